Background: an optimization exercise with open tools, aiming at small area. Do not read the settings as production practice. Where RTL was checked, it was by simulation tests only, not by an equivalence proof against the original. Order is by start time. A run may have started before the one above it ended, and the first run may already hold edits. Not every run is shown, and edits may drop behaviour that the tests do not exercise. No functional check of the RTL was part of run 2. The clock port is modelled as an ideal driver; clocking choices that lean on that would not hold on a real chip. No activity file was given, so power comes from the tool's default toggle rates.

**flow/run.sh**
```bash
#!/bin/bash
# synth_recipe.tcl (not shown) runs the flow's synth.tcl, then flattens the netlist and writes it again
# the make line also repeats each setting of config.mk as NAME=value (left out here)
make -C /OpenROAD-flow-scripts/flow DESIGN_CONFIG=/design/flow/config.mk WORK_HOME=/design/flow/orfs CLKGATE_MAP_FILE= SYNTH_SCRIPT=/design/flow/synth_recipe.tcl finish
```
**flow/constraint.sdc**
```tcl
create_clock -name core_clock -period 10.0 [get_ports {Clk}]
set_input_delay 2.0000 -clock core_clock [delete_from_list [all_inputs] [get_ports {Clk}]]
set_output_delay 2.0000 -clock core_clock [all_outputs]
set_load 0.01 [all_outputs]
```
**flow/design.v**
```verilog
module uart_byte_rx(
	Clk,
	Rst_n,
	baud_set,
	uart_rx,
	data_byte,
	Rx_Done
);
	input Clk;     
	input Rst_n;   
	input [2:0]baud_set;  
	input uart_rx;   
	output [7:0]data_byte;  
	output Rx_Done;    
	reg [7:0]data_byte;
	reg Rx_Done;
	reg uart_rx_sync1;   
	reg uart_rx_sync2;   
	reg uart_rx_reg1;    
	reg uart_rx_reg2;    
	reg [15:0]bps_DR;    
	reg [15:0]div_cnt;   
	reg bps_clk;   
	reg [7:0] bps_cnt;   
	reg uart_state;
	wire uart_rx_nedge;  
	reg [2:0]START_BIT;
	reg [2:0]STOP_BIT;
	reg [2:0]data_byte_pre [7:0];
	always@(posedge Clk or negedge Rst_n)
	if(!Rst_n)begin
		uart_rx_sync1 <= 1'b0;
		uart_rx_sync2 <= 1'b0;	
	end
	else begin
		uart_rx_sync1 <= uart_rx;
		uart_rx_sync2 <= uart_rx_sync1;	
	end
	always@(posedge Clk or negedge Rst_n)
	if(!Rst_n)begin
		uart_rx_reg1 <= 1'b0;
		uart_rx_reg2 <= 1'b0;	
	end
	else begin
		uart_rx_reg1 <= uart_rx_sync2;
		uart_rx_reg2 <= uart_rx_reg1;	
	end
	assign uart_rx_nedge = !uart_rx_reg1 & uart_rx_reg2;
	always@(posedge Clk or negedge Rst_n)
	if(!Rst_n)
		bps_DR <= 16'd324;
	else begin
		case(baud_set)
			0:bps_DR <= 16'd324;
			1:bps_DR <= 16'd162;
			2:bps_DR <= 16'd80;
			3:bps_DR <= 16'd53;
			4:bps_DR <= 16'd26;
			default:bps_DR <= 16'd324;			
		endcase
	end
	always@(posedge Clk or negedge Rst_n)
	if(!Rst_n)
		div_cnt <= 16'd0;
	else if(uart_state)begin
		if(div_cnt == bps_DR)
			div_cnt <= 16'd0;
		else
			div_cnt <= div_cnt + 1'b1;
	end
	else
		div_cnt <= 16'd0;
	always@(posedge Clk or negedge Rst_n)
	if(!Rst_n)
		bps_clk <= 1'b0;
	else if(div_cnt == 16'd1)
		bps_clk <= 1'b1;
	else
		bps_clk <= 1'b0;
	always@(posedge Clk or negedge Rst_n)
	if(!Rst_n)	
		bps_cnt <= 8'd0;
	else if(bps_cnt == 8'd159 | (bps_cnt == 8'd12 && (START_BIT > 2)))
		bps_cnt <= 8'd0;
	else if(bps_clk)
		bps_cnt <= bps_cnt + 1'b1;
	else
		bps_cnt <= bps_cnt;
	always@(posedge Clk or negedge Rst_n)
	if(!Rst_n)
		Rx_Done <= 1'b0;
	else if(bps_cnt == 8'd159)
		Rx_Done <= 1'b1;
	else
		Rx_Done <= 1'b0;		
	always@(posedge Clk or negedge Rst_n)
	if(!Rst_n)begin
		START_BIT <= 3'd0;
		data_byte_pre[0] <= 3'd0;
		data_byte_pre[1] <= 3'd0;
		data_byte_pre[2] <= 3'd0;
		data_byte_pre[3] <= 3'd0;
		data_byte_pre[4] <= 3'd0;
		data_byte_pre[5] <= 3'd0;
		data_byte_pre[6] <= 3'd0;
		data_byte_pre[7] <= 3'd0;
		STOP_BIT <= 3'd0;
	end
	else if(bps_clk)begin
		case(bps_cnt)
			0:begin
        START_BIT <= 3'd0;
        data_byte_pre[0] <= 3'd0;
        data_byte_pre[1] <= 3'd0;
        data_byte_pre[2] <= 3'd0;
        data_byte_pre[3] <= 3'd0;
        data_byte_pre[4] <= 3'd0;
        data_byte_pre[5] <= 3'd0;
        data_byte_pre[6] <= 3'd0;
        data_byte_pre[7] <= 3'd0;
        STOP_BIT <= 3'd0;			
      end
			6 ,7 ,8 ,9 ,10,11:START_BIT <= START_BIT + uart_rx_sync2;
			22,23,24,25,26,27:data_byte_pre[0] <= data_byte_pre[0] + uart_rx_sync2;
			38,39,40,41,42,43:data_byte_pre[1] <= data_byte_pre[1] + uart_rx_sync2;
			54,55,56,57,58,59:data_byte_pre[2] <= data_byte_pre[2] + uart_rx_sync2;
			70,71,72,73,74,75:data_byte_pre[3] <= data_byte_pre[3] + uart_rx_sync2;
			86,87,88,89,90,91:data_byte_pre[4] <= data_byte_pre[4] + uart_rx_sync2;
			102,103,104,105,106,107:data_byte_pre[5] <= data_byte_pre[5] + uart_rx_sync2;
			118,119,120,121,122,123:data_byte_pre[6] <= data_byte_pre[6] + uart_rx_sync2;
			134,135,136,137,138,139:data_byte_pre[7] <= data_byte_pre[7] + uart_rx_sync2;
			150,151,152,153,154,155:STOP_BIT <= STOP_BIT + uart_rx_sync2;
			default:
      begin
        START_BIT <= START_BIT;
        data_byte_pre[0] <= data_byte_pre[0];
        data_byte_pre[1] <= data_byte_pre[1];
        data_byte_pre[2] <= data_byte_pre[2];
        data_byte_pre[3] <= data_byte_pre[3];
        data_byte_pre[4] <= data_byte_pre[4];
        data_byte_pre[5] <= data_byte_pre[5];
        data_byte_pre[6] <= data_byte_pre[6];
        data_byte_pre[7] <= data_byte_pre[7];
        STOP_BIT <= STOP_BIT;
      end
		endcase
	end
	always@(posedge Clk or negedge Rst_n)
	if(!Rst_n)
		data_byte <= 8'd0;
	else if(bps_cnt == 8'd159)begin
		data_byte[0] <= data_byte_pre[0][2];
		data_byte[1] <= data_byte_pre[1][2];
		data_byte[2] <= data_byte_pre[2][2];
		data_byte[3] <= data_byte_pre[3][2];
		data_byte[4] <= data_byte_pre[4][2];
		data_byte[5] <= data_byte_pre[5][2];
		data_byte[6] <= data_byte_pre[6][2];
		data_byte[7] <= data_byte_pre[7][2];
	end	
	always@(posedge Clk or negedge Rst_n)
	if(!Rst_n)
		uart_state <= 1'b0;
	else if(uart_rx_nedge)
		uart_state <= 1'b1;
	else if(Rx_Done || (bps_cnt == 8'd12 && (START_BIT > 2)) || (bps_cnt == 8'd155 && (STOP_BIT < 3)))
		uart_state <= 1'b0;
	else
		uart_state <= uart_state;		
endmodule
module uart_byte_tx(
	Clk,
	Rst_n,
	data_byte,
	send_en,   
	Baud_Set,  
	uart_tx,  
	Tx_Done,   
	uart_state 
);
	input Clk ;     
	input Rst_n;    
	input [7:0]data_byte;   
	input send_en;    
	input [2:0]Baud_Set;   
	output reg uart_tx;    
	output reg Tx_Done;     
	output reg uart_state; 
	localparam START_BIT = 1'b0;
	localparam STOP_BIT = 1'b1; 
	reg bps_clk;	     
	reg [15:0]div_cnt;      
	reg [15:0]bps_DR;       
	reg [3:0]bps_cnt;      
	reg [7:0]data_byte_reg; 
	always@(posedge Clk or negedge Rst_n)
	if(!Rst_n)
		uart_state <= 1'b0;
	else if(send_en)
		uart_state <= 1'b1;
	else if(bps_cnt == 4'd11)
		uart_state <= 1'b0;
	else
		uart_state <= uart_state;
	always@(posedge Clk or negedge Rst_n)
	if(!Rst_n)
		data_byte_reg <= 8'd0;
	else if(send_en)
		data_byte_reg <= data_byte;
	else
		data_byte_reg <= data_byte_reg;
	always@(posedge Clk or negedge Rst_n)
	if(!Rst_n)
		bps_DR <= 16'd5207;
	else begin
		case(Baud_Set)
			0:bps_DR <= 16'd5207;
			1:bps_DR <= 16'd2603;
			2:bps_DR <= 16'd1301;
			3:bps_DR <= 16'd867;
			4:bps_DR <= 16'd433;
			default:bps_DR <= 16'd5207;			
		endcase
	end	
	always@(posedge Clk or negedge Rst_n)
	if(!Rst_n)
		div_cnt <= 16'd0;
	else if(uart_state)begin
		if(div_cnt == bps_DR)
			div_cnt <= 16'd0;
		else
			div_cnt <= div_cnt + 1'b1;
	end
	else
		div_cnt <= 16'd0;
	always@(posedge Clk or negedge Rst_n)
	if(!Rst_n)
		bps_clk <= 1'b0;
	else if(div_cnt == 16'd1)
		bps_clk <= 1'b1;
	else
		bps_clk <= 1'b0;
	always@(posedge Clk or negedge Rst_n)
	if(!Rst_n)	
		bps_cnt <= 4'd0;
	else if(bps_cnt == 4'd11)
		bps_cnt <= 4'd0;
	else if(bps_clk)
		bps_cnt <= bps_cnt + 1'b1;
	else
		bps_cnt <= bps_cnt;
	always@(posedge Clk or negedge Rst_n)
	if(!Rst_n)
		Tx_Done <= 1'b0;
	else if(bps_cnt == 4'd11)
		Tx_Done <= 1'b1;
	else
		Tx_Done <= 1'b0;
	always@(posedge Clk or negedge Rst_n)
	if(!Rst_n)
		uart_tx <= 1'b1;
	else begin
		case(bps_cnt)
			0:uart_tx <= 1'b1;
			1:uart_tx <= START_BIT;
			2:uart_tx <= data_byte_reg[0];
			3:uart_tx <= data_byte_reg[1];
			4:uart_tx <= data_byte_reg[2];
			5:uart_tx <= data_byte_reg[3];
			6:uart_tx <= data_byte_reg[4];
			7:uart_tx <= data_byte_reg[5];
			8:uart_tx <= data_byte_reg[6];
			9:uart_tx <= data_byte_reg[7];
			10:uart_tx <= STOP_BIT;
			default:uart_tx <= 1'b1;
		endcase
	end	
endmodule
module uart_data_rx(
	Clk,
	Rst_n,
  	uart_rx,
	data,
	Rx_Done,
	timeout_flag,
	Baud_Set
);
	parameter DATA_WIDTH = 16;
	parameter MSB_FIRST = 1;
	input Clk;
	input Rst_n;
	input uart_rx;
	output reg [DATA_WIDTH - 1 : 0]data;
	input [2:0]Baud_Set;
	output reg Rx_Done;
	output reg timeout_flag;
	reg [DATA_WIDTH - 1 : 0]data_r;
	wire [7:0] data_byte;
	wire byte_rx_done;
	wire [19:0] TIMEOUT;
	uart_byte_rx uart_byte_rx(
		.Clk(Clk),
		.Rst_n(Rst_n),
		.baud_set(Baud_Set),
		.uart_rx(uart_rx),
		.data_byte(data_byte),
		.Rx_Done(byte_rx_done)
	);
    assign TIMEOUT = (Baud_Set == 3'd0) ? 20'd182291:
                     (Baud_Set == 3'd1) ? 20'd91145:
                     (Baud_Set == 3'd2) ? 20'd45572:
                     (Baud_Set == 3'd3) ? 20'd30381:
                                          20'd15190;
	reg [8:0]cnt;
	reg [1:0]state;
	localparam S0 = 0;	
	localparam S1 = 1;	
	localparam S2 = 2;	
	reg [31:0]timeout_cnt;
	always@(posedge Clk or negedge Rst_n)
	if(!Rst_n)
		timeout_flag <= 1'd0;
    else if(timeout_cnt >= TIMEOUT)
		timeout_flag <= 1'd1;
	else if(state == S0)
	    timeout_flag <= 1'd0;
	reg to_state;
	always@(posedge Clk or negedge Rst_n)
	if(!Rst_n)
	   	to_state <= 0;
	else if(!uart_rx)
	   to_state <= 1;
    else if(byte_rx_done)
        to_state <= 0; 
	always@(posedge Clk or negedge Rst_n)
	if(!Rst_n)
		timeout_cnt <= 32'd0;
	else if(to_state)begin
        if(byte_rx_done)
            timeout_cnt <= 32'd0;
        else if(timeout_cnt >= TIMEOUT)
            timeout_cnt <= TIMEOUT;
        else
            timeout_cnt <= timeout_cnt + 1'd1;
    end
	always@(posedge Clk or negedge Rst_n)
	if(!Rst_n)begin
		data_r <= 0;
		state <= S0;
		cnt <= 0;
		data <= 0;
		Rx_Done <= 0;
	end
	else begin
		case(state)
			S0: 
				begin
					Rx_Done <= 0;
					data_r <= 0;
					if(DATA_WIDTH == 8)begin
						data <= data_byte;
						Rx_Done <= byte_rx_done;
					end
					else if(byte_rx_done)begin
						state <= S1;
						cnt <= cnt + 9'd8;
						if(MSB_FIRST == 1)
							data_r <= {data_r[DATA_WIDTH - 1 - 8 : 0], data_byte};
						else
							data_r <= {data_byte, data_r[DATA_WIDTH - 1 : 8]};
					end
				end
			S1:
				if(timeout_flag)begin
					state <= S0;
					Rx_Done <= 1;	
				end
				else if(byte_rx_done)begin
					state <= S2;
					cnt <= cnt + 9'd8;
					if(MSB_FIRST == 1)
						data_r <= {data_r[DATA_WIDTH - 1 - 8 : 0], data_byte};
					else
						data_r <= {data_byte, data_r[DATA_WIDTH - 1 : 8]};
				end
			S2:
				if(cnt >= DATA_WIDTH)begin
					state <= S0;
					cnt <= 0;
					data <= data_r;
					Rx_Done <= 1;
				end
				else begin
					state <= S1;
					Rx_Done <= 0;
				end
			default:state <= S0;
		endcase	
	end
endmodule
module uart_data_tx(
	Clk,
	Rst_n,
	data,
	send_en,   
	Baud_Set,  
	uart_tx,  
	Tx_Done,   
	uart_state
);
	parameter DATA_WIDTH = 8;
	parameter MSB_FIRST = 1;
	input Clk;
	input Rst_n;
	input [DATA_WIDTH - 1 : 0]data;
	input send_en;
	input [2:0]Baud_Set;
	output uart_tx;
	output reg Tx_Done;
	output uart_state;
	reg [DATA_WIDTH - 1 : 0]data_r;
	reg [7:0] data_byte;
	reg byte_send_en;
	wire byte_tx_done;
	uart_byte_tx uart_byte_tx(
		.Clk(Clk),
		.Rst_n(Rst_n),
		.data_byte(data_byte),
		.send_en(byte_send_en),   
		.Baud_Set(Baud_Set),  
		.uart_tx(uart_tx),  
		.Tx_Done(byte_tx_done),   
		.uart_state(uart_state) 
	);
	reg [8:0]cnt;
	reg [1:0]state;
	localparam S0 = 0;	
	localparam S1 = 1;	
	localparam S2 = 2;	
	localparam S3 = 3;	
	always@(posedge Clk or negedge Rst_n)
	if(!Rst_n)begin
		data_byte <= 0;
		byte_send_en <= 0;
		state <= S0;
		cnt <= 0;
		Tx_Done <= 0;
		data_r <= 0;
	end
	else begin
		case(state)
			S0: 
				begin
					data_byte <= 0;
					cnt <= 0;
					Tx_Done <= 0;
					if(send_en)begin
						state <= S1;
						data_r <= data;
					end
					else begin
						state <= S0;
						data_r <= data_r;
					end
				end
			S1:
				begin
					byte_send_en <= 1;
					if(MSB_FIRST == 1)begin
						data_byte <= data_r[DATA_WIDTH-1:DATA_WIDTH - 8];
						data_r <= data_r << 8;
					end
					else begin
						data_byte <= data_r[7:0];
						data_r <= data_r >> 8;					
					end
					state <= S2;
				end
			S2:
				begin
					byte_send_en <= 0;
					if(byte_tx_done)begin
						state <= S3;
						cnt <= cnt + 9'd8;
					end
					else
						state <= S2;
				end
			S3:
				if(cnt >= DATA_WIDTH)begin
					state <= S0;
					cnt <= 0;
					Tx_Done <= 1;
				end
				else begin
					state <= S1;
					Tx_Done <= 0;
				end
			default:state <= S0;
		endcase	
	end
endmodule
`timescale 1ns / 1ps
module Hex8(
    Clk,
    Reset_n,
    Disp_Data,
    SEL,
    SEG
    );
    input Reset_n;
    input Clk;
    input[31:0] Disp_Data;
    output reg [7:0] SEG;
    output reg [7:0] SEL;
    reg[29:0] cnt;
    reg[2:0] which;
    parameter CLOCK_FREQ = 50_000_000;
    parameter TURN_FREQ = 1000;
    parameter MCNT = CLOCK_FREQ / TURN_FREQ - 1;
    always@(posedge Clk or negedge Reset_n)
    begin
        if (!Reset_n)
            cnt <= 0;
        else if (cnt == MCNT)
            cnt <= 0;
        else
            cnt <= cnt + 1;
    end
    always@(posedge Clk or negedge Reset_n)
    begin
        if (!Reset_n)
            which <= 0;
        else if (cnt == MCNT)
            which <= which + 1;
    end
    always@(posedge Clk or negedge Reset_n)
    begin
        if (!Reset_n)
            SEL <= 8'b00000000;
        else
            begin
                case(which)
                    3'd0:SEL <= 8'b00000001;
                    3'd1:SEL <= 8'b00000010;
                    3'd2:SEL <= 8'b00000100;
                    3'd3:SEL <= 8'b00001000;
                    3'd4:SEL <= 8'b00010000;
                    3'd5:SEL <= 8'b00100000;
                    3'd6:SEL <= 8'b01000000;
                    3'd7:SEL <= 8'b10000000;
                endcase
            end
    end
    reg [3:0] data_temp;
    always@(posedge Clk)
    begin
        case(data_temp)
            0:SEG <= 8'b1100_0000;
            1:SEG <= 8'b1111_1001;
            2:SEG <= 8'b1010_0100;
            3:SEG <= 8'b1011_0000;
            4:SEG <= 8'b1001_1001;
            5:SEG <= 8'b1001_0010;
            6:SEG <= 8'b1000_0010;
            7:SEG <= 8'b1111_1000;
            8:SEG <= 8'b1000_0000;
            9:SEG <= 8'b1001_0000;
            10:SEG <= 8'b1000_1000;
            11:SEG <= 8'b1000_0011;
            12:SEG <= 8'b1100_0110;
            13:SEG <= 8'b1010_0001;
            14:SEG <= 8'b1000_0110;
            15:SEG <= 8'b1000_1110;
        endcase
    end
    always@(*)
        case (which)
            0: data_temp <= Disp_Data[3:0];
            1: data_temp <= Disp_Data[7:4];
            2: data_temp <= Disp_Data[11:8];
            3: data_temp <= Disp_Data[15:12];
            4: data_temp <= Disp_Data[19:16];
            5: data_temp <= Disp_Data[23:20];
            6: data_temp <= Disp_Data[27:24];
            7: data_temp <= Disp_Data[31:28];
        endcase
endmodule
`timescale 1ns / 1ps
module HC595_Driver(
    Clk,
    Reset_n,
    SEG,
    SEL,
    DIO,
    SRCLK,
    RCLK
    );
input Reset_n;
input Clk;
input [7:0] SEG;
input [7:0] SEL;
output reg DIO;
output reg SRCLK;
output reg RCLK;
reg[29:0] cnt;
parameter CLOCK_FREQ = 50_000_000;
parameter SRCLK_FREQ = 12_500_000; 
parameter MCNT = CLOCK_FREQ / (2 * SRCLK_FREQ)  - 1; 
always @(posedge Clk or negedge Reset_n) begin
    if (!Reset_n) begin
        cnt <= 0;
    end else begin
        if (cnt == MCNT) 
        cnt <= 0;
        else
        cnt <= cnt + 1;
    end
end  
reg[4:0] R_cnt; 
always@(posedge Clk or negedge Reset_n)
    if (!Reset_n) 
        R_cnt <= 0;
    else 
        if (cnt == MCNT) 
            R_cnt <= R_cnt + 1;
always@(posedge Clk or negedge Reset_n) 
    if (!Reset_n) begin
        DIO <= 0;
        SRCLK <= 0;
        RCLK<=0;
    end
    else begin
        case (R_cnt)
            0:begin DIO <= SEG[7]; SRCLK <= 0;RCLK<=1;end 
            1:begin SRCLK <= 1;RCLK<=0; end                
            2:begin DIO <= SEG[6]; SRCLK <= 0;end
            3:SRCLK <= 1;
            4:begin DIO <= SEG[5]; SRCLK <= 0;end
            5:SRCLK <= 1;
            6:begin DIO <= SEG[4]; SRCLK <= 0;end
            7:SRCLK <= 1;
            8:begin DIO <= SEG[3]; SRCLK <= 0;end
            9:SRCLK <= 1;
            10:begin DIO <= SEG[2]; SRCLK <= 0;end
            11:SRCLK <= 1;
            12:begin DIO <= SEG[1]; SRCLK <= 0;end
            13:SRCLK <= 1;
            14:begin DIO <= SEG[0]; SRCLK <= 0;end
            15:SRCLK <= 1;
            16:begin DIO <= SEL[7]; SRCLK <= 0;end
            17:SRCLK <= 1;
            18:begin DIO <= SEL[6]; SRCLK <= 0;end
            19:SRCLK <= 1;
            20:begin DIO <= SEL[5]; SRCLK <= 0;end
            21:SRCLK <= 1;
            22:begin DIO <= SEL[4]; SRCLK <= 0;end
            23:SRCLK <= 1;
            24:begin DIO <= SEL[3]; SRCLK <= 0;end
            25:SRCLK <= 1;
            26:begin DIO <= SEL[2]; SRCLK <= 0;end
            27:SRCLK <= 1;
            28:begin DIO <= SEL[1]; SRCLK <= 0;end
            29:SRCLK <= 1;
            30:begin DIO <= SEL[0]; SRCLK <= 0;end
            31:SRCLK <= 1;
        endcase
    end
endmodule
module hex8_hc595_test(
    Clk,
    Reset_n,
    Disp_Data,
    DIO,
    SRCLK,
    RCLK
    );
input Reset_n;
input Clk;
output  DIO;
output  SRCLK;
output  RCLK;
wire [7:0] SEG,SEL;
input [31:0] Disp_Data;
HC595_Driver HC595_Driver(
    .Reset_n(Reset_n),
    .Clk(Clk),
    .SEG(SEG),
    .SEL(SEL),
    .DIO(DIO),
    .SRCLK(SRCLK),
    .RCLK(RCLK)
);
Hex8 Hex8(
    .Clk(Clk),
    .Reset_n(Reset_n),
    .Disp_Data(Disp_Data),
    .SEL(SEL),
    .SEG(SEG)
);
endmodule
module uart_loopback(
    Clk,
    Rst_n,
    uart_rx,
    uart_tx,
    DIO,
    SRCLK,
    RCLK
 );
    parameter DATA_WIDTH = 32;  
	parameter MSB_FIRST = 0; 
    input Clk;
    input Rst_n;
    input uart_rx;
    output uart_tx;
    wire [DATA_WIDTH-1:0]rx_data_r;
    wire [DATA_WIDTH-1:0]rx_data;
    wire Rx_Done;
    wire [7:0]data_byte;
    output  DIO;
    output  SRCLK;
    output  RCLK;
    genvar i;
    generate
        for (i = ((DATA_WIDTH / 8) - 1); i>=0; i= i -1) begin
            assign rx_data_r[((i+1)*8 - 1):i*8] = rx_data[((DATA_WIDTH / 8  - i)*8 -1):((DATA_WIDTH / 8  - i - 1)*8)];
        end
    endgenerate
    uart_data_rx 
    #(
		.DATA_WIDTH(DATA_WIDTH),
		.MSB_FIRST(MSB_FIRST)		
	)
	uart_data_rx(
        .Clk(Clk),
        .Rst_n(Rst_n),
        .uart_rx(uart_rx),
        .data(rx_data),
        .Rx_Done(Rx_Done),
        .timeout_flag(),
        .Baud_Set(3'd4)
     );
    uart_data_tx 
    #(
		.DATA_WIDTH(DATA_WIDTH),
		.MSB_FIRST(MSB_FIRST)
	)uart_data_tx(
        .Clk(Clk),
        .Rst_n(Rst_n),
        .data(rx_data),
        .send_en(Rx_Done),   
        .Baud_Set(3'd4),  
        .uart_tx(uart_tx),  
        .Tx_Done(),   
        .uart_state()
    );
    hex8_hc595_test hex8_hc595_test(
        .Clk(Clk),
        .Reset_n(Rst_n),
        .Disp_Data(rx_data_r),
        .DIO(DIO),
        .SRCLK(SRCLK),
        .RCLK(RCLK)
    );
endmodule
```
**flow/config.mk**
```make
export PLATFORM = sky130hd
export DESIGN_NAME = uart_loopback
export DESIGN_NICKNAME = uart_loopback
export VERILOG_FILES = /design/flow/design.v
export SDC_FILE = /design/flow/constraint.sdc
export NUM_CORES = 4
export LEC_CHECK = 0
export CAP_MARGIN = 20
export CORE_MARGIN = 2
export CORE_UTILIZATION = 40
export SLEW_MARGIN = 20
```
==> summary.txt, run 1 <==
Status
  – Run status: finished clean

Final layout
  – Multi-input gate area: 7080 um2
  – Fill cell count: 3780
  – Storage cell area: 8600 um2
  – Area growth, synth to finish: 11.9%
  – Diode count: 0
  – Fraction of layout cells with a size suffix above 1: 7.46%
  – Nets: 1672
  – Final Util: 45.4%

Routing
  – DR pass1 iterations: 5
  – Total detailed-routing wirelength: 31000 um
  – Drt drc: 0
  – DRT iter0 DRCs: 720
  – Routed length per instance: 14.4 um
  – Met1 WL: 15600 um
  – Wire length on met3: 955 um
  – Met2 wire length: 13800 um
  – Final ANT Viol Nets: 0
  – Top Metal Used: met4
  – DR vias: 11149
  – Via density: 5.16

Logic synthesis
  – Avg Cell Area, Syn: 10.1 um2
  – Number of synthesized register bits: 345
  – Commonest cells in the synthesized netlist: 336 x dfrtp_1, 288 x nand2_1, 121 x o21ai_0
  – Async SR Flop Fraction: 98.0%
  – Synth Area in XOR/XNOR: 5.09%
  – Syn nets: 1674
  – Synth area leaders: dfrtp_1 52%, nand2_1 6.7%, ha_1 5.0%
  – Post-synthesis cell count: 1607
  – Top cell type's share of synthesized area: 52.0%
  – Most frequent cell after synthesis: dfrtp_1
  – Synth area leader: dfrtp_1
  – Post-synthesis mux area share: 4.20%
  – Compound-gate portion of the synthesized area: 9.85%
  – Simple-Gate Fraction of Synth Area: 19.5%
  – Main combinational cell family by area after synthesis: simple AND/OR/NAND/NOR gates
  – Yosys cell types: 74
  – Top_reg_cell synth: dfrtp_1
  – Number of synthesis warnings: 7
  – Number of synthesized flops with an enable pin: 0
  – Sequential area share after synthesis: 53.2%
  – Mapped Area: 16200 um2
  – Post-Synth Adder-Cell Area: 4.96%

Place
  – Input/output buffers: 6
  – Dpl hpwl: 19900 um
  – Routability Congestion: 0.821

Floorplanning
  – # IOs: 7
  – Total core area: 39800 um2
  – Die area: 42000 um2
  – Starting density of the core: 40.6%
  – # rows: 73
  – Die Height: 205 um
  – Die span in x: 205 um

Setup path
  – Worst-path maximum fanout: 1
  – Cell chain of the critical path: clkdlybuf4s50_1
  – CP Capture Type: output pin
  – Crit path launch type: register
  – Crit path kind: reg -> out
  – Reg2Reg Depth: 7
  – Crit path max-delay cell type: clkdlybuf4s50_1
  – Worst r2r src: hex8_hc595_test.Hex8.which[2]$_DFFE_PN0N_
  – Register-to-Register Setup Slack: 6880 ps
  – Top delay family on crit path: buffers and inverters
  – Required @ worst endpoint: 8000 ps
  – Reg-to-reg endpoint: hex8_hc595_test.Hex8.SEG[4]$_DFF_P_
  – Worst Path Buf+Inv: 1
  – Crit path largest cell delay: 540 ps
  – Crit path DAT: 1590 ps

Clock network
  – Post-CTS Setup Inserts: 0
  – Clock Sinks: 345
  – CTS tree: built
  – Cts bufs inserted: 40
  – Clock transition at path regs: 60 ps
  – Clk buf depth: 3
  – Hold Buf Count CTS: 0
  – H-tree depth: 2
  – Post-CTS sizing: 0
  – Clock Latency Late Sink: 550 ps
  – CTS Root Cell: clkbuf_16

Power
  – Pwr Density: 170 nW/um2
  – Leakage: 8.15 nW
  – VDD IR-drop max: 0.121 mV
  – Pwr Total: 3.08 mW

STA
  – Final hold violation count: 0
  – Crit share post-route: 35.9%
  – RSZ-0062 raised after global routing: false
  – Fin crit period: 3590 ps
  – Normalized max-slew margin: 33.6%
  – F_max: 0.278 GHz
  – Final setup skew: 18.8 ps
  – Pins Over Slew Limit: 0
  – Worst slew pin tran: 991 ps
  – Setup_tns: 0 ps
  – Final setup viols: 0

Hold path
  – Worst Hold Class: reg -> reg
  – HP Start: uart_data_rx.uart_byte_rx.uart_rx_sync1$_DFF_PN0_
  – Hold path endpoint: uart_data_rx.uart_byte_rx.uart_rx_sync2$_DFF_PN0_
  – Hold Path Cell Cnt: 0

Global route
  – Global-route wire length before repair: 54500 um
  – Largest net degree at the start of global routing: 93
  – GRT overflow: 0
  – Global router's overall resource usage: 15.6%
  – Number of global-route vias before repair: 11012
  – Initial antenna violation count: 0

Run
  – MaxCap Viol Count: 0
[cell type report]
cell class              count  share of cell area, %
clock buffers              50                   6.08
clock inverters            22                   1.26
inverters                  69                   1.43
multi-input cells        1130                   39.1
flip-flops and latches    345                   47.6
well taps                 525                   3.63
repair buffers             19                  0.899
[logic make-up after synthesis]
| family | after synthesis |
|---|---|
| fa+ha+maj | 64 |
| buf+inv | 132 |
| xor+xnor | 94 |
| other cells | 2 |
| simple gates | 652 |
| compound gates | 254 |
| mux | 64 |
| flops | 345 |
[worst max path at each step]
stage	end	slack, ps	cells past startpoint	from
after floorplan	hex8_hc595_test.Hex8.SEG[3]$_DFF_P_	7200	10	hex8_hc595_test.Hex8.which[2]$_DFFE_PN0N_
after global placement	uart_data_rx.timeout_cnt[28]$_DFFE_PN0P_	5800	3	Rst_n
after detailed placement	uart_data_rx.timeout_cnt[16]$_DFFE_PN0P_	5760	3	Rst_n
after CTS	uart_data_rx.data[20]$_DFFE_PN0P_	6350	3	Rst_n
after global routing	uart_data_rx.data[20]$_DFFE_PN0P_	6110	3	Rst_n
final	uart_tx	6410	1	uart_data_tx.uart_byte_tx.uart_tx$_DFF_PN1_
[metrics by stage]
| stage | setup slack (ps) | area (um2) | hold WS (ps) | instances |
|---|---|---|---|---|
| after floorplan | 7200 | 16200 | 331 | 1607 |
| after global placement | 5800 | 16800 | 334 | 2088 |
| after detailed placement | 5760 | 16800 | 340 | 2088 |
| after CTS | 6350 | 18100 | 355 | 2160 |
| after global routing | 6110 | 18100 | 369 | 2160 |
| final | 6410 | 18100 | 357 | 2160 |
[report_power, final]
| part | internal (mW) | switching, mW |
|---|---|---|
| registers | 1.42 | 0.0485 |
| logic | 0.0512 | 0.0843 |
| clock network | 0.885 | 0.587 |
| total | 2.36 | 0.720 |
[placed cells by master (no fill, tap or decap), types with 12 or more instances in the layout]
master,netlist,layout
dfrtp_1,336,336
nand2_1,288,288
o21ai_0,121,120
nor2_1,87,87
inv_1,69,69
ha_1,64,63
xnor2_1,62,62
nand3_1,51,51
mux2i_1,43,43
nand4_1,42,42
clkbuf_16,0,41
nor2b_1,36,35
xor2_1,32,32
nor4_1,31,30
a21oi_1,30,28
and3_1,25,25
nor3_1,20,20
mux2_2,20,20
and4_1,17,17
and2_1,15,15
a22o_1,14,14
buf_4,1,13
clkinv_2,0,12
[layer usage]
metal	up-vias	global-route usage, %
met4	0	4.91
met3	49	2.74
met2	112	24.1
met1	5409	22.2
li1	5579	-
met5	-	0
==> run 2: changes to the inputs <==
==> flow/design.v (replaced) <==
module uart_loopback(
    Clk,
    Rst_n,
    uart_rx,
    uart_tx,
    DIO,
    SRCLK,
    RCLK
);
    input  Clk;
    input  Rst_n;
    input  uart_rx;
    output uart_tx;
    output DIO;
    output SRCLK;
    output RCLK;
    reg s1, s2, r1, r2;
    always @(posedge Clk or negedge Rst_n)
        if (!Rst_n) begin
            s1 <= 1'b0; s2 <= 1'b0; r1 <= 1'b0; r2 <= 1'b0;
        end else begin
            s1 <= uart_rx; s2 <= s1; r1 <= s2; r2 <= r1;
        end
    wire nedge = ~r1 & r2;
    reg       rx_on;       
    reg [4:0] rdiv;        
    reg       rtick;       
    reg [7:0] rcnt;        
    reg [2:0] acc;         
    reg [7:0] rsr;         
    reg       bdone;       
    wire r_is12  = (rcnt == 8'd12);
    wire r_is155 = (rcnt == 8'd155);
    wire r_is159 = (rcnt == 8'd159);
    wire acc_hi  = acc[2] | (acc[1] & acc[0]);    
    always @(posedge Clk or negedge Rst_n)
        if (!Rst_n) begin
            rdiv  <= 5'd0;
            rtick <= 1'b0;
            rcnt  <= 8'd0;
            bdone <= 1'b0;
            rx_on <= 1'b0;
        end else begin
            if (rx_on)
                rdiv <= (rdiv == 5'd26) ? 5'd0 : rdiv + 5'd1;
            else
                rdiv <= 5'd0;
            rtick <= (rdiv == 5'd1);
            if (r_is159 | (r_is12 & acc_hi))
                rcnt <= 8'd0;
            else if (rtick)
                rcnt <= rcnt + 8'd1;
            bdone <= r_is159;
            if (nedge)
                rx_on <= 1'b1;
            else if (bdone | (r_is12 & acc_hi) | (r_is155 & ~acc_hi))
                rx_on <= 1'b0;
        end
    always @(posedge Clk)
        if (rtick) begin
            if (rcnt[3:0] == 4'd0) begin
                acc <= 3'd0;
                rsr <= {acc[2], rsr[7:1]};
            end else if (rcnt[3:0] >= 4'd6 && rcnt[3:0] <= 4'd11)
                acc <= acc + {2'b0, s2};
        end
    localparam W0 = 2'd0, W1 = 2'd1, W2 = 2'd2, W3 = 2'd3;   
    reg [1:0]  wst;
    reg [5:0]  wcnt;       
    reg        wdone;
    reg [31:0] dr;
    reg [31:0] data;       
    reg        to_state;
    reg [13:0] tcnt;
    reg        tflag;
    wire t_full = (tcnt == 14'd15190);
    always @(posedge Clk or negedge Rst_n)
        if (!Rst_n) begin
            to_state <= 1'b0;
            tcnt     <= 14'd0;
            tflag    <= 1'b0;
        end else begin
            if (!uart_rx)
                to_state <= 1'b1;
            else if (bdone)
                to_state <= 1'b0;
            if (to_state) begin
                if (bdone)
                    tcnt <= 14'd0;
                else if (!t_full)
                    tcnt <= tcnt + 14'd1;
            end
            if (t_full)
                tflag <= 1'b1;
            else if (wst == W0 || wst == W3)
                tflag <= 1'b0;
        end
    always @(posedge Clk or negedge Rst_n)
        if (!Rst_n) begin
            wst   <= W0;
            wcnt  <= 6'd0;
            wdone <= 1'b0;
            data  <= 32'd0;
        end else begin
            case (wst)
                W0: begin
                    wdone <= 1'b0;
                    if (bdone) begin
                        wst  <= W1;
                        wcnt <= wcnt + 6'd1;
                    end
                end
                W1:
                    if (tflag) begin
                        wst   <= W0;
                        wdone <= 1'b1;
                    end else if (bdone) begin
                        wst  <= W2;
                        wcnt <= wcnt + 6'd1;
                    end
                W2:
                    if (wcnt[5:2] != 4'd0) begin
                        wst   <= W3;
                        wcnt  <= 6'd0;
                        wdone <= 1'b1;
                    end else
                        wst <= W1;
                W3: begin
                    wst   <= W0;
                    wdone <= 1'b0;
                    data  <= dr;
                end
            endcase
        end
    always @(posedge Clk)
        case (wst)
            W0:      dr <= bdone ? {rsr, dr[31:8]} : 32'd0;
            W1:      if (!tflag && bdone) dr <= {rsr, dr[31:8]};
            W3:      dr <= 32'd0;
            default: ;
        endcase
    reg [3:0]  tslot;
    reg [1:0]  tbyte;
    reg [8:0]  ttim;
    reg [15:0] tcp;        
    wire t_last = (tbyte == 2'd3);
    wire t_end  = (tslot == 4'd14) ? (ttim == 9'd5) :
                  (tslot == 4'd8)  ? (t_last ? (ttim == 9'd435) : (ttim == 9'd441)) :
                                     (ttim == 9'd433);
    always @(posedge Clk or negedge Rst_n)
        if (!Rst_n) begin
            tslot <= 4'd13;
            tbyte <= 2'd0;
            ttim  <= 9'd0;
        end else if (tslot == 4'd13) begin
            ttim  <= 9'd0;
            tbyte <= 2'd0;
            if (wdone)
                tslot <= 4'd14;
        end else if (t_end) begin
            ttim <= 9'd0;
            if (tslot == 4'd8) begin
                tslot <= t_last ? 4'd13 : 4'd15;
                tbyte <= tbyte + 2'd1;
            end else
                tslot <= tslot + 4'd1;
        end else
            ttim <= ttim + 9'd1;
    always @(posedge Clk)
        if (tslot == 4'd14)
            tcp <= data[31:16];
    wire [31:0] tword = {tcp, data[15:0]};
    wire        tbit  = tword[{tbyte, tslot[2:0]}];
    assign uart_tx = ~((tslot == 4'd15) | (~tslot[3] & ~tbit));
    reg [5:0]  c6;         
    reg [11:0] hhi;        
    reg [2:0]  which;
    reg        dio_r, srclk_r;
    wire c_lo15 = (c6[3:0] == 4'd15);
    wire h_wrap = (hhi == 12'd3124);
    always @(posedge Clk or negedge Rst_n)
        if (!Rst_n) begin
            c6    <= 6'd0;
            hhi   <= 12'd0;
            which <= 3'd0;
        end else begin
            c6 <= c6 + 6'd1;
            if (c_lo15) begin
                hhi <= h_wrap ? 12'd0 : hhi + 12'd1;
                if (h_wrap)
                    which <= which + 3'd1;
            end
        end
    wire       just_wrapped = (hhi == 12'd0) && (c6[3:0] == 4'd0);
    wire [2:0] wsel = which - {2'b0, just_wrapped};
    wire [31:0] disp = {data[7:0], data[15:8], data[23:16], data[31:24]};
    wire [3:0]  nib  = disp[{wsel, 2'b00} +: 4];
    reg  [7:0]  seg;
    always @(*)
        case (nib)
            4'd0:  seg = 8'b1100_0000;
            4'd1:  seg = 8'b1111_1001;
            4'd2:  seg = 8'b1010_0100;
            4'd3:  seg = 8'b1011_0000;
            4'd4:  seg = 8'b1001_1001;
            4'd5:  seg = 8'b1001_0010;
            4'd6:  seg = 8'b1000_0010;
            4'd7:  seg = 8'b1111_1000;
            4'd8:  seg = 8'b1000_0000;
            4'd9:  seg = 8'b1001_0000;
            4'd10: seg = 8'b1000_1000;
            4'd11: seg = 8'b1000_0011;
            4'd12: seg = 8'b1100_0110;
            4'd13: seg = 8'b1010_0001;
            4'd14: seg = 8'b1000_0110;
            default: seg = 8'b1000_1110;
        endcase
    wire [2:0] pos = ~c6[4:2];
    wire seg_bit = seg[pos];
    wire sel_bit = (wsel == pos);
    wire dio_d   = c6[5] ? sel_bit : seg_bit;
    always @(posedge Clk or negedge Rst_n)
        if (!Rst_n) begin
            dio_r   <= 1'b0;
            srclk_r <= 1'b0;
        end else begin
            if (!c6[1])
                dio_r <= dio_d;
            srclk_r <= c6[1];
        end
    assign DIO   = dio_r;
    assign SRCLK = srclk_r;
    assign RCLK  = (c6 == 6'd1) | (c6 == 6'd2);
endmodule
==> run 2 against run 1 <==
Combinational power fell by 42%. Via count fell by 54%. Total power fell by 50%. Die area fell by 47%. Global-route usage fell by 0.70 points. Clock skew fell by 5.6 ps. Flip-flop and latch count fell by 171. First-iteration DRC count fell by 64%. Routed wire length fell by 51%. Critical path depth rose by 5. Sequential share of layout area rose by 2.0 points. Largest cell class unchanged. Largest power group unchanged. Highest routed layer unchanged.
==> summary.txt, run 2 <==
Power
  – Seq pwr share: 51.7% (+3.9 points)
  – Pint: 1.17 mW (-50%)
  – Leakage: 3.96 nW (-51%)
  – Clock power frac: 43.2% (-4.6 points)
  – Sw Ratio: 23.0% (-0.41 points)
  – Logic pwr share: 5.1% (+0.7 points)
  – Pwr Density: 162 nW/um2 (-4.7%)
  – Pwr Total: 1.52 mW (-50%)
  – Net switching power: 0.350 mW (-51%)
  – VDD IR-drop max: 0.109 mV (-9.9%)

Global route
  – Grt met1 use: 19.4% (-2.8 points)
  – M2 GR Usage: 24.7% (+0.65 points)
  – Initial antenna violation count: 0 (unchanged)
  – GR Util met3: 3.75% (+1.0 points)
  – Global-route wire length before repair: 26400 um (-52%)
  – Number of global-route vias before repair: 5263 (-52%)
  – Busiest grt layer: met2
  – Global router's overall resource usage: 14.8% (-0.70 points)
  – Largest net degree at the start of global routing: 69 (-26%)
  – GRT overflow: 0 (unchanged)

Routing
  – Final ANT Viol Nets: 0 (unchanged)
  – DR pass1 iterations: 5 (unchanged)
  – DR vias: 5180 (-54%)
  – Total detailed-routing wirelength: 15300 um (-51%)
  – DRT iter0 DRCs: 260 (-64%)
  – Routed length per instance: 15.4 um (+7.2%)
  – Drt drc: 0 (unchanged)
  – Via density: 5.22 (+1.2%)

Clock network
  – CTS Root Cell: clkbuf_16
  – Post-CTS sizing: 0 (unchanged)
  – Clock Sinks: 174 (-50%)
  – Cts bufs inserted: 17 (-57%)
  – Post-CTS Setup Inserts: 0 (unchanged)
  – Hold Buf Count CTS: 0 (unchanged)
  – CTS tree: built
  – H-tree depth: 4 (+2)
  – Clk buf depth: 2 (-1)
  – Clock transition at path regs: 70 ps (about the same)
  – Clock Latency Late Sink: 420 ps (-130 ps)

Floorplanning
  – Die span in x: 149 um (-27%)
  – Starting density of the core: 40.5% (-0.086 points)
  – Die area: 22300 um2 (-47%)
  – # rows: 53 (-27%)
  – Die Height: 149 um (-27%)
  – # IOs: 7 (unchanged)
  – Total core area: 20900 um2 (-48%)

STA
  – Fin crit period: 5160 ps (+1560 ps)
  – Crit share post-route: 51.6% (+16 points)
  – Normalized max-slew margin: 41.2% (+7.5 points)
  – Final setup skew: 13.1 ps (-5.65 ps)
  – Final setup viols: 0 (unchanged)
  – Fin Hold WS: 354 ps (-2.81 ps)
  – Final setup margin: 4840 ps (-1560 ps)
  – RSZ-0062 raised after global routing: false
  – F_max: 0.194 GHz (-30%)
  – Worst slew pin tran: 883 ps (-108 ps)
  – Pins Over Slew Limit: 0 (unchanged)
  – Setup_tns: 0 ps (unchanged)
  – Final hold violation count: 0 (unchanged)

Setup path
  – Crit path launch type: register
  – Crit path DAT: 3160 ps (+1570 ps)
  – Required @ worst endpoint: 8000 ps (about the same)
  – Crit path kind: reg -> out
  – CP Capture Type: output pin
  – Worst-path maximum fanout: 14 (+13)
  – Reg2Reg Depth: 12 (+5)

Place
  – Dpl hpwl: 10200 um (-49%)
  – Pre-CTS setup slack: 5270 ps (-489 ps)
  – Routability Congestion: 0.862 (+5.0%)
  – Input/output buffers: 6 (unchanged)
  – DP Area: 8800 um2 (-47%)

Status
  – Run status: finished clean

Final layout
  – Diode count: 0 (unchanged)
  – Most common cell after layout, fill and taps aside: dfrtp_1
  – Nets: 745 (-55%)
  – Regs by FF count: data x32, dr x32, tcp x16
  – Fill cell count: 1911 (-49%)
  – Commonest non-fill, non-tap cells in the layout: 112 x dfrtp_1, 65 x nor2_1, 59 x edfxtp_1
  – Fraction of layout cells with a size suffix above 1: 14.2% (+6.8 points)
  – Area growth, synth to finish: 11.1%
  – Design Area, Final: 9390 um2 (-48%)

Logic synthesis
  – Most frequent cell after synthesis: dfrtp_1
  – Number of synthesis warnings: 1 (-6)
  – Post-synthesis cell count: 701 (-56%)
  – Async SR Flop Fraction: 66.1% (-32 points)
  – Yosys cell types: 59 (-20%)
  – Mapped Area: 8460 um2 (-48%)
  – Avg Cell Area, Syn: 12.1 um2 (+20%)
  – Number of synthesized flops with an enable pin: 59 (+59)
  – Top cell type's share of synthesized area: 33.1% (-19 points)
  – Sequential area share after synthesis: 55.0% (+1.8 points)
  – Number of synthesized register bits: 174 (-50%)
  – Top_reg_cell synth: dfrtp_1
  – Synth area leaders: dfrtp_1 33%, edfxtp_1 21%, ha_1 5.6%
  – Syn nets: 742 (-56%)
  – Commonest cells in the synthesized netlist: 112 x dfrtp_1, 65 x nor2_1, 59 x edfxtp_1
  – Synth area leader: dfrtp_1

Hold path
  – Worst Hold Class: reg -> reg
  – Hold Path Cell Cnt: 0 (unchanged)

Run
  – MaxCap Viol Count: 0 (unchanged)
-- run 2: cell types whose count changed after synthesis, moves of 28 or more --
cell      previous run  this run
clkbuf_1            56        21
nand4_1             42        12
o21ai_0            121        25
mux2i_1             43        15
dfrtp_1            336       112
edfxtp_1             0        59
inv_1               69        27
xnor2_1             62        21
nand2_1            288        34
-- run 2: critical path, stage by stage (launching register included) --
cell and delay (ps):
dfstp_2 750, mux4_2 560, mux4_2 460, nor2b_1 140, a211oi_1 270, a31oi_1 70, clkdlybuf4s50_1 480
-- run 2: logic make-up after synthesis --
family	after synthesis	synth area share, %
AO/OA/AOI/OAI	70	5.18
XOR/XNOR	46	4.76
multiplexers	67	10.6
AND/OR/NAND/NOR	251	16.2
adder cells (fa/ha/maj)	38	5.62
flip-flops	174	55.0
buffers and inverters	55	2.60
-- run 2: cell type report --
class                   count  area (um2)  area share, %
flip-flops and latches    174        4650           49.5
multi-input cells         472        3590           38.3
clock buffers              22         495           5.28
well taps                 275         344           3.66
repair buffers             12         103           1.09
clock inverters            10         101           1.08
inverters                  27         101           1.08
-- run 2: worst paths after layout --
path                                       from                   end  slack [ps]
setup / recovery           tslot[0]$_DFFE_PN1P_               uart_tx        4840
hold / removal                     s1$_DFF_PN0_          s2$_DFF_PN0_         350
max in group asynchronous                 Rst_n  data[23]$_DFFE_PN0P_        7070
setup reg to reg                c6[2]$_DFF_PN0_     dio_r$_DFFE_PN0N_        5650
min in group asynchronous                 Rst_n     ttim[7]$_DFF_PN0_        1590
hold reg to reg                    s1$_DFF_PN0_          s2$_DFF_PN0_         350
-- run 2: stage by stage --
stage | instances | util [%]
2_1_floorplan | 701 | -
3_3_place_gp | 960 | 42.1
3_5_place_dp | 960 | 42.1
4_1_cts | 992 | 45.0
5_1_grt | 992 | 45.0
6_report | 992 | 45.0
-- run 2: power groups by stage --
stage,logic [mW],clock network [mW],registers (mW)
after global placement,0.0755,0,0.799
final,0.0783,0.658,0.788
after detailed placement,0.0803,0,0.801
after floorplan,0.0650,0,0.789
after global routing,0.0926,0.711,0.793
after CTS,0.0808,0.678,0.787
-- run 2: metal layers --
| layer | up-vias | share of wire (%) |
|---|---|---|
| met5 | - | 0 |
| met4 | 0 | 0.76 |
| met3 | 13 | 2.4 |
| met2 | 64 | 50 |
| met1 | 2594 | 47 |
| li1 | 2509 | - |
==> run 3: changes to the inputs <==
==> flow/design.v (replaced) <==
module uart_loopback(
    Clk,
    Rst_n,
    uart_rx,
    uart_tx,
    DIO,
    SRCLK,
    RCLK
);
    input  Clk;
    input  Rst_n;
    input  uart_rx;
    output uart_tx;
    output DIO;
    output SRCLK;
    output RCLK;
    reg s1, s2, r1, r2;
    always @(posedge Clk or negedge Rst_n)
        if (!Rst_n) begin
            s1 <= 1'b0; s2 <= 1'b0; r1 <= 1'b0; r2 <= 1'b0;
        end else begin
            s1 <= uart_rx; s2 <= s1; r1 <= s2; r2 <= r1;
        end
    wire nedge = ~r1 & r2;
    reg       rx_on;       
    reg [4:0] rdiv;        
    reg       rtick;       
    reg [7:0] rcnt;        
    reg [2:0] acc;         
    reg [7:0] rsr;         
    reg       bdone;       
    wire r_is12  = (rcnt == 8'd12);
    wire r_is155 = (rcnt == 8'd155);
    wire r_is159 = (rcnt == 8'd159);
    wire acc_hi  = acc[2] | (acc[1] & acc[0]);    
    always @(posedge Clk or negedge Rst_n)
        if (!Rst_n) begin
            rcnt  <= 8'd0;
            rx_on <= 1'b0;
        end else begin
            if (r_is159 | (r_is12 & acc_hi))
                rcnt <= 8'd0;
            else if (rtick)
                rcnt <= rcnt + 8'd1;
            if (nedge)
                rx_on <= 1'b1;
            else if (bdone | (r_is12 & acc_hi) | (r_is155 & ~acc_hi))
                rx_on <= 1'b0;
        end
    always @(posedge Clk) begin
        if (rx_on && rdiv != 5'h13)
            rdiv <= {rdiv[3:0], ~(rdiv[4] ^ rdiv[2])};
        else
            rdiv <= 5'd0;
        rtick <= (rdiv == 5'h01);
        bdone <= r_is159;
    end
    always @(posedge Clk)
        if (rtick) begin
            if (rcnt[3:0] == 4'd0) begin
                acc <= 3'd0;
                rsr <= {acc[2], rsr[7:1]};
            end else if (rcnt[3:0] >= 4'd6 && rcnt[3:0] <= 4'd11)
                acc <= acc + {2'b0, s2};
        end
    localparam WZ = 2'd0, WI = 2'd1, WA = 2'd2, WB = 2'd3;
    reg [1:0]  wst;
    reg [5:0]  wcnt;       
    reg        wdone;
    reg [31:0] dr;
    reg [31:0] data;       
    reg        to_state;
    reg [13:0] tcnt;       
    reg        tflag;
    wire t_full = (tcnt == 14'h3e25);
    always @(posedge Clk or negedge Rst_n)
        if (!Rst_n)
            to_state <= 1'b0;
        else if (!uart_rx)
            to_state <= 1'b1;
        else if (bdone)
            to_state <= 1'b0;
    always @(posedge Clk) begin
        if (!to_state || bdone)
            tcnt <= 14'd0;
        else if (!t_full)
            tcnt <= {tcnt[12:0], ~(tcnt[13] ^ tcnt[1] ^ tcnt[0])};
        if (t_full)
            tflag <= 1'b1;
        else if (!wst[1])
            tflag <= 1'b0;
    end
    always @(posedge Clk or negedge Rst_n)
        if (!Rst_n)
            wst <= WZ;
        else case (wst)
            WZ:      wst <= WI;
            WI:      if (bdone) wst <= WA;
            WA:      if (tflag) wst <= WI; else if (bdone) wst <= WB;
            default: wst <= (wcnt[5:2] != 4'd0) ? WZ : WA;
        endcase
    always @(posedge Clk) begin
        case (wst)
            WZ: begin
                wdone <= 1'b0;
                wcnt  <= 6'd0;
                data  <= dr;
                dr    <= 32'd0;
            end
            WI: begin
                wdone <= 1'b0;
                if (bdone) begin
                    wcnt <= wcnt + 6'd1;
                    dr   <= {rsr, dr[31:8]};
                end else
                    dr   <= 32'd0;
            end
            WA:
                if (tflag)
                    wdone <= 1'b1;
                else if (bdone) begin
                    wcnt <= wcnt + 6'd1;
                    dr   <= {rsr, dr[31:8]};
                end
            default:
                if (wcnt[5:2] != 4'd0)
                    wdone <= 1'b1;
        endcase
    end
    reg [3:0]  tslot;
    reg [1:0]  tbyte;
    reg [8:0]  ttim;       
    reg [15:0] tcp;        
    wire t_last = (tbyte == 2'd3);
    wire t_end  = (tslot == 4'd14) ? ttim[4] :
                  (tslot == 4'd8)  ? (t_last ? (ttim == 9'h0d8) : (ttim == 9'h014)) :
                                     (ttim == 9'h0b6);
    always @(posedge Clk or negedge Rst_n)
        if (!Rst_n)
            tslot <= 4'd13;
        else if (tslot == 4'd13) begin
            if (wdone)
                tslot <= 4'd14;
        end else if (t_end)
            tslot <= (tslot == 4'd8) ? (t_last ? 4'd13 : 4'd15) : tslot + 4'd1;
    always @(posedge Clk)
        if (tslot == 4'd13) begin
            ttim  <= 9'd0;
            tbyte <= 2'd0;
        end else if (t_end) begin
            ttim <= 9'd0;
            if (tslot == 4'd8)
                tbyte <= tbyte + 2'd1;
        end else
            ttim <= {ttim[7:0], ~(ttim[8] ^ ttim[4])};
    always @(posedge Clk)
        if (tslot == 4'd14)
            tcp <= data[31:16];
    wire [31:0] tword = {tcp, data[15:0]};
    wire        tbit  = tword[{tbyte, tslot[2:0]}];
    assign uart_tx = ~((tslot == 4'd15) | (~tslot[3] & ~tbit));
    reg [5:0]  c6;         
    reg [11:0] hhi;        
    reg [2:0]  wsel;       
    reg        wrap_d;
    reg        dio_r, srclk_r;
    wire c_lo15 = (c6[3:0] == 4'd15);
    wire h_wrap = ((hhi & 12'hfee) == 12'hbea);
    always @(posedge Clk or negedge Rst_n)
        if (!Rst_n) begin
            c6   <= 6'd0;
            hhi  <= 12'd0;
            wsel <= 3'd0;
        end else begin
            c6 <= c6 + 6'd1;
            if (c_lo15)
                hhi <= h_wrap ? 12'd0 : {hhi[10:0], ~(hhi[11] ^ hhi[0])};
            if (wrap_d)
                wsel <= wsel + 3'd1;
        end
    always @(posedge Clk)
        wrap_d <= c_lo15 & h_wrap;
    wire [31:0] disp = {data[7:0], data[15:8], data[23:16], data[31:24]};
    wire [3:0]  nib  = disp[{wsel, 2'b00} +: 4];
    reg  [7:0]  seg;
    always @(*)
        case (nib)
            4'd0:  seg = 8'b1100_0000;
            4'd1:  seg = 8'b1111_1001;
            4'd2:  seg = 8'b1010_0100;
            4'd3:  seg = 8'b1011_0000;
            4'd4:  seg = 8'b1001_1001;
            4'd5:  seg = 8'b1001_0010;
            4'd6:  seg = 8'b1000_0010;
            4'd7:  seg = 8'b1111_1000;
            4'd8:  seg = 8'b1000_0000;
            4'd9:  seg = 8'b1001_0000;
            4'd10: seg = 8'b1000_1000;
            4'd11: seg = 8'b1000_0011;
            4'd12: seg = 8'b1100_0110;
            4'd13: seg = 8'b1010_0001;
            4'd14: seg = 8'b1000_0110;
            default: seg = 8'b1000_1110;
        endcase
    wire [2:0] pos = ~c6[4:2];
    wire seg_bit = seg[pos];
    wire sel_bit = (wsel == pos);
    wire dio_d   = c6[5] ? sel_bit : seg_bit;
    always @(posedge Clk or negedge Rst_n)
        if (!Rst_n) begin
            dio_r   <= 1'b0;
            srclk_r <= 1'b0;
        end else begin
            if (!c6[1])
                dio_r <= dio_d;
            srclk_r <= c6[1];
        end
    assign DIO   = dio_r;
    assign SRCLK = srclk_r;
    assign RCLK  = (c6 == 6'd1) | (c6 == 6'd2);
endmodule
==> run 3 against run 2 <==
Still clean. Count of clock-buffer cells in the layout fell by 5. Critical path depth fell by 1. Global-route usage fell by 1.3 points. Maximum frequency increased by 4.2%. Register-to-register slack improved by 950 ps. Highest routed layer unchanged. Die area down 12%. Clock power increased by 1%. Synthesized cell count down 21%. Routed wire length fell by 19%. Total power is 6.3% higher. Worst hold slack worse by 1.0 ps. Clock skew shrank 1.7 ps.
==> summary.txt, run 3 <==
Setup path
  – Crit path DAT: 2950 ps (-210 ps)
  – Crit path launch type: register
  – Crit path max-delay cell type: dfstp_2
  – Reg2Reg Depth: 8 (-4)
  – Cell chain of the critical path: mux4_2 -> mux4_2 -> mux2i_1 -> o21ai_0 -> clkdlybuf4s50_1
  – Required @ worst endpoint: 8000 ps (about the same)
  – CP Capture Type: output pin
  – Top delay family on crit path: multiplexers
  – Worst-path maximum fanout: 13 (-1)
  – Worst Path Buf+Inv: 1 (unchanged)
  – Stages on the worst setup path: 5 (-1)
  – Top cell by count, worst path: mux4_2
  – Crit path kind: reg -> out
  – Crit path largest cell delay: 760 ps (about the same)

STA
  – Final setup skew: 11.4 ps (-1.75 ps)
  – Final hold violation count: 0 (unchanged)
  – Worst slew pin tran: 775 ps (-107 ps)
  – Crit share post-route: 49.5% (-2.1 points)
  – Final setup margin: 5050 ps (+206 ps)
  – Final setup viols: 0 (unchanged)
  – Normalized max-slew margin: 47.8% (+6.7 points)
  – Fin crit period: 4950 ps (-206 ps)
  – RSZ-0062 raised after global routing: false
  – Setup_tns: 0 ps (unchanged)
  – F_max: 0.202 GHz (+4.2%)
  – Pins Over Slew Limit: 0 (unchanged)

Global route
  – Largest net degree at the start of global routing: 44 (-36%)
  – Number of global-route vias before repair: 4111 (-22%)
  – Initial antenna violation count: 0 (unchanged)
  – Global-route wire length before repair: 20900 um (-21%)
  – GRT overflow: 0 (unchanged)
  – Global router's overall resource usage: 13.5% (-1.3 points)

Routing
  – DR vias: 4101 (-21%)
  – DR pass1 iterations: 4 (-1)
  – Total detailed-routing wirelength: 12400 um (-19%)
  – Via density: 5.09 (-2.6%)
  – Routed length per instance: 15.3 um (-0.37%)
  – Final ANT Viol Nets: 0 (unchanged)
  – Drt drc: 0 (unchanged)
  – DRT iter0 DRCs: 241 (-7.3%)

Clock network
  – Post-CTS sizing: 0 (unchanged)
  – Clk buf depth: 2 (unchanged)
  – Cts bufs inserted: 17 (unchanged)
  – CTS tree: built
  – Hold Buf Count CTS: 0 (unchanged)
  – Post-CTS Setup Inserts: 0 (unchanged)
  – H-tree depth: 4 (unchanged)
  – Clock transition at path regs: 60 ps (about the same)
  – Clock Sinks: 175 (+0.57%)
  – Clock Latency Late Sink: 420 ps (about the same)
  – CTS Root Cell: clkbuf_16

Floorplanning
  – Die Height: 141 um (-6.0%)
  – # rows: 49 (-7.5%)
  – Die area: 19700 um2 (-12%)
  – Die span in x: 141 um (-6.0%)
  – Total core area: 18100 um2 (-13%)
  – # IOs: 7 (unchanged)
  – Starting density of the core: 41.1% (+0.59 points)

Logic synthesis
  – Number of synthesis warnings: 1 (unchanged)
  – Most frequent cell after synthesis: edfxtp_1
  – Number of synthesized register bits: 175 (+0.57%)
  – Mapped Area: 7450 um2 (-12%)
  – Yosys cell types: 59 (unchanged)
  – Post-synthesis cell count: 555 (-21%)
  – Top cell type's share of synthesized area: 39.5% (+6.3 points)
  – Avg Cell Area, Syn: 13.4 um2 (+11%)
  – Synth area leader: edfxtp_1
  – Top_reg_cell synth: edfxtp_1
  – Commonest cells in the synthesized netlist: 98 x edfxtp_1, 59 x and2_1, 47 x nand2_1
  – Async SR Flop Fraction: 24.6% (-42 points)
  – Synth area leaders: edfxtp_1 39%, dfrtp_1 13%, dfxtp_1 9.1%
  – Sequential area share after synthesis: 63.1% (+8.1 points)
  – Syn nets: 584 (-21%)
  – Number of synthesized flops with an enable pin: 98 (+66%)

Power
  – Pwr Density: 194 nW/um2 (+20%)
  – VDD IR-drop max: 0.139 mV (+28%)
  – Leakage: 3.17 nW (-20%)

Final layout
  – Fraction of layout cells with a size suffix above 1: 10.2% (-4.0 points)
  – Most common cell after layout, fill and taps aside: edfxtp_1
  – Commonest non-fill, non-tap cells in the layout: 98 x edfxtp_1, 59 x and2_1, 47 x nand2_1
  – Area growth, synth to finish: 11.8%
  – Diode count: 0 (unchanged)
  – Regs by FF count: data x32, dr x32, tcp x16
  – Nets: 593 (-20%)

Place
  – Input/output buffers: 6 (unchanged)
  – Pre-CTS setup slack: 5470 ps (+199 ps)
  – Routability Congestion: 0.772 (-10%)
  – Dpl hpwl: 8310 um (-18%)

Hold path
  – Hold Path Cell Cnt: 0 (unchanged)
  – Worst Hold Class: reg -> reg

Status
  – Run status: finished clean

Run
  – MaxCap Viol Count: 0 (unchanged)
[run 3: changes by cell type after synthesis, sizes merged, moves of 34 or more]
cell,previous run,this run
edfxtp,59,98
nor2,65,30
dfrtp,112,40
mux2,38,3
dfxtp,0,34
and2,4,60
[run 3: cells by family (layout without fill, tap and decap cells)]
logic type               Yosys count  after routing  synth area share (%)
XOR/XNOR                          25             25                  2.94
AO/OA/AOI/OAI                     58             58                  4.97
adder cells (fa/ha/maj)           26             26                  4.36
flip-flops                       175            175                  63.1
AND/OR/NAND/NOR                  198            198                  14.3
multiplexers                      35             35                  8.14
buffers and inverters             38             60                  2.18
[run 3: area by class of cell]
class | instances | area (um2)
Clock buffer | 17 | 425
Tap cell | 229 | 287
Timing Repair Buffer | 10 | 87.6
Clock inverter | 15 | 169
Multi-Input combinational cell | 342 | 2590
Sequential cell | 175 | 4700
Fill cell | 1626 | 9820
Inverter | 18 | 67.6
[run 3: path summary, 6_finish.rpt]
check	start	endpoint	slack, ps
setup / recovery	tslot[0]$_DFFE_PN1P_	uart_tx	5050
hold / removal	s1$_DFF_PN0_	s2$_DFF_PN0_	350
setup reg to reg	wsel[0]$_DFFE_PN0P_	dio_r$_DFFE_PN0N_	6600
hold reg to reg	s1$_DFF_PN0_	s2$_DFF_PN0_	350
max in group asynchronous	Rst_n	rx_on$_DFFE_PN0P_	8000
min in group asynchronous	Rst_n	tslot[1]$_DFFE_PN0P_	1580
[run 3: per-layer routing]
metal	share of wire, %	vias to the layer above	global-route usage, %	wire (um)
met2	50	49	22.3	6180
li1	-	2015	-	-
met3	2.7	8	3.76	338
met1	47	2029	17.5	5770
met4	0.63	0	4.21	78
met5	0	-	0	0
[run 3: per-stage QoR]
stage / total power [mW] / instances / utilization (%) / area, um2 / hold slack, ps
5_1_grt: 1.69 / 806 / 45.9 / 8330 / 373
6_report: 1.62 / 806 / 45.9 / 8330 / 353
3_5_place_dp: 0.971 / 774 / 42.6 / 7730 / 342
3_3_place_gp: 0.963 / 774 / 42.6 / 7730 / 333
4_1_cts: 1.64 / 806 / 45.9 / 8330 / 356
2_1_floorplan: 0.941 / 555 / - / 7450 / 331
[run 3: power by group]
group | internal (mW) | leakage (nW) | total [mW] | switching (mW)
Sequential | 0.812 | 1.81 | 0.854 | 0.0418
Clock | 0.391 | 0.277 | 0.665 | 0.274
Combinational | 0.0540 | 1.08 | 0.101 | 0.0472
==> run 4: changes to the inputs <==
--- a/flow/config.mk
+++ b/flow/config.mk
@@ -7,5 +7,6 @@
 export LEC_CHECK = 0
 export CAP_MARGIN = 20
 export CORE_MARGIN = 2
-export CORE_UTILIZATION = 40
+export CORE_UTILIZATION = 60
+export CTS_BUF_LIST = sky130_fd_sc_hd__clkbuf_8
 export SLEW_MARGIN = 20
==> run 4 against run 3 <==
First-iteration DRC count grew 45%. Maximum frequency shrank 0.71%. Cell count shrank 7.6%. Clock skew shrank 0.75 ps. Die area shrank 32%. Synthesized cell count is the same. Critical endpoint unchanged.
==> summary.txt, run 4 <==
Place
  – Routability Congestion: 0.793 (+2.7%)
  – DP Area: 7660 um2 (-0.99%)
  – Dpl hpwl: 7950 um (-4.3%)
  – Input/output buffers: 6 (unchanged)

Logic synthesis
  – Mapped Area: 7450 um2 (unchanged)
  – Most frequent cell after synthesis: edfxtp_1
  – Number of synthesized flops with an enable pin: 98 (unchanged)
  – Top cell type's share of synthesized area: 39.5% (unchanged)
  – Syn nets: 584 (unchanged)
  – Async SR Flop Fraction: 24.6% (unchanged)
  – Sequential area share after synthesis: 63.1% (unchanged)
  – Post-synthesis cell count: 555 (unchanged)
  – Top_reg_cell synth: edfxtp_1
  – Yosys cell types: 59 (unchanged)
  – Number of synthesized register bits: 175 (unchanged)
  – Synth area leaders: edfxtp_1 39%, dfrtp_1 13%, dfxtp_1 9.1%
  – Commonest cells in the synthesized netlist: 98 x edfxtp_1, 59 x and2_1, 47 x nand2_1
  – Avg Cell Area, Syn: 13.4 um2 (unchanged)
  – Synth area leader: edfxtp_1
  – Number of synthesis warnings: 1 (unchanged)

Clock network
  – Post-CTS sizing: 0 (unchanged)
  – Hold Buf Count CTS: 0 (unchanged)
  – Clock transition at path regs: 100 ps (+40 ps)
  – Cts bufs inserted: 17 (unchanged)
  – CTS tree: built
  – H-tree depth: 4 (unchanged)
  – Clk buf depth: 2 (unchanged)
  – Clock Latency Late Sink: 460 ps (+40 ps)
  – Clock Sinks: 175 (unchanged)
  – Post-CTS Setup Inserts: 0 (unchanged)
  – CTS Root Cell: clkbuf_8

Setup path
  – Crit path kind: reg -> out
  – Worst-path maximum fanout: 13 (unchanged)
  – CP Capture Type: output pin
  – Crit path launch type: register
  – Crit path DAT: 2990 ps (+40 ps)
  – Required @ worst endpoint: 8000 ps (about the same)

STA
  – Pins Over Slew Limit: 0 (unchanged)
  – Final setup skew: 10.6 ps (-0.751 ps)
  – Setup_tns: 0 ps (unchanged)
  – Normalized max-slew margin: 49.3% (+1.4 points)
  – Final setup viols: 0 (unchanged)
  – Crit share post-route: 49.9% (+0.36 points)
  – Worst slew pin tran: 754 ps (-21.4 ps)
  – RSZ-0062 raised after global routing: false
  – Final hold violation count: 0 (unchanged)
  – F_max: 0.201 GHz (-0.71%)
  – Fin crit period: 4990 ps (+35.6 ps)

Routing
  – Routed length per instance: 15.8 um (+3.3%)
  – Drt drc: 0 (unchanged)
  – DR pass1 iterations: 5 (+1)
  – Final ANT Viol Nets: 0 (unchanged)
  – DR vias: 4135 (+0.83%)
  – DRT iter0 DRCs: 349 (+45%)
  – Total detailed-routing wirelength: 11800 um (-4.5%)
  – Via density: 5.55 (+9.1%)

Power
  – Pwr Density: 176 nW/um2 (-9.2%)
  – Pwr Total: 1.42 mW (-12%)
  – VDD IR-drop max: 0.145 mV (+4.4%)
  – Leakage: 3.11 nW (-1.9%)

Final layout
  – Most common cell after layout, fill and taps aside: edfxtp_1
  – Fraction of layout cells with a size suffix above 1: 10.2% (unchanged)
  – Diode count: 0 (unchanged)
  – Regs by FF count: data x32, dr x32, tcp x16
  – Area growth, synth to finish: 8.27%
  – Fill cell count: 888 (-45%)
  – Nets: 593 (unchanged)
  – Commonest non-fill, non-tap cells in the layout: 98 x edfxtp_1, 59 x and2_1, 47 x nand2_1
  – Design Area, Final: 8070 um2 (-3.1%)

Hold path
  – Worst Hold Class: reg -> reg

Floorplanning
  – # rows: 40 (-18%)
  – Die Height: 115 um (-18%)
  – Starting density of the core: 61.8% (+21 points)
  – Total core area: 12100 um2 (-34%)
  – Die area: 13300 um2 (-32%)
  – Die span in x: 115 um (-18%)
  – # IOs: 7 (unchanged)

Global route
  – Global router's overall resource usage: 19.8% (+6.3 points)
  – Initial antenna violation count: 0 (unchanged)
  – Number of global-route vias before repair: 3948 (-4.0%)
  – Largest net degree at the start of global routing: 44 (unchanged)
  – Global-route wire length before repair: 20000 um (-4.3%)
  – GRT overflow: 0 (unchanged)

Run
  – MaxCap Viol Count: 0 (unchanged)

Status
  – Run status: finished clean
-- run 4: changes by cell type in the layout (fill, tap and decap cells not counted), moves of 2 or more --
cell	previous run	this run
inv_8	0	5
clkbuf_8	0	17
bufinv_16	3	1
inv_6	2	4
clkinvlp_4	4	2
clkbuf_16	17	0
-- run 4: cell type report --
type	count	area (um2)	share of cell area [%]
multi-input cells	342	2600	32.2
flip-flops and latches	175	4700	58.3
clock inverters	15	149	1.84
inverters	18	67.6	0.837
clock buffers	17	234	2.90
well taps	168	210	2.60
repair buffers	10	108	1.33
-- run 4: through the flow --
stage	utilization (%)	cells	setup slack (ps)	hold WS [ps]
after floorplan	-	555	5960	331
after global placement	63.5	712	5480	348
after detailed placement	63.5	712	5480	338
after CTS	66.7	744	4950	359
after global routing	66.9	745	4810	372
final	66.9	745	5010	357
-- run 4: path summary, 6_finish.rpt --
check,to,depth (start not counted),slack [ps],start
worst min register to register,s2$_DFF_PN0_,0,360,s1$_DFF_PN0_
max in group asynchronous,wst[0]$_DFFE_PN0P_,1,8070,Rst_n
worst max register to register,dio_r$_DFFE_PN0N_,8,6570,wsel[0]$_DFFE_PN0P_
worst max-delay path,uart_tx,5,5010,tslot[0]$_DFFE_PN1P_
worst min-delay path,s2$_DFF_PN0_,0,360,s1$_DFF_PN0_
min in group asynchronous,tslot[1]$_DFFE_PN0P_,1,1540,Rst_n
-- run 4: per-layer routing --
metal  vias to the layer above  wire (um)  global-route usage (%)
li1                       2012          -                       -
met4                         0        159                    6.51
met5                         -          0                       0
met2                        68       5480                    29.1
met3                        13        420                    5.65
met1                      2042       5740                    28.9
-- run 4: cell families (layout without fill, tap and decap cells) --
group	Yosys count	after routing	share of synthesized area, %
AND/OR/NAND/NOR	198	198	14.3
multiplexers	35	35	8.14
flip-flops	175	175	63.1
buffers and inverters	38	60	2.18
AO/OA/AOI/OAI	58	58	4.97
XOR/XNOR	25	25	2.94
adder cells (fa/ha/maj)	26	26	4.36
-- run 4: power breakdown --
part	internal [mW]	switching [mW]	leakage [nW]	total, mW
Clock	0.206	0.266	0.196	0.472
Combinational	0.0539	0.0458	1.10	0.0998
Sequential	0.811	0.0413	1.81	0.852
Total	1.07	0.354	3.11	1.42
-- run 4: worst max-delay path: stages (launching register included) --
cell and delay, ps:
dfstp_2 770, mux4_2 560, mux4_2 470, mux2i_1 170
o21ai_0 90, clkdlybuf4s50_1 480
==> run 5: changes to the inputs <==
==> flow/flow/run.sh (new file) <==
#!/bin/bash
# Standard ORFS layout with a leaner clock tree (no dummy loads, clkbuf_8)
# and minimum-size port buffers. Each tool's output goes to its own log.
set -uo pipefail
export CTS_ARGS="-sink_clustering_enable -repair_clock_nets -dont_use_dummy_load -buf_list sky130_fd_sc_hd__clkbuf_8"
export BUFFER_PORTS_ARGS="-buffer_cell sky130_fd_sc_hd__buf_1"
bash standard.sh > standard_flow.log 2>&1
status=$?
cp -r orfs/logs/*/uart_loopback/base ./orfs_logs 2>/dev/null || true
exit $status
==> flow/standard.sh (new file) <==
#!/bin/bash
# synth_recipe.tcl (not shown) runs the flow's synth.tcl, then flattens the netlist and writes it again
# the make line also repeats each setting of config.mk as NAME=value (left out here)
make -C /OpenROAD-flow-scripts/flow DESIGN_CONFIG=/design/flow/config.mk WORK_HOME=/design/flow/orfs CLKGATE_MAP_FILE= SYNTH_SCRIPT=/design/flow/synth_recipe.tcl "${@:-finish}"
--- a/flow/config.mk
+++ b/flow/config.mk
@@ -8,5 +8,4 @@
 export CAP_MARGIN = 20
 export CORE_MARGIN = 2
 export CORE_UTILIZATION = 60
-export CTS_BUF_LIST = sky130_fd_sc_hd__clkbuf_8
 export SLEW_MARGIN = 20
removed: flow/run.sh
==> run 5 against run 4 <==
Still clean. Die area stayed put. Synthesized cell count stayed put. Critical path depth stayed put. Routed wire length is 0.91% higher. Area after synthesis stayed put. Total power is 7.6% lower. Largest cell class unchanged. Highest routed layer unchanged.
==> summary.txt, run 5 <==
Setup path
  – CP Capture Type: output pin
  – Worst-path maximum fanout: 13 (unchanged)
  – Crit path DAT: 2630 ps (-360 ps)
  – Crit path kind: reg -> out
  – Required @ worst endpoint: 8000 ps (about the same)
  – Crit path launch type: register

STA
  – F_max: 0.216 GHz (+7.6%)
  – Fin crit period: 4630 ps (-354 ps)
  – Final setup margin: 5370 ps (+354 ps)
  – Final setup skew: 39.5 ps (+28.8 ps)
  – RSZ-0062 raised after global routing: false
  – Normalized max-slew margin: 49.5% (+0.24 points)
  – Setup_tns: 0 ps (unchanged)
  – Worst slew pin tran: 750 ps (-3.62 ps)
  – Crit share post-route: 46.3% (-3.5 points)
  – Pins Over Slew Limit: 0 (unchanged)
  – Final hold violation count: 0 (unchanged)
  – Final setup viols: 0 (unchanged)

Power
  – Net switching power: 0.300 mW (-15%)
  – VDD IR-drop max: 0.170 mV (+17%)
  – Leakage: 3.02 nW (-2.6%)
  – Sw Ratio: 22.8% (-2.0 points)
  – Pwr Density: 167 nW/um2 (-5.6%)
  – Seq pwr share: 64.9% (+5.1 points)
  – Pint: 1.02 mW (-5.2%)
  – Logic pwr share: 7.7% (+0.7 points)
  – Clock power frac: 27.4% (-5.8 points)

Logic synthesis
  – Sequential area share after synthesis: 63.1% (unchanged)
  – Syn nets: 584 (unchanged)
  – Top cell type's share of synthesized area: 39.5% (unchanged)
  – Most frequent cell after synthesis: edfxtp_1
  – Mapped Area: 7450 um2 (unchanged)
  – Number of synthesized register bits: 175 (unchanged)
  – Synth area leaders: edfxtp_1 39%, dfrtp_1 13%, dfxtp_1 9.1%
  – Async SR Flop Fraction: 24.6% (unchanged)
  – Avg Cell Area, Syn: 13.4 um2 (unchanged)
  – Post-synthesis cell count: 555 (unchanged)
  – Number of synthesis warnings: 1 (unchanged)
  – Number of synthesized flops with an enable pin: 98 (unchanged)
  – Synth area leader: edfxtp_1
  – Commonest cells in the synthesized netlist: 98 x edfxtp_1, 59 x and2_1, 47 x nand2_1
  – Yosys cell types: 59 (unchanged)
  – Top_reg_cell synth: edfxtp_1

Clock network
  – Hold Buf Count CTS: 0 (unchanged)
  – H-tree depth: 4 (unchanged)
  – Post-CTS Setup Inserts: 0 (unchanged)
  – CTS Root Cell: clkbuf_8
  – Clk buf depth: 2 (unchanged)
  – Clock Sinks: 175 (unchanged)
  – Cts bufs inserted: 17 (unchanged)
  – Clock transition at path regs: 80 ps (-20 ps)
  – Post-CTS sizing: 0 (unchanged)
  – CTS tree: built
  – Clock Latency Late Sink: 460 ps (about the same)

Final layout
  – Fraction of layout cells with a size suffix above 1: 8.35% (-1.9 points)
  – Nets: 594 (+0.17%)
  – Commonest non-fill, non-tap cells in the layout: 98 x edfxtp_1, 59 x and2_1, 47 x nand2_1
  – Most common cell after layout, fill and taps aside: edfxtp_1
  – Area growth, synth to finish: 5.92%
  – Diode count: 0 (unchanged)
  – Regs by FF count: data x32, dr x32, tcp x16
  – Storage cell area: 4700 um2 (unchanged)
  – Multi-input gate area: 2600 um2 (unchanged)
  – Fill cell count: 910 (+2.5%)

Floorplanning
  – Starting density of the core: 61.8% (unchanged)
  – Total core area: 12100 um2 (unchanged)
  – Die Height: 115 um (unchanged)
  – # rows: 40 (unchanged)
  – # IOs: 7 (unchanged)
  – Die area: 13300 um2 (unchanged)
  – Die span in x: 115 um (unchanged)

Place
  – Input/output buffers: 6 (unchanged)
  – Pre-CTS setup slack: 5790 ps (+311 ps)
  – Routability Congestion: 0.816 (+2.9%)
  – Dpl hpwl: 8110 um (+2.0%)

Run
  – MaxCap Viol Count: 0 (unchanged)

Routing
  – DR vias: 4084 (-1.2%)
  – Routed length per instance: 16.3 um (+2.8%)
  – DRT iter0 DRCs: 382 (+9.5%)
  – Via density: 5.59 (+0.66%)
  – Drt drc: 0 (unchanged)
  – Final ANT Viol Nets: 0 (unchanged)
  – Total detailed-routing wirelength: 11900 um (+0.91%)
  – DR pass1 iterations: 4 (-1)

Hold path
  – Worst Hold Class: reg -> reg

Global route
  – Initial antenna violation count: 0 (unchanged)
  – Global-route wire length before repair: 20200 um (+0.75%)
  – GRT overflow: 0 (unchanged)
  – Number of global-route vias before repair: 4033 (+2.2%)
  – Largest net degree at the start of global routing: 39 (-11%)
  – Global router's overall resource usage: 20.1% (+0.33 points)

Status
  – Run status: finished clean
-- run 5: power by group through the flow --
stage	clock network, mW	registers [mW]	logic, mW
after global routing	0.399	0.862	0.116
final	0.361	0.854	0.101
after floorplan	0	0.853	0.0886
after detailed placement	0	0.868	0.103
after global placement	0	0.867	0.0972
after CTS	0.370	0.854	0.103
-- run 5: per-stage QoR --
stage	area, um2	power, mW	hold slack (ps)	cells	util (%)
floorplan	7450	0.941	331	555	-
global placement	7630	0.964	342	713	63.3
detailed placement	7630	0.971	351	713	63.3
CTS	7870	1.33	371	730	65.2
global route	7900	1.38	390	731	65.5
finish	7900	1.32	368	731	65.5
-- run 5: logic make-up (layout without fill, tap and decap cells) --
logic type	Yosys count	count (layout)	synth area share [%]
buffers and inverters	38	46	2.18
flip-flops	175	175	63.1
multiplexers	35	35	8.14
AO/OA/AOI/OAI	58	58	4.97
AND/OR/NAND/NOR	198	198	14.3
XOR/XNOR	25	25	2.94
adder cells (fa/ha/maj)	26	26	4.36
-- run 5: final timing paths --
kind	from	to	slack, ps	cells past startpoint
worst max-delay path	tslot[0]$_DFFE_PN1P_	uart_tx	5370	5
worst min-delay path	s1$_DFF_PN0_	s2$_DFF_PN0_	370	0
max in group asynchronous	Rst_n	rcnt[5]$_DFFE_PN0P_	7900	2
worst max register to register	wsel[0]$_DFFE_PN0P_	dio_r$_DFFE_PN0N_	6630	8
min in group asynchronous	Rst_n	dio_r$_DFFE_PN0N_	1390	1
worst min register to register	s1$_DFF_PN0_	s2$_DFF_PN0_	370	0
-- run 5: layer usage --
layer | wire [um] | global-route usage (%) | part of all wire (%) | up-vias
li1 | - | - | - | 1999
met1 | 5710 | 28.3 | 48 | 2014
met2 | 5660 | 30.4 | 48 | 60
met3 | 404 | 6.17 | 3.4 | 11
met4 | 129 | 6.75 | 1.1 | 0
met5 | 0 | 0 | 0 | -
-- run 5: area by class of cell --
| cell class | count | area share, % |
|---|---|---|
| Timing Repair Buffer | 11 | 1.03 |
| Sequential cell | 175 | 59.6 |
| Inverter | 18 | 0.856 |
| Clock buffer | 17 | 2.96 |
| Tap cell | 168 | 2.66 |
| Multi-Input combinational cell | 342 | 32.9 |
-- run 5: critical path, stage by stage, from the launching register on --
cell	delay [ps]
dfstp_2	750
mux4_2	570
mux4_2	470
mux2i_1	190
o21ai_0	90
buf_1	130
==> run 6: changes to the inputs <==
--- a/flow/config.mk
+++ b/flow/config.mk
@@ -5,7 +5,7 @@
 export SDC_FILE = /design/flow/constraint.sdc
 export NUM_CORES = 4
 export LEC_CHECK = 0
-export CAP_MARGIN = 20
+export CAP_MARGIN = 0
 export CORE_MARGIN = 2
 export CORE_UTILIZATION = 60
-export SLEW_MARGIN = 20
+export SLEW_MARGIN = 0
==> run 6 against run 5 <==
Still clean on timing, DRC and antenna. Count of clock-buffer cells in the layout is the same. Flip-flop and latch count is the same. Worst hold slack is essentially flat. Via count grew 0.66%. Combinational power is essentially flat. Clock power is essentially flat. Sequential share of layout area grew 0.21 points. Synthesized cell count is the same. Register-to-register slack is essentially flat. Total power shrank 0.13%. Highest routed layer unchanged.
==> summary.txt, run 6 <==
Setup path
  – Crit path DAT: 2620 ps (about the same)
  – Crit path from: tslot[0]$_DFFE_PN1P_
  – Register-to-Register Setup Slack: 6620 ps (about the same)
  – Crit path launch type: register
  – Reg2Reg Depth: 8 (unchanged)
  – Worst r2r src: wsel[0]$_DFFE_PN0P_
  – CP Capture Type: output pin
  – Required @ worst endpoint: 8000 ps (about the same)
  – Crit path kind: reg -> out
  – Worst-path maximum fanout: 13 (unchanged)
  – Reg-to-reg endpoint: dio_r$_DFFE_PN0N_

Logic synthesis
  – Sequential area share after synthesis: 63.1% (unchanged)
  – Commonest cells in the synthesized netlist: 98 x edfxtp_1, 59 x and2_1, 47 x nand2_1
  – Post-synthesis cell count: 555 (unchanged)
  – Avg Cell Area, Syn: 13.4 um2 (unchanged)
  – Yosys cell types: 59 (unchanged)
  – Most frequent cell after synthesis: edfxtp_1
  – Synth area leader: edfxtp_1
  – Number of synthesized flops with an enable pin: 98 (unchanged)
  – Number of synthesis warnings: 1 (unchanged)
  – Async SR Flop Fraction: 24.6% (unchanged)
  – Top_reg_cell synth: edfxtp_1
  – Synth area leaders: edfxtp_1 39%, dfrtp_1 13%, dfxtp_1 9.1%
  – Mapped Area: 7450 um2 (unchanged)
  – Number of synthesized register bits: 175 (unchanged)
  – Top cell type's share of synthesized area: 39.5% (unchanged)
  – Syn nets: 584 (unchanged)

Clock network
  – Post-CTS Setup Inserts: 0 (unchanged)
  – Hold Buf Count CTS: 0 (unchanged)
  – CTS Root Cell: clkbuf_8
  – CTS tree: built
  – Clk buf depth: 2 (unchanged)
  – Post-CTS sizing: 0 (unchanged)
  – Cts bufs inserted: 17 (unchanged)
  – H-tree depth: 4 (unchanged)
  – Clock transition at path regs: 80 ps (about the same)
  – Clock Sinks: 175 (unchanged)
  – Clock Latency Late Sink: 460 ps (about the same)

STA
  – F_max: 0.216 GHz (+0.18%)
  – Final setup skew: 40.3 ps (+0.789 ps)
  – Final setup margin: 5380 ps (+8.43 ps)
  – RSZ-0062 raised after global routing: false
  – Crit share post-route: 46.2% (-0.084 points)
  – Setup_tns: 0 ps (unchanged)
  – Pins Over Slew Limit: 0 (unchanged)
  – Final setup viols: 0 (unchanged)
  – Final hold violation count: 0 (unchanged)
  – Fin crit period: 4620 ps (-8.43 ps)
  – Worst slew pin tran: 1060 ps (+312 ps)
  – Fin Hold WS: 368 ps (-0.0440 ps)
  – Normalized max-slew margin: 29.0% (-21 points)

Routing
  – Final ANT Viol Nets: 0 (unchanged)
  – Total detailed-routing wirelength: 11900 um (-0.29%)
  – Drt drc: 0 (unchanged)
  – Routed length per instance: 16.3 um (-0.16%)
  – DRT iter0 DRCs: 379 (-0.79%)
  – DR pass1 iterations: 4 (unchanged)
  – DR vias: 4111 (+0.66%)
  – Via density: 5.63 (+0.80%)

Power
  – Sw Ratio: 22.7% (-0.10 points)
  – Seq pwr share: 65.0% (about the same)
  – Pint: 1.02 mW (about the same)
  – VDD IR-drop max: 0.183 mV (+7.8%)
  – Pwr Density: 167 nW/um2 (+0.22%)
  – Logic pwr share: 7.7% (about the same)
  – Clock power frac: 27.3% (about the same)
  – Leakage: 3.01 nW (-0.46%)
  – Pwr Total: 1.31 mW (-0.13%)
  – Net switching power: 0.299 mW (-0.56%)

Place
  – Routability Congestion: 0.816 (unchanged)
  – Pre-CTS setup slack: 5790 ps (unchanged)
  – Input/output buffers: 6 (unchanged)
  – Dpl hpwl: 8110 um (unchanged)
  – Cell count after placement: 713 (unchanged)

Global route
  – Largest net degree at the start of global routing: 39 (unchanged)
  – Initial antenna violation count: 0 (unchanged)
  – Global router's overall resource usage: 20.1% (unchanged)
  – Number of global-route vias before repair: 4033 (unchanged)
  – GRT overflow: 0 (unchanged)
  – Global-route wire length before repair: 20200 um (unchanged)

Final layout
  – Finished Layout Cells: 730 (-0.14%)
  – Fill cell count: 912 (+0.22%)
  – Commonest non-fill, non-tap cells in the layout: 98 x edfxtp_1, 59 x and2_1, 47 x nand2_1
  – Most common cell after layout, fill and taps aside: edfxtp_1
  – Diode count: 0 (unchanged)
  – Regs by FF count: data x32, dr x32, tcp x16
  – Area growth, synth to finish: 5.56%
  – Nets: 593 (-0.17%)
  – Fraction of layout cells with a size suffix above 1: 8.19% (-0.16 points)

Floorplanning
  – # rows: 40 (unchanged)
  – Die span in x: 115 um (unchanged)
  – # IOs: 7 (unchanged)
  – Die area: 13300 um2 (unchanged)
  – Total core area: 12100 um2 (unchanged)
  – Starting density of the core: 61.8% (unchanged)
  – Die Height: 115 um (unchanged)

Hold path
  – Hold path endpoint: s2$_DFF_PN0_
  – HP Start: s1$_DFF_PN0_
  – Hold Path Cell Cnt: 0 (unchanged)
  – Worst Hold Class: reg -> reg

Run
  – MaxCap Viol Count: 0 (unchanged)

Status
  – Run status: finished clean
## run 6: layout make-up
class | count | area, um2 | share of cell area (%)
clock buffer | 17 | 234 | 2.97
timing repair buffer | 10 | 53.8 | 0.684
inverter | 18 | 67.6 | 0.859
sequential | 175 | 4700 | 59.8
tap | 168 | 210 | 2.67
multi-input combinational | 342 | 2600 | 33.0
## run 6: cells by family (layout without fill, tap and decap cells)
group / after synthesis / count (layout) / synth area share [%]
adders and majority gates: 26 / 26 / 4.36
muxes: 35 / 35 / 8.14
AOI/OAI and AO/OA: 58 / 58 / 4.97
DFF: 175 / 175 / 63.1
and+or+nand+nor: 198 / 198 / 14.3
buffers and inverters: 38 / 45 / 2.18
xor gates and xnor gates: 25 / 25 / 2.94
## run 6: how the worst max path moves through the flow
| stage | endpoint | slack [ps] |
|---|---|---|
| after floorplan | dr[0]$_DFFE_PP_ | 5960 |
| final | uart_tx | 5380 |
| after detailed placement | uart_tx | 5790 |
| after CTS | uart_tx | 5310 |
| after global placement | uart_tx | 5810 |
| after global routing | uart_tx | 5170 |
## run 6: metal layers
| metal | GRT usage (%) | vias up | part of all wire (%) |
|---|---|---|---|
| li1 | - | 1996 | - |
| met1 | 28.3 | 2044 | 49 |
| met2 | 30.4 | 55 | 47 |
| met3 | 6.17 | 16 | 2.9 |
| met4 | 6.75 | 0 | 1.4 |
| met5 | 0 | - | 0 |
## run 6: stage by stage
step | instance area (um2) | utilization, %
floorplan | 7450 | -
global placement | 7630 | 63.3
detailed placement | 7630 | 63.3
CTS | 7870 | 65.2
global route | 7870 | 65.2
finish | 7870 | 65.2
## run 6: worst max-delay path, cell delays in order, from the launching register on
cell     delay (ps)
dfstp_2         750
mux4_2          570
mux4_2          470
mux2i_1         190
o21ai_0          90
buf_1           130
## run 6: power groups by stage
stage               clock [mW]  combinational [mW]  sequential, mW
finish                   0.359               0.101           0.854
global route             0.398               0.116           0.862
detailed placement           0               0.103           0.868
floorplan                    0              0.0886           0.853
global placement             0              0.0972           0.867
CTS                      0.370               0.103           0.854
==> run 7: changes to the inputs <==
--- a/flow/design.v
+++ b/flow/design.v
@@ -40,8 +40,8 @@
         end else begin
             if (r_is159 | (r_is12 & acc_hi))
                 rcnt <= 8'd0;
-            else if (rtick)
-                rcnt <= rcnt + 8'd1;
+            else
+                rcnt <= rcnt + {7'd0, rtick};
             if (nedge)
                 rx_on <= 1'b1;
             else if (bdone | (r_is12 & acc_hi) | (r_is155 & ~acc_hi))
@@ -55,14 +55,16 @@
         rtick <= (rdiv == 5'h01);
         bdone <= r_is159;
     end
-    always @(posedge Clk)
-        if (rtick) begin
-            if (rcnt[3:0] == 4'd0) begin
-                acc <= 3'd0;
-                rsr <= {acc[2], rsr[7:1]};
-            end else if (rcnt[3:0] >= 4'd6 && rcnt[3:0] <= 4'd11)
-                acc <= acc + {2'b0, s2};
-        end
+    wire r_lo0  = (rcnt[3:0] == 4'd0);
+    wire r_samp = (rcnt[3:0] >= 4'd6) && (rcnt[3:0] <= 4'd11);
+    always @(posedge Clk) begin
+        if (rtick & r_lo0)
+            acc <= 3'd0;
+        else
+            acc <= acc + {2'b0, rtick & r_samp & s2};
+        if (rtick & r_lo0)
+            rsr <= {acc[2], rsr[7:1]};
+    end
     localparam WZ = 2'd0, WI = 2'd1, WA = 2'd2, WB = 2'd3;
     reg [1:0]  wst;
     reg [5:0]  wcnt;       
@@ -71,8 +73,8 @@
     reg [31:0] data;       
     reg        to_state;
     reg [13:0] tcnt;       
+    reg        tsat;       
     reg        tflag;
-    wire t_full = (tcnt == 14'h3e25);
     always @(posedge Clk or negedge Rst_n)
         if (!Rst_n)
             to_state <= 1'b0;
@@ -81,11 +83,15 @@
         else if (bdone)
             to_state <= 1'b0;
     always @(posedge Clk) begin
-        if (!to_state || bdone)
+        if (!to_state || bdone) begin
             tcnt <= 14'd0;
-        else if (!t_full)
+            tsat <= 1'b0;
+        end else begin
             tcnt <= {tcnt[12:0], ~(tcnt[13] ^ tcnt[1] ^ tcnt[0])};
-        if (t_full)
+            if (tcnt == 14'h3f12)
+                tsat <= 1'b1;
+        end
+        if (tsat)
             tflag <= 1'b1;
         else if (!wst[1])
             tflag <= 1'b0;
@@ -103,38 +109,40 @@
         case (wst)
             WZ: begin
                 wdone <= 1'b0;
-                wcnt  <= 6'd0;
                 data  <= dr;
                 dr    <= 32'd0;
             end
             WI: begin
                 wdone <= 1'b0;
-                if (bdone) begin
-                    wcnt <= wcnt + 6'd1;
+                if (bdone)
                     dr   <= {rsr, dr[31:8]};
-                end else
+                else
                     dr   <= 32'd0;
             end
             WA:
                 if (tflag)
                     wdone <= 1'b1;
-                else if (bdone) begin
-                    wcnt <= wcnt + 6'd1;
+                else if (bdone)
                     dr   <= {rsr, dr[31:8]};
-                end
             default:
                 if (wcnt[5:2] != 4'd0)
                     wdone <= 1'b1;
         endcase
     end
+    wire w_inc = bdone & ((wst == WI) | ((wst == WA) & ~tflag));
+    always @(posedge Clk)
+        if (wst == WZ)
+            wcnt <= 6'd0;
+        else
+            wcnt <= wcnt + {5'd0, w_inc};
     reg [3:0]  tslot;
     reg [1:0]  tbyte;
     reg [8:0]  ttim;       
     reg [15:0] tcp;        
     wire t_last = (tbyte == 2'd3);
-    wire t_end  = (tslot == 4'd14) ? ttim[4] :
-                  (tslot == 4'd8)  ? (t_last ? (ttim == 9'h0d8) : (ttim == 9'h014)) :
-                                     (ttim == 9'h0b6);
+    wire t_end  = (tslot == 4'd14) ? ttim[4] :                   
+                  (tslot == 4'd9)  ? (t_last ? ttim[0] : ttim[6]) :  
+                                     (ttim == 9'h0b6);               
     always @(posedge Clk or negedge Rst_n)
         if (!Rst_n)
             tslot <= 4'd13;
@@ -142,17 +150,17 @@
             if (wdone)
                 tslot <= 4'd14;
         end else if (t_end)
-            tslot <= (tslot == 4'd8) ? (t_last ? 4'd13 : 4'd15) : tslot + 4'd1;
-    always @(posedge Clk)
-        if (tslot == 4'd13) begin
-            ttim  <= 9'd0;
+            tslot <= (tslot == 4'd9) ? (t_last ? 4'd13 : 4'd15) : tslot + 4'd1;
+    always @(posedge Clk) begin
+        if (tslot == 4'd13 || t_end)
+            ttim <= 9'd0;
+        else
+            ttim <= {ttim[7:0], ~(ttim[8] ^ ttim[4])};
+        if (tslot == 4'd13)
             tbyte <= 2'd0;
-        end else if (t_end) begin
-            ttim <= 9'd0;
-            if (tslot == 4'd8)
-                tbyte <= tbyte + 2'd1;
-        end else
-            ttim <= {ttim[7:0], ~(ttim[8] ^ ttim[4])};
+        else
+            tbyte <= tbyte + {1'b0, t_end & (tslot == 4'd9)};
+    end
     always @(posedge Clk)
         if (tslot == 4'd14)
             tcp <= data[31:16];
@@ -160,21 +168,21 @@
     wire        tbit  = tword[{tbyte, tslot[2:0]}];
     assign uart_tx = ~((tslot == 4'd15) | (~tslot[3] & ~tbit));
     reg [5:0]  c6;         
-    reg [11:0] hhi;        
+    reg [11:0] hhi;
     reg [2:0]  wsel;       
     reg        wrap_d;
     reg        dio_r, srclk_r;
     wire c_lo15 = (c6[3:0] == 4'd15);
-    wire h_wrap = ((hhi & 12'hfee) == 12'hbea);
+    wire h_wrap = (hhi[10:0] == 11'h6e5);    
     always @(posedge Clk or negedge Rst_n)
         if (!Rst_n) begin
             c6   <= 6'd0;
-            hhi  <= 12'd0;
+            hhi  <= 12'hdca;
             wsel <= 3'd0;
         end else begin
             c6 <= c6 + 6'd1;
             if (c_lo15)
-                hhi <= h_wrap ? 12'd0 : {hhi[10:0], ~(hhi[11] ^ hhi[0])};
+                hhi <= {hhi[10:0], ~(hhi[11] ^ hhi[0] ^ h_wrap)};
             if (wrap_d)
                 wsel <= wsel + 3'd1;
         end
==> flow/flow/run.sh (replaced) <==
#!/bin/bash
# Standard ORFS layout with a leaner clock tree: CTS with clkbuf_4 and no
# dummy loads, then clock buffers whose sinks see high slew are upsized to
# clkbuf_8; minimum-size port buffers. Each tool's output goes to its own log.
set -uo pipefail
export CTS_ARGS="-sink_clustering_enable -repair_clock_nets -dont_use_dummy_load -buf_list sky130_fd_sc_hd__clkbuf_4"
export BUFFER_PORTS_ARGS="-buffer_cell sky130_fd_sc_hd__buf_1"
R=orfs/results/sky130hd/uart_loopback/base
bash standard.sh cts > standard_flow_to_cts.log 2>&1 || exit 1
openroad -no_init -exit flow/fix_clock.tcl > fix_clock.log 2>&1 || exit 1
bash standard.sh > standard_flow_finish.log 2>&1
status=$?
cp -r orfs/logs/sky130hd/uart_loopback/base ./orfs_logs 2>/dev/null || true
exit $status
==> flow/flow/fix_clock.tcl (new file) <==
# Upsize clock buffers whose sink pins see more than 100 ps of slew.
set R orfs/results/sky130hd/uart_loopback/base
read_liberty $::env(FLOW_HOME)/platforms/sky130hd/lib/sky130_fd_sc_hd__tt_025C_1v80.lib
read_db $R/4_cts.odb
read_sdc $R/4_cts.sdc
source $::env(FLOW_HOME)/platforms/sky130hd/setRC.tcl
estimate_parasitics -placement
set big [get_lib_cells */sky130_fd_sc_hd__clkbuf_8]
set n 0
foreach inst [get_cells clkbuf_*] {
  set out [get_pins -of_objects $inst -filter "direction == output"]
  set worst 0
  foreach p [get_pins -of_objects [get_nets -of_objects $out] -filter "direction == input"] {
    set s [get_property $p slew_max]
    if {$s > $worst} { set worst $s }
  }
  puts "clock buffer [get_name $inst] [get_property $inst ref_name] worst sink slew $worst"
  if {$worst > 0.100} {
    replace_cell $inst $big
    incr n
  }
}
puts "upsized $n clock buffers"
detailed_placement
check_placement -verbose
estimate_parasitics -placement
set worst 0
foreach pin [get_pins -hierarchical */CLK] {
  set s [get_property $pin slew_max]
  if {$s > $worst} { set worst $s }
}
puts "worst clock pin slew after upsizing $worst"
write_db $R/4_cts.odb
==> run 7 against run 6 <==
Sequential power is 6.3% lower. Largest cell class unchanged. Combinational power is 55% lower. Still clean on timing, DRC and antenna. Cell count decreased by 7.9%. Critical path depth is the same. Via count shrank 8.7%. Worst hold slack got worse by 12 ps. Final area down 3.7%. Clock skew fell by 11 ps. Area after synthesis shrank 3.4%. Critical endpoint unchanged. Maximum frequency fell by 0.23%. Global-route usage decreased by 1.2 points. Clock power down 7.2%.
==> summary.txt, run 7 <==
Logic synthesis
  – Simple-Gate Fraction of Synth Area: 13.3% (-0.98 points)
  – Commonest cells in the synthesized netlist: 89 x edfxtp_1, 61 x and2_1, 44 x dfxtp_1
  – Number of synthesized register bits: 176 (+0.57%)
  – Yosys cell types: 58 (-1.7%)
  – Post-synthesis cell count: 513 (-7.6%)
  – Number of synthesis warnings: 1 (unchanged)
  – Synth area leaders: edfxtp_1 37%, dfxtp_1 12%, dfrtp_1 11%
  – Syn nets: 540 (-7.5%)
  – Most frequent cell after synthesis: edfxtp_1
  – Main combinational cell family by area after synthesis: simple AND/OR/NAND/NOR gates
  – Synth Area in XOR/XNOR: 3.40% (+0.47 points)
  – Top cell type's share of synthesized area: 37.1% (-2.4 points)
  – Avg Cell Area, Syn: 14.0 um2 (+4.6%)
  – Synth area leader: edfxtp_1
  – Post-Synth Adder-Cell Area: 4.17% (-0.20 points)
  – Top_reg_cell synth: edfxtp_1
  – Sequential area share after synthesis: 64.4% (+1.3 points)
  – Number of synthesized flops with an enable pin: 89 (-9.2%)
  – Async SR Flop Fraction: 24.4% (-0.14 points)
  – Mapped Area: 7200 um2 (-3.4%)
  – Post-synthesis mux area share: 9.08% (+0.94 points)
  – Compound-gate portion of the synthesized area: 3.63% (-1.3 points)

Power
  – Pint: 0.934 mW (-8.1%)
  – VDD IR-drop max: 0.114 mV (-38%)
  – Logic pwr share: 3.8% (-3.9 points)
  – Pwr Total: 1.18 mW (-10%)
  – Net switching power: 0.245 mW (-18%)
  – Clock power frac: 28.3% (+1.0 points)
  – Sw Ratio: 20.8% (-2.0 points)
  – Seq pwr share: 67.9% (+2.9 points)
  – Leakage: 2.91 nW (-3.4%)
  – Pwr Density: 155 nW/um2 (-6.9%)

Routing
  – DR pass1 iterations: 4 (unchanged)
  – DR vias: 3753 (-8.7%)
  – Met2 wire length: 5190 um (-7.1%)
  – DRT iter0 DRCs: 261 (-31%)
  – Total detailed-routing wirelength: 10800 um (-8.7%)
  – Routed length per instance: 16.1 um (-0.78%)
  – Via density: 5.58 (-0.83%)
  – Final ANT Viol Nets: 0 (unchanged)
  – Wire length on met3: 387 um (+12%)
  – Met1 WL: 5110 um (-11%)
  – Drt drc: 0 (unchanged)
  – Top Metal Used: met4

Hold path
  – Worst Hold Class: reg -> reg
  – Hold Path Cell Cnt: 0 (unchanged)

Final layout
  – Diode count: 0 (unchanged)
  – Nets: 554 (-6.6%)
  – Most common cell after layout, fill and taps aside: edfxtp_1
  – Regs by FF count: data x32, dr x32, tcp x16
  – Area growth, synth to finish: 5.19%
  – Fraction of layout cells with a size suffix above 1: 13.3% (+5.1 points)
  – Storage cell area: 4640 um2 (-1.3%)
  – Commonest non-fill, non-tap cells in the layout: 89 x edfxtp_1, 61 x and2_1, 44 x dfxtp_1
  – Fill cell count: 912 (unchanged)
  – Finished Layout Cells: 672 (-7.9%)
  – Design Area, Final: 7580 um2 (-3.7%)
  – Multi-input gate area: 2430 um2 (-6.7%)

Clock network
  – Clock transition at path regs: 70 ps (about the same)
  – Hold Buf Count CTS: 0 (unchanged)
  – H-tree depth: 4 (unchanged)
  – Clock Latency Late Sink: 450 ps (about the same)
  – CTS Root Cell: clkbuf_4
  – Post-CTS Setup Inserts: 0 (unchanged)
  – Post-CTS sizing: 0 (unchanged)
  – Clock Sinks: 176 (+0.57%)
  – CTS tree: built
  – Clk buf depth: 2 (unchanged)
  – Cts bufs inserted: 17 (unchanged)

STA
  – Crit share post-route: 46.3% (+0.11 points)
  – F_max: 0.216 GHz (-0.23%)
  – Worst slew pin tran: 739 ps (-323 ps)
  – Pins Over Slew Limit: 0 (unchanged)
  – Normalized max-slew margin: 50.7% (+22 points)
  – Setup_tns: 0 ps (unchanged)
  – Final setup skew: 28.9 ps (-11.4 ps)
  – Fin crit period: 4630 ps (+10.7 ps)
  – RSZ-0062 raised after global routing: false
  – Final setup viols: 0 (unchanged)
  – Final hold violation count: 0 (unchanged)

Floorplanning
  – Starting density of the core: 60.7% (-1.1 points)
  – Die area: 12900 um2 (-3.2%)
  – # rows: 40 (unchanged)
  – # IOs: 7 (unchanged)
  – Total core area: 11900 um2 (-1.7%)
  – Die Height: 114 um (-1.6%)
  – Die span in x: 114 um (-1.6%)

Setup path
  – Crit path DAT: 2630 ps (about the same)
  – Reg2Reg Depth: 8 (unchanged)
  – Crit path launch type: register
  – CP Capture Type: output pin
  – Worst-path maximum fanout: 14 (+1)
  – Required @ worst endpoint: 8000 ps (about the same)
  – Crit path kind: reg -> out

Place
  – Cell count after placement: 655 (-8.1%)
  – Dpl hpwl: 7530 um (-7.2%)
  – DP Area: 7370 um2 (-3.5%)
  – Routability Congestion: 0.818 (+0.13%)
  – Input/output buffers: 6 (unchanged)

Global route
  – Global router's overall resource usage: 18.9% (-1.2 points)
  – GRT overflow: 0 (unchanged)
  – Number of global-route vias before repair: 3740 (-7.3%)
  – Global-route wire length before repair: 18300 um (-9.1%)
  – Largest net degree at the start of global routing: 44 (+13%)
  – Initial antenna violation count: 0 (unchanged)

Run
  – MaxCap Viol Count: 0 (unchanged)

Status
  – Run status: finished clean
-- run 7: changes by cell type after synthesis, moves of 8 or more --
cell	delta
a21oi_1	-15
mux2_2	+10
dfxtp_1	+10
edfxtp_1	-9
nand2_1	-19
mux2i_1	-8
-- run 7: cells by family after synthesis --
kind of cell,Yosys count
buf+inv,32
mux,38
xor+xnor,28
compound gates,39
fa+ha+maj,24
flops,176
simple gates,176
-- run 7: final cells by class --
type                       count  area share [%]
tap                          147            2.43
multi-input combinational    305            32.0
sequential                   176            61.3
clock buffer                  17            2.76
inverter                      17           0.842
timing repair buffer          10           0.710
-- run 7: worst max-delay path, cell delays in order, from the launching register on --
cell and delay [ps]:
dfstp_2 770, mux4_2 560, mux4_2 470, mux2i_1 170
o21ai_0 90, buf_1 130
-- run 7: worst paths after layout --
kind | start | endpoint | slack [ps]
max | tslot[0]$_DFFE_PN1P_ | uart_tx | 5370
min | s1$_DFF_PN0_ | s2$_DFF_PN0_ | 360
max reg2reg | wsel[0]$_DFFE_PN0P_ | dio_r$_DFFE_PN0N_ | 6720
min reg2reg | s1$_DFF_PN0_ | s2$_DFF_PN0_ | 360
max in group asynchronous | Rst_n | hhi[8]$_DFFE_PN1P_ | 7980
min in group asynchronous | Rst_n | c6[3]$_DFF_PN0_ | 1620
-- run 7: power groups by stage --
stage	sequential [mW]	clock (mW)	combinational (mW)
floorplan	0.810	0	0.0355
global placement	0.814	0	0.0438
detailed placement	0.815	0	0.0465
CTS	0.799	0.284	0.0465
global route	0.803	0.376	0.0537
finish	0.800	0.333	0.0451
-- run 7: metal layers --
metal  track usage [%]  vias to the layer above
li1                  -                     1848
met1              25.1                     1847
met2              29.4                       46
met3              6.06                       12
met4              7.64                        0
met5                 0                        -
-- run 7: metrics by stage --
stage          setup slack [ps]  utilization, %  hold slack (ps)
5_1_grt                    5180            63.9              380
2_1_floorplan              5740               -              331
3_3_place_gp               5830            62.1              332
6_report                   5370            63.9              356
3_5_place_dp               5810            62.1              343
4_1_cts                    5220            63.2              373
==> run 8: changes to the inputs <==
--- a/flow/flow/fix_clock.tcl
+++ b/flow/flow/fix_clock.tcl
@@ -1,4 +1,4 @@
-# Upsize clock buffers whose sink pins see more than 100 ps of slew.
+# Upsize clock buffers whose sink pins see more than 116 ps of slew.
 set R orfs/results/sky130hd/uart_loopback/base
 read_liberty $::env(FLOW_HOME)/platforms/sky130hd/lib/sky130_fd_sc_hd__tt_025C_1v80.lib
 read_db $R/4_cts.odb
@@ -15,7 +15,7 @@
     if {$s > $worst} { set worst $s }
   }
   puts "clock buffer [get_name $inst] [get_property $inst ref_name] worst sink slew $worst"
-  if {$worst > 0.100} {
+  if {$worst > 0.116} {
     replace_cell $inst $big
     incr n
   }
==> run 8 against run 7 <==
Utilization is 0.37 points lower. Clock skew is essentially flat. Area after synthesis unchanged. Setup slack better by 25 ps. Non-clock buffer count is the same. Via count is 0.75% lower. Global-route usage about the same. Combinational power barely moved. Sequential power about the same. First-iteration DRC count fell by 15%. Critical path depth did not move. Largest cell class unchanged. Die area unchanged.
==> summary.txt, run 8 <==
Status
  – Run status: finished clean

Power
  – Logic pwr share: 3.9% (about the same)
  – Pint: 0.904 mW (-3.1%)
  – Net switching power: 0.242 mW (-1.2%)
  – Clock power frac: 26.3% (-2.0 points)
  – Pwr Total: 1.15 mW (-2.7%)
  – Pwr Density: 152 nW/um2 (-2.2%)
  – VDD IR-drop max: 0.114 mV (+0.18%)
  – Seq pwr share: 69.7% (+1.8 points)
  – Sw Ratio: 21.1% (+0.32 points)
  – Leakage: 2.89 nW (-0.62%)

Logic synthesis
  – Top cell type's share of synthesized area: 37.1% (unchanged)
  – Synth area leader: edfxtp_1
  – Mapped Area: 7200 um2 (unchanged)
  – Most frequent cell after synthesis: edfxtp_1
  – Async SR Flop Fraction: 24.4% (unchanged)
  – Post-synthesis cell count: 513 (unchanged)
  – Syn nets: 540 (unchanged)
  – Commonest cells in the synthesized netlist: 89 x edfxtp_1, 61 x and2_1, 44 x dfxtp_1
  – Yosys cell types: 58 (unchanged)
  – Number of synthesized register bits: 176 (unchanged)
  – Synth area leaders: edfxtp_1 37%, dfxtp_1 12%, dfrtp_1 11%
  – Sequential area share after synthesis: 64.4% (unchanged)
  – Number of synthesis warnings: 1 (unchanged)
  – Avg Cell Area, Syn: 14.0 um2 (unchanged)
  – Number of synthesized flops with an enable pin: 89 (unchanged)
  – Top_reg_cell synth: edfxtp_1

STA
  – Fin crit period: 4610 ps (-24.5 ps)
  – Worst slew pin tran: 746 ps (+6.95 ps)
  – Final hold violation count: 0 (unchanged)
  – RSZ-0062 raised after global routing: false
  – Fin Hold WS: 363 ps (+7.69 ps)
  – Pins Over Slew Limit: 0 (unchanged)
  – Final setup skew: 28.9 ps (+0.0251 ps)
  – Final setup viols: 0 (unchanged)
  – F_max: 0.217 GHz (+0.53%)
  – Normalized max-slew margin: 50.3% (-0.46 points)
  – Crit share post-route: 46.1% (-0.25 points)
  – Setup_tns: 0 ps (unchanged)

Setup path
  – Top delay family on crit path: multiplexers
  – Required @ worst endpoint: 8000 ps (about the same)
  – Crit path largest cell delay: 770 ps (about the same)
  – Top cell by count, worst path: mux4_2
  – CP Capture Type: output pin
  – Worst Path Buf+Inv: 1 (unchanged)
  – Cell chain of the critical path: mux4_2 -> mux4_2 -> mux2i_1 -> o21ai_0 -> buf_1
  – Crit path launch type: register
  – Crit path max-delay cell type: dfstp_2
  – Worst-path maximum fanout: 14 (unchanged)
  – Crit path kind: reg -> out
  – Crit path DAT: 2610 ps (-20 ps)

Routing
  – Drt drc: 0 (unchanged)
  – Via density: 5.54 (-0.75%)
  – DR vias: 3725 (-0.75%)
  – DRT iter0 DRCs: 222 (-15%)
  – Total detailed-routing wirelength: 10900 um (+0.16%)
  – Final ANT Viol Nets: 0 (unchanged)
  – DR pass1 iterations: 4 (unchanged)
  – Routed length per instance: 16.2 um (+0.16%)

Final layout
  – Diode count: 0 (unchanged)
  – Commonest non-fill, non-tap cells in the layout: 89 x edfxtp_1, 61 x and2_1, 44 x dfxtp_1
  – Most common cell after layout, fill and taps aside: edfxtp_1
  – Fill cell count: 917 (+0.55%)
  – Final Util: 63.5% (-0.37 points)
  – Area growth, synth to finish: 4.58%
  – Storage cell area: 4640 um2 (unchanged)
  – Fraction of layout cells with a size suffix above 1: 13.3% (unchanged)
  – Design Area, Final: 7530 um2 (-0.58%)
  – Nets: 554 (unchanged)
  – Regs by FF count: data x32, dr x32, tcp x16
  – Multi-input gate area: 2430 um2 (unchanged)

Hold path
  – Worst Hold Class: reg -> reg

Clock network
  – CTS tree: built
  – Hold Buf Count CTS: 0 (unchanged)
  – Post-CTS Setup Inserts: 0 (unchanged)
  – Clock transition at path regs: 110 ps (+40 ps)
  – H-tree depth: 4 (unchanged)
  – Clock Latency Late Sink: 440 ps (about the same)
  – Clock Sinks: 176 (unchanged)
  – CTS Root Cell: clkbuf_4
  – Clk buf depth: 2 (unchanged)
  – Cts bufs inserted: 17 (unchanged)
  – Post-CTS sizing: 0 (unchanged)

Place
  – Input/output buffers: 6 (unchanged)
  – Routability Congestion: 0.818 (unchanged)
  – DP Area: 7370 um2 (unchanged)
  – Dpl hpwl: 7530 um (unchanged)

Global route
  – Initial antenna violation count: 0 (unchanged)
  – GRT overflow: 0 (unchanged)
  – Largest net degree at the start of global routing: 44 (unchanged)
  – Global-route wire length before repair: 18300 um (about the same)
  – Global router's overall resource usage: 18.9% (-0.023 points)
  – Number of global-route vias before repair: 3728 (-0.32%)

Floorplanning
  – Total core area: 11900 um2 (unchanged)
  – # rows: 40 (unchanged)
  – Starting density of the core: 60.7% (unchanged)
  – Die area: 12900 um2 (unchanged)
  – # IOs: 7 (unchanged)
  – Die span in x: 114 um (unchanged)
  – Die Height: 114 um (unchanged)

Run
  – MaxCap Viol Count: 0 (unchanged)
run 8: cell counts after synthesis:
Identical to the previous run, type by type.
run 8: power by group through the flow:
stage	sequential, mW	combinational, mW	clock (mW)
2_1_floorplan	0.810	0.0355	0
3_3_place_gp	0.814	0.0438	0
3_5_place_dp	0.815	0.0465	0
4_1_cts	0.799	0.0465	0.284
5_1_grt	0.803	0.0537	0.342
6_report	0.799	0.0452	0.301
run 8: per-stage QoR:
step	worst slack (ps)	instances
floorplan	5740	513
global placement	5830	655
detailed placement	5810	655
CTS	5220	672
global route	5210	672
finish	5390	672
run 8: final timing paths:
kind / startpoint / end / cells past startpoint / slack [ps]
min: s1$_DFF_PN0_ / s2$_DFF_PN0_ / 0 / 360
min reg2reg: s1$_DFF_PN0_ / s2$_DFF_PN0_ / 0 / 360
max in group asynchronous: Rst_n / hhi[11]$_DFFE_PN1P_ / 2 / 7990
max: tslot[0]$_DFFE_PN1P_ / uart_tx / 5 / 5390
max reg2reg: wsel[0]$_DFFE_PN0P_ / dio_r$_DFFE_PN0N_ / 8 / 6670
min in group asynchronous: Rst_n / c6[0]$_DFF_PN0_ / 2 / 1620
run 8: logic make-up after synthesis:
family,Yosys count,synth area share (%)
compound gates,39,3.63
xor+xnor,28,3.40
fa+ha+maj,24,4.17
buf+inv,32,1.95
flops,176,64.4
mux,38,9.08
simple gates,176,13.3
run 8: metal layers:
metal / vias up / routed length [um] / global-route usage (%)
li1: 1847 / - / -
met3: 8 / 384 / 6.06
met1: 1819 / 5080 / 25.2
met5: - / 0 / 0
met2: 51 / 5280 / 29.3
met4: 0 / 110 / 7.40
run 8: worst register-to-register path: cells and delay by family, from the launching register on:
| kind | cells | cell delay (ps) |
|---|---|---|
| multiplexers | 2 | 1160 |
| adder cells (fa/ha/maj) | 1 | 250 |
| flip-flops | 1 | 760 |
| AO/OA/AOI/OAI | 2 | 430 |
| buffers and inverters | 1 | 160 |
| AND/OR/NAND/NOR | 2 | 450 |
run 8: cell type report:
cell class | count | area share [%]
repair buffers | 10 | 0.714
clock buffers | 17 | 2.19
flip-flops and latches | 176 | 61.6
inverters | 17 | 0.847
multi-input cells | 305 | 32.2
well taps | 147 | 2.44
==> run 9: changes to the inputs <==
--- a/flow/config.mk
+++ b/flow/config.mk
@@ -7,5 +7,5 @@
 export LEC_CHECK = 0
 export CAP_MARGIN = 0
 export CORE_MARGIN = 2
-export CORE_UTILIZATION = 60
+export CORE_UTILIZATION = 70
 export SLEW_MARGIN = 0
==> run 9 against run 8 <==
Sequential share of layout area hardly changed. First-iteration DRC count is 25% higher. Utilization is 11 points higher. Area after synthesis stayed put. Via count is 2.3% higher. Clock skew is 1.5 ps higher. Non-clock buffer count stayed put. Still clean. Largest cell class unchanged.
==> summary.txt, run 9 <==
Status
  – Run status: finished clean

Routing
  – Routed length per instance: 16.8 um (+4.1%)
  – DR vias: 3812 (+2.3%)
  – DRT iter0 DRCs: 278 (+25%)
  – Via density: 5.77 (+4.0%)
  – DR pass1 iterations: 5 (+1)
  – Drt drc: 0 (unchanged)
  – Total detailed-routing wirelength: 11100 um (+2.4%)
  – Final ANT Viol Nets: 0 (unchanged)

Final layout
  – Area growth, synth to finish: 4.57% (about the same)
  – Diode count: 0 (unchanged)
  – Commonest non-fill, non-tap cells in the layout: 89 x edfxtp_1, 61 x and2_1, 44 x dfxtp_1
  – Regs by FF count: data x32, dr x32, tcp x16
  – Multi-input gate area: 2430 um2 (unchanged)
  – Storage cell area: 4640 um2 (unchanged)
  – Nets: 554 (unchanged)
  – Fill cell count: 642 (-30%)
  – Fraction of layout cells with a size suffix above 1: 13.3% (unchanged)
  – Most common cell after layout, fill and taps aside: edfxtp_1

Clock network
  – CTS tree: built
  – H-tree depth: 4 (unchanged)
  – Clock transition at path regs: 70 ps (-40 ps)
  – Clock Latency Late Sink: 440 ps (about the same)
  – Clk buf depth: 2 (unchanged)
  – Cts bufs inserted: 17 (unchanged)
  – Hold Buf Count CTS: 0 (unchanged)
  – Post-CTS sizing: 0 (unchanged)
  – Clock Sinks: 176 (unchanged)
  – CTS Root Cell: clkbuf_4
  – Post-CTS Setup Inserts: 0 (unchanged)

Global route
  – Largest net degree at the start of global routing: 44 (unchanged)
  – Number of global-route vias before repair: 3878 (+4.0%)
  – Initial antenna violation count: 0 (unchanged)
  – Grt met1 use: 29.8% (+4.6 points)
  – GRT overflow: 0 (unchanged)
  – Global-route wire length before repair: 18700 um (+2.1%)
  – GR Util met3: 6.74% (+0.68 points)
  – Global router's overall resource usage: 22.4% (+3.5 points)
  – M2 GR Usage: 34.6% (+5.3 points)
  – Busiest grt layer: met2

Floorplanning
  – Total core area: 10100 um2 (-15%)
  – # rows: 37 (-7.5%)
  – Die Height: 105 um (-7.2%)
  – # IOs: 7 (unchanged)
  – Die area: 11100 um2 (-14%)
  – Starting density of the core: 71.1% (+10 points)
  – Die span in x: 105 um (-7.2%)

Logic synthesis
  – Number of synthesized register bits: 176 (unchanged)
  – Yosys cell types: 58 (unchanged)
  – Most frequent cell after synthesis: edfxtp_1
  – Synth Area in XOR/XNOR: 3.40% (unchanged)
  – Syn nets: 540 (unchanged)
  – Commonest cells in the synthesized netlist: 89 x edfxtp_1, 61 x and2_1, 44 x dfxtp_1
  – Avg Cell Area, Syn: 14.0 um2 (unchanged)
  – Synth area leaders: edfxtp_1 37%, dfxtp_1 12%, dfrtp_1 11%
  – Number of synthesis warnings: 1 (unchanged)
  – Top_reg_cell synth: edfxtp_1
  – Post-synthesis mux area share: 9.08% (unchanged)
  – Post-Synth Adder-Cell Area: 4.17% (unchanged)
  – Compound-gate portion of the synthesized area: 3.63% (unchanged)
  – Main combinational cell family by area after synthesis: simple AND/OR/NAND/NOR gates
  – Top cell type's share of synthesized area: 37.1% (unchanged)
  – Async SR Flop Fraction: 24.4% (unchanged)
  – Synth area leader: edfxtp_1
  – Mapped Area: 7200 um2 (unchanged)
  – Sequential area share after synthesis: 64.4% (unchanged)
  – Simple-Gate Fraction of Synth Area: 13.3% (unchanged)
  – Post-synthesis cell count: 513 (unchanged)
  – Number of synthesized flops with an enable pin: 89 (unchanged)

Setup path
  – Crit path kind: reg -> out
  – Worst-path maximum fanout: 14 (unchanged)
  – CP Capture Type: output pin
  – Crit path DAT: 2670 ps (+60 ps)
  – Required @ worst endpoint: 8000 ps (about the same)
  – Crit path launch type: register

Run
  – MaxCap Viol Count: 0 (unchanged)

STA
  – Worst slew pin tran: 758 ps (+11.7 ps)
  – Final setup margin: 5330 ps (-60.1 ps)
  – Final hold violation count: 0 (unchanged)
  – Fin crit period: 4670 ps (+60.1 ps)
  – Crit share post-route: 46.7% (+0.60 points)
  – Normalized max-slew margin: 49.5% (-0.78 points)
  – Setup_tns: 0 ps (unchanged)
  – F_max: 0.214 GHz (-1.3%)
  – Final setup skew: 30.4 ps (+1.54 ps)
  – RSZ-0062 raised after global routing: false
  – Final setup viols: 0 (unchanged)
  – Pins Over Slew Limit: 0 (unchanged)

Hold path
  – Worst Hold Class: reg -> reg

Place
  – Pre-CTS setup slack: 5780 ps (-22.0 ps)
  – Input/output buffers: 6 (unchanged)
  – Routability Congestion: 0.822 (+0.51%)
  – Dpl hpwl: 7750 um (+2.9%)

Power
  – Pwr Total: 1.15 mW (+0.54%)
  – VDD IR-drop max: 0.180 mV (+58%)
  – Leakage: 2.89 nW (+0.18%)
  – Pwr Density: 153 nW/um2 (+0.56%)
==> run 9: worst paths after layout <==
| path | startpoint | end | slack (ps) | depth (start not counted) |
|---|---|---|---|---|
| min in group asynchronous | Rst_n | wsel[0]$_DFFE_PN0P_ | 1630 | 2 |
| max | tslot[0]$_DFFE_PN1P_ | uart_tx | 5330 | 5 |
| max in group asynchronous | Rst_n | to_state$_DFFE_PN0P_ | 7970 | 2 |
| min | s1$_DFF_PN0_ | s2$_DFF_PN0_ | 350 | 0 |
| min reg2reg | s1$_DFF_PN0_ | s2$_DFF_PN0_ | 350 | 0 |
| max reg2reg | wsel[0]$_DFFE_PN0P_ | dio_r$_DFFE_PN0N_ | 6650 | 8 |
==> run 9: logic make-up (layout without fill, tap and decap cells) <==
| kind of cell | after synthesis | in the layout |
|---|---|---|
| adder cells (fa/ha/maj) | 24 | 24 |
| XOR/XNOR | 28 | 28 |
| AO/OA/AOI/OAI | 39 | 39 |
| multiplexers | 38 | 38 |
| AND/OR/NAND/NOR | 176 | 176 |
| buffers and inverters | 32 | 44 |
| flip-flops | 176 | 176 |
==> run 9: report_power, final <==
part / switching [mW] / internal (mW)
Combinational: 0.0230 / 0.0227
Sequential: 0.0230 / 0.777
Clock: 0.194 / 0.113
==> run 9: critical path: stages (launching register included) <==
cell	delay (ps)
dfstp_2	780
mux4_2	560
mux4_2	490
mux2i_1	170
o21ai_0	110
buf_1	140
==> run 9: per-layer routing <==
metal  vias to the layer above  wire length, um
met4                         0              179
li1                       1844                -
met2                        82             5450
met5                         -                0
met3                        17              453
met1                      1869             5040
==> run 9: area by class of cell <==
| type | instances | area share, % |
|---|---|---|
| Clock buffer | 17 | 2.36 |
| Inverter | 17 | 0.847 |
| Multi-Input combinational cell | 305 | 32.2 |
| Sequential cell | 176 | 61.6 |
| Tap cell | 136 | 2.26 |
| Timing Repair Buffer | 10 | 0.714 |
==> run 9: metrics by stage <==
| stage | util [%] | hold slack (ps) | instances | instance area [um2] |
|---|---|---|---|---|
| after floorplan | - | 331 | 513 | 7200 |
| final | 74.3 | 351 | 661 | 7530 |
| after global placement | 72.6 | 333 | 644 | 7360 |
| after global routing | 74.3 | 361 | 661 | 7530 |
| after CTS | 73.8 | 365 | 661 | 7480 |
| after detailed placement | 72.6 | 337 | 644 | 7360 |
==> run 10: changes to the inputs <==
--- a/flow/config.mk
+++ b/flow/config.mk
@@ -7,5 +7,5 @@
 export LEC_CHECK = 0
 export CAP_MARGIN = 0
 export CORE_MARGIN = 2
-export CORE_UTILIZATION = 70
+export CORE_UTILIZATION = 80
 export SLEW_MARGIN = 0
==> run 10 against run 9 <==
Global-route usage increased by 4.8 points. Critical endpoint unchanged. Largest cell class unchanged. Maximum frequency decreased by 0.11%. Die area decreased by 12%. Flip-flop and latch count unchanged. Total power increased by 1.5%. Critical path type unchanged. Still clean.
==> summary.txt, run 10 <==
Floorplanning
  – Die Height: 98.9 um (-6.2%)
  – Die area: 9780 um2 (-12%)
  – Die span in x: 98.9 um (-6.2%)
  – # rows: 34 (-8.1%)
  – Starting density of the core: 82.6% (+12 points)
  – # IOs: 7 (unchanged)
  – Total core area: 8720 um2 (-14%)

Setup path
  – Cell chain of the critical path: mux4_2 -> mux4_2 -> mux2i_1 -> o21ai_0 -> buf_1
  – Required @ worst endpoint: 8000 ps (about the same)
  – Register-to-Register Setup Slack: 6670 ps (+20 ps)
  – Crit path from: tslot[0]$_DFFE_PN1P_
  – Top cell by count, worst path: mux4_2
  – Worst r2r src: wsel[0]$_DFFE_PN0P_
  – Reg-to-reg endpoint: dio_r$_DFFE_PN0N_
  – Crit path kind: reg -> out
  – Crit path max-delay cell type: dfstp_2
  – Crit path largest cell delay: 780 ps (about the same)
  – Crit path DAT: 2670 ps (about the same)
  – Worst Path Buf+Inv: 1 (unchanged)
  – Top delay family on crit path: multiplexers
  – Reg2Reg Depth: 8 (unchanged)
  – Stages on the worst setup path: 5 (unchanged)
  – CP Capture Type: output pin
  – Crit path launch type: register
  – CP endpoint: uart_tx
  – Worst-path maximum fanout: 14 (unchanged)

Clock network
  – Clock transition at path regs: 100 ps (+30 ps)
  – Post-CTS sizing: 0 (unchanged)
  – H-tree depth: 4 (unchanged)
  – Post-CTS Setup Inserts: 0 (unchanged)
  – Cts bufs inserted: 17 (unchanged)
  – Hold Buf Count CTS: 0 (unchanged)
  – CTS tree: built
  – Clock Sinks: 176 (unchanged)
  – Clk buf depth: 2 (unchanged)
  – CTS Root Cell: clkbuf_4
  – Clock Latency Late Sink: 420 ps (-20 ps)

Routing
  – Via density: 6.26 (+8.5%)
  – Routed length per instance: 18.8 um (+12%)
  – DRT iter0 DRCs: 258 (-7.2%)
  – Drt drc: 0 (unchanged)
  – DR vias: 3954 (+3.7%)
  – Final ANT Viol Nets: 0 (unchanged)
  – Total detailed-routing wirelength: 11900 um (+7.1%)
  – DR pass1 iterations: 5 (unchanged)

STA
  – F_max: 0.214 GHz (-0.11%)
  – Normalized max-slew margin: 34.4% (-15 points)
  – Fin Hold WS: 357 ps (+5.79 ps)
  – RSZ-0062 raised after global routing: false
  – Setup_tns: 0 ps (unchanged)
  – Pins Over Slew Limit: 0 (unchanged)
  – Fin crit period: 4670 ps (+5.23 ps)
  – Final hold violation count: 0 (unchanged)
  – Worst slew pin tran: 980 ps (+222 ps)
  – Final setup viols: 0 (unchanged)
  – Final setup skew: 27.1 ps (-3.35 ps)
  – Crit share post-route: 46.7% (+0.052 points)

Power
  – VDD IR-drop max: 0.126 mV (-30%)
  – Pwr Density: 156 nW/um2 (+1.9%)
  – Pwr Total: 1.17 mW (+1.5%)
  – Leakage: 2.89 nW (about the same)

Global route
  – Global router's overall resource usage: 27.2% (+4.8 points)
  – GRT overflow: 0 (unchanged)
  – Initial antenna violation count: 0 (unchanged)
  – Largest net degree at the start of global routing: 44 (unchanged)
  – Global-route wire length before repair: 20300 um (+8.6%)
  – Number of global-route vias before repair: 4226 (+9.0%)

Final layout
  – Fill cell count: 402 (-37%)
  – Regs by FF count: data x32, dr x32, tcp x16
  – Diode count: 0 (unchanged)
  – Multi-input gate area: 2430 um2 (+0.10%)
  – Fraction of layout cells with a size suffix above 1: 13.4% (+0.025 points)
  – Area growth, synth to finish: 4.10%
  – Finished Layout Cells: 632 (-4.4%)
  – Nets: 553 (-0.18%)
  – Most common cell after layout, fill and taps aside: edfxtp_1
  – Storage cell area: 4640 um2 (unchanged)
  – Commonest non-fill, non-tap cells in the layout: 89 x edfxtp_1, 61 x and2_1, 44 x dfxtp_1

Place
  – Routability Congestion: 0.909 (+11%)
  – Dpl hpwl: 8240 um (+6.4%)
  – Cell count after placement: 615 (-4.5%)
  – Input/output buffers: 6 (unchanged)

Logic synthesis
  – Most frequent cell after synthesis: edfxtp_1
  – Syn nets: 540 (unchanged)
  – Number of synthesis warnings: 1 (unchanged)
  – Number of synthesized flops with an enable pin: 89 (unchanged)
  – Yosys cell types: 58 (unchanged)
  – Top_reg_cell synth: edfxtp_1
  – Mapped Area: 7200 um2 (unchanged)
  – Number of synthesized register bits: 176 (unchanged)
  – Async SR Flop Fraction: 24.4% (unchanged)
  – Post-synthesis cell count: 513 (unchanged)
  – Synth area leader: edfxtp_1
  – Top cell type's share of synthesized area: 37.1% (unchanged)
  – Commonest cells in the synthesized netlist: 89 x edfxtp_1, 61 x and2_1, 44 x dfxtp_1
  – Synth area leaders: edfxtp_1 37%, dfxtp_1 12%, dfrtp_1 11%
  – Sequential area share after synthesis: 64.4% (unchanged)
  – Avg Cell Area, Syn: 14.0 um2 (unchanged)

Hold path
  – Worst Hold Class: reg -> reg
  – HP Start: r1$_DFF_PN0_
  – Hold Path Cell Cnt: 0 (unchanged)

Status
  – Run status: finished clean

Run
  – MaxCap Viol Count: 0 (unchanged)
-- run 10: cell counts after synthesis --
Identical to the previous run, type by type.
-- run 10: logic make-up (layout without fill, tap and decap cells) --
group	after synthesis	in the layout	share of synthesized area, %
buf+inv	32	43	1.95
simple gates	176	176	13.3
flops	176	176	64.4
fa+ha+maj	24	24	4.17
compound gates	39	39	3.63
xor+xnor	28	28	3.40
mux	38	38	9.08
-- run 10: power breakdown --
| group | switching, mW | total, mW | internal, mW | leakage [nW] |
|---|---|---|---|---|
| clock network | 0.196 | 0.314 | 0.118 | 0.102 |
| logic | 0.0280 | 0.0513 | 0.0233 | 1.03 |
| registers | 0.0270 | 0.804 | 0.777 | 1.76 |
-- run 10: stage by stage --
step	util [%]	instance area (um2)	worst slack, ps
6_report	86.0	7500	5330
5_1_grt	86.0	7500	5220
4_1_cts	85.4	7440	5210
3_5_place_dp	83.9	7320	5780
3_3_place_gp	83.9	7320	5860
2_1_floorplan	-	7200	5740
-- run 10: how the worst min path moves through the flow --
stage	to	slack (ps)
2_1_floorplan	s2$_DFF_PN0_	330
3_3_place_gp	s2$_DFF_PN0_	330
3_5_place_dp	s2$_DFF_PN0_	340
4_1_cts	s2$_DFF_PN0_	370
5_1_grt	s2$_DFF_PN0_	370
6_report	r2$_DFF_PN0_	360
-- run 10: layout make-up --
cell class                 count  share of cell area [%]
clock buffer                  17                    2.45
inverter                      17                   0.851
multi-input combinational    305                    32.4
sequential                   176                    61.9
tap                          108                    1.80
timing repair buffer           9                   0.617
-- run 10: metal layers --
metal | vias up | GRT usage (%) | wire [um]
met5 | - | 0 | 0
met4 | 0 | 9.91 | 191
met3 | 18 | 6.17 | 467
met2 | 109 | 46.0 | 6310
met1 | 1975 | 34.8 | 4940
li1 | 1852 | - | -
==> run 11: changes to the inputs <==
--- a/flow/config.mk
+++ b/flow/config.mk
@@ -7,5 +7,6 @@
 export LEC_CHECK = 0
 export CAP_MARGIN = 0
 export CORE_MARGIN = 2
-export CORE_UTILIZATION = 80
+export CORE_UTILIZATION = 60
+export GPL_TIMING_DRIVEN = 0
 export SLEW_MARGIN = 0
==> run 11 against run 10 <==
Total power down 0.63%. Largest cell class unchanged. Worst hold slack better by 23 ps. Area after synthesis unchanged. First-iteration DRC count down 24%. Register-to-register slack worse by 120 ps. Global-route usage down 8.1 points. Synthesized cell count unchanged. Via count down 2.8%. Sequential power down 0.5%. Still clean on timing, DRC and antenna.
==> summary.txt, run 11 <==
Clock network
  – Hold Buf Count CTS: 0 (unchanged)
  – Cts bufs inserted: 17 (unchanged)
  – Clk buf depth: 2 (unchanged)
  – CTS tree: built
  – Clock Latency Late Sink: 430 ps (about the same)
  – Post-CTS Setup Inserts: 0 (unchanged)
  – CTS Root Cell: clkbuf_4
  – Post-CTS sizing: 0 (unchanged)
  – H-tree depth: 4 (unchanged)
  – Clock Sinks: 176 (unchanged)
  – Clock transition at path regs: 80 ps (-20 ps)

Power
  – Leakage: 2.94 nW (+1.5%)
  – Seq pwr share: 68.9% (about the same)
  – Sw Ratio: 21.0% (-0.48 points)
  – Clock power frac: 27.2% (+0.4 points)
  – Pwr Total: 1.16 mW (-0.63%)
  – VDD IR-drop max: 0.124 mV (-2.0%)
  – Logic pwr share: 3.9% (-0.5 points)
  – Pwr Density: 152 nW/um2 (-2.6%)
  – Pint: 0.918 mW (about the same)
  – Net switching power: 0.244 mW (-2.8%)

Global route
  – GRT overflow: 0 (unchanged)
  – Initial antenna violation count: 0 (unchanged)
  – Number of global-route vias before repair: 3722 (-12%)
  – Largest net degree at the start of global routing: 38 (-14%)
  – Global-route wire length before repair: 18500 um (-8.7%)
  – Global router's overall resource usage: 19.1% (-8.1 points)

Logic synthesis
  – Post-synthesis cell count: 513 (unchanged)
  – Async SR Flop Fraction: 24.4% (unchanged)
  – Top cell type's share of synthesized area: 37.1% (unchanged)
  – Syn nets: 540 (unchanged)
  – Number of synthesis warnings: 1 (unchanged)
  – Mapped Area: 7200 um2 (unchanged)
  – Synth area leaders: edfxtp_1 37%, dfxtp_1 12%, dfrtp_1 11%
  – Commonest cells in the synthesized netlist: 89 x edfxtp_1, 61 x and2_1, 44 x dfxtp_1
  – Most frequent cell after synthesis: edfxtp_1
  – Sequential area share after synthesis: 64.4% (unchanged)
  – Yosys cell types: 58 (unchanged)
  – Synth area leader: edfxtp_1
  – Number of synthesized register bits: 176 (unchanged)
  – Number of synthesized flops with an enable pin: 89 (unchanged)
  – Top_reg_cell synth: edfxtp_1
  – Avg Cell Area, Syn: 14.0 um2 (unchanged)

STA
  – Crit share post-route: 50.7% (+4.0 points)
  – Fin crit period: 5070 ps (+397 ps)
  – Setup_tns: 0 ps (unchanged)
  – Final hold violation count: 0 (unchanged)
  – Final setup viols: 0 (unchanged)
  – Worst slew pin tran: 812 ps (-168 ps)
  – Fin Hold WS: 380 ps (+22.8 ps)
  – Normalized max-slew margin: 45.8% (+11 points)
  – F_max: 0.197 GHz (-7.8%)
  – Pins Over Slew Limit: 0 (unchanged)
  – Final setup skew: 33.7 ps (+6.60 ps)
  – RSZ-0062 raised after global routing: false

Floorplanning
  – Total core area: 11900 um2 (+36%)
  – # rows: 40 (+18%)
  – # IOs: 7 (unchanged)
  – Die area: 12900 um2 (+32%)
  – Die Height: 114 um (+15%)
  – Die span in x: 114 um (+15%)
  – Starting density of the core: 60.7% (-22 points)

Final layout
  – Regs by FF count: data x32, dr x32, tcp x16
  – Fill cell count: 914 (+130%)
  – Nets: 567 (+2.5%)
  – Fraction of layout cells with a size suffix above 1: 13.8% (+0.40 points)
  – Commonest non-fill, non-tap cells in the layout: 89 x edfxtp_1, 61 x and2_1, 44 x dfxtp_1
  – Storage cell area: 4640 um2 (unchanged)
  – Diode count: 0 (unchanged)
  – Most common cell after layout, fill and taps aside: edfxtp_1
  – Area growth, synth to finish: 6.18%
  – Multi-input gate area: 2440 um2 (+0.31%)

Place
  – Routability Congestion: 0.852 (-6.3%)
  – Input/output buffers: 6 (unchanged)
  – Dpl hpwl: 7780 um (-5.6%)

Setup path
  – Reg2Reg Depth: 10 (+2)
  – Reg-to-reg endpoint: tslot[1]$_DFFE_PN0P_
  – Crit path launch type: register
  – Register-to-Register Setup Slack: 6550 ps (-120 ps)
  – Crit path kind: reg -> out
  – Crit path DAT: 3070 ps (+400 ps)
  – Required @ worst endpoint: 8000 ps (about the same)
  – Worst r2r src: tslot[0]$_DFFE_PN1P_
  – Worst-path maximum fanout: 10 (-4)
  – CP Capture Type: output pin

Routing
  – DRT iter0 DRCs: 197 (-24%)
  – Final ANT Viol Nets: 0 (unchanged)
  – Via density: 5.61 (-10%)
  – Drt drc: 0 (unchanged)
  – Routed length per instance: 16.3 um (-13%)
  – DR pass1 iterations: 4 (-1)
  – DR vias: 3844 (-2.8%)
  – Total detailed-routing wirelength: 11200 um (-6.0%)

Hold path
  – Worst Hold Class: reg -> reg
  – Hold Path Cell Cnt: 0 (unchanged)
  – HP Start: s2$_DFF_PN0_
  – Hold path endpoint: r1$_DFF_PN0_

Run
  – MaxCap Viol Count: 0 (unchanged)

Status
  – Run status: finished clean
run 11: critical path, stage by stage, from the launching register on:
cell and delay, ps:
dfstp_2 620, buf_1 570, mux4_2 590, mux4_2 500
mux2i_1 150, o21ai_0 90, buf_1 130
run 11: kinds of logic after synthesis:
family	count (synthesis)	synth area share [%]
AO/OA/AOI/OAI	39	3.63
XOR/XNOR	28	3.40
adder cells (fa/ha/maj)	24	4.17
buffers and inverters	32	1.95
flip-flops	176	64.4
multiplexers	38	9.08
AND/OR/NAND/NOR	176	13.3
run 11: how the worst max path moves through the flow:
stage / from / cells after the start / endpoint / slack (ps)
floorplan: tslot[0]$_DFFE_PN1P_ / 5 / uart_tx / 5740
global placement: tslot[0]$_DFFE_PN1P_ / 6 / uart_tx / 5360
detailed placement: tslot[0]$_DFFE_PN1P_ / 6 / uart_tx / 5330
CTS: tslot[0]$_DFFE_PN1P_ / 6 / uart_tx / 4750
global route: tslot[0]$_DFFE_PN1P_ / 6 / uart_tx / 4720
finish: tslot[0]$_DFFE_PN1P_ / 6 / uart_tx / 4930
run 11: routing by layer:
layer / global-route usage [%] / wire length [um] / vias up
met3: 5.74 / 314 / 15
met4: 6.99 / 193 / 0
li1: - / - / 1882
met1: 25.7 / 5350 / 1888
met2: 29.8 / 5330 / 59
met5: 0 / 0 / -
run 11: area by class of cell:
class | count | area share [%]
plain buffers | 15 | 0.998
clock buffers | 17 | 2.40
inverters | 17 | 0.834
multi-input cells | 305 | 31.8
flip-flops and latches | 176 | 60.7
well taps | 147 | 2.40
repair buffers | 8 | 0.834
run 11: stage by stage:
step | std cells | worst slack, ps | cell area (um2) | util [%]
3_3_place_gp | 666 | 5360 | 7410 | 62.5
5_1_grt | 685 | 4720 | 7650 | 64.5
3_5_place_dp | 668 | 5330 | 7460 | 62.9
6_report | 685 | 4930 | 7650 | 64.5
2_1_floorplan | 513 | 5740 | 7200 | -
4_1_cts | 685 | 4750 | 7590 | 64.0
run 11: power groups by stage:
stage	Sequential [mW]	Clock, mW	Combinational, mW
floorplan	0.810	0	0.0355
global placement	0.814	0	0.0438
CTS	0.801	0.286	0.0470
finish	0.800	0.316	0.0457
detailed placement	0.816	0	0.0474
global route	0.804	0.353	0.0535

==> re-timing with driven ports <==
The results above use ideal ports. As a check the final layouts listed here were re-extracted and re-timed, cells and wires unchanged. Step 1: set_driving_cell puts a clkbuf_16 on Clk and a buf_2 on each other input, an assumption about the parent block. Step 2 moves the port delays by t, midway between the first and last clock arrival at a register: inputs arrive t later, outputs are due t later. That takes back most of the time a late clock gives input paths. Three values: ideal, step 1, step 2; two values: the first two.
run | t (ns) | setup WS [ns] | worst setup path after step 2 | pins driven straight from the clock port
run 1 | 0.593 | 6.409 / 6.359 / 5.875 | input, reset recovery | 1
run 2 | 0.462 | 4.844 / 4.800 / 5.262 | register to output | 1
run 3 | 0.457 | 5.050 / 5.010 / 5.467 | register to output | 1
run 4 | 0.484 | 5.015 / 4.980 / 5.464 | register to output | 1
run 5 | 0.477 | 5.368 / 5.334 / 5.811 | register to output | 1
run 6 | 0.476 | 5.377 / 5.342 / 5.818 | register to output | 1
run 7 | 0.474 | 5.366 / 5.329 / 5.803 | register to output | 1
run 8 | 0.459 | 5.391 / 5.358 / 5.817 | register to output | 1
run 9 | 0.461 | 5.331 / 5.296 / 5.756 | register to output | 1
run 10 | 0.442 | 5.325 / 5.291 / 5.733 | register to output | 1
run 11 | 0.454 | 4.929 / 4.892 / 5.346 | register to output | 1
After both steps setup and hold are still met in every run listed. The setup slack of run 1, which loses most, moves by -0.050 ns with the drivers and by -0.534 ns with both steps. Setup slack includes reset recovery checks.
